Source: an optimization exercise on an open RTL-to-GDS flow (aim: small area). Production flows keep margins and buffers that such runs may drop.
In this exercise RTL edits were held to simulation tests only and were not proved equivalent to the original.
Runs are listed by start time; runs that overlapped did not see each other's results, and the first one shown may already differ from the original design.
Not every run is shown, and edits may drop behaviour that the tests do not exercise.
No activity file was given, so power comes from the tool's default toggle rates.

$ cat flow/run.sh
#!/bin/bash
# Own layout flow: the standard flow (standard.sh) unchanged, except that synthesis reads
# the 64 disparity-lane pairs (module bt_pair) as a hand-mapped sky130 netlist written by
# flow/gen_pair.py, which implements the same function as the RTL's bt_pair, instead of
# synthesising them from the RTL. The rest of the design (all registers included) is
# synthesised from the RTL as usual, and floorplan, power grid, placement, CTS and routing are
# standard.sh's own.
set -euo pipefail
W=$(pwd)
python3 flow/gen_pair.py "$W/bt_pair_cells.v" > "$W/gen_pair.log" 2>&1
python3 - "$W" > "$W/prep.log" 2>&1 <<'PY'
import re, sys
w = sys.argv[1]
src = open(f'{w}/design.v').read()
m = re.search(r'^module bt_pair\b.*?^endmodule\b[^\n]*\n', src, re.S | re.M)
assert m, 'module bt_pair not found in design.v'
out = src[:m.start()] + src[m.end():] + '\n' + open(f'{w}/bt_pair_cells.v').read()
open(f'{w}/design_hm.v', 'w').write(out)
print('design_hm.v: bt_pair replaced by the cell netlist')
PY
{ cat "$W/config.mk"; echo "export VERILOG_FILES = $W/design_hm.v"; } > "$W/config_hm.mk"
sed "s#DESIGN_CONFIG=[^ ]*#DESIGN_CONFIG=$W/config_hm.mk#" "$W/standard.sh" > "$W/standard_hm.sh"
bash "$W/standard_hm.sh" "$@" > "$W/flow.log" 2>&1
$ cat flow/gen_pair.py
#!/usr/bin/env python3
"""Writes bt_pair_cells.v: module bt_pair (same ports and function as rtl/minmax3_0cycle.sv)
as a netlist of sky130_fd_sc_hd cells. Usage: gen_pair.py OUT.v"""
import sys

P = 'sky130_fd_sc_hd__'
lines = []
cnt = [0]


def cell(kind, **pins):
    cnt[0] += 1
    conn = ', '.join(f'.{k}({v})' for k, v in pins.items())
    lines.append(f'  {P}{kind} c{cnt[0]} ({conn});')


wires = []


def w(name, width=1):
    wires.append((name, width))
    return name


def add_chain(pfx, a, b, n, cin, need_sum_from):
    """ripple a+b+cin over bits 0..n-1 (a, b lists of net names); cin in {0,1}.
    Returns (sums dict bit->net for bits >= need_sum_from, carry_out net)."""
    sums = {}
    c = None
    for k in range(n):
        s = w(f'{pfx}_s{k}') if k >= need_sum_from else None
        co = w(f'{pfx}_c{k+1}')
        if k == 0:
            if cin == 0:
                if s:
                    cell('ha_1', A=a[0], B=b[0], SUM=s, COUT=co)
                else:
                    cell('and2_1', A=a[0], B=b[0], X=co)
            else:
                if s:
                    cell('xnor2_1', A=a[0], B=b[0], Y=s)
                cell('or2_1', A=a[0], B=b[0], X=co)
        else:
            if s:
                cell('fa_1', A=a[k], B=b[k], CIN=c, SUM=s, COUT=co)
            else:
                cell('maj3_1', A=a[k], B=b[k], C=c, X=co)
        c = co
        if s:
            sums[k] = s
    return sums, c


def bits(name, n):
    return [f'{name}[{k}]' for k in range(n)]


def lane(p, e):
    """cost of one lane; e = entry bus name. Returns list of 8 (net, inverted?)"""
    v1 = [f'{e}[{37+k}]' for k in range(8)]
    nv0 = [f'{e}[{29+k}]' for k in range(8)]
    v = [f'{e}[{21+k}]' for k in range(8)]
    vg1 = [f'{e}[{14+k}]' for k in range(7)]
    nvg0 = [f'{e}[{7+k}]' for k in range(7)]
    nvg = [f'{e}[{k}]' for k in range(7)]
    # intensity: a = v1+nu, b = u+nv0, c = v+nu1+1, d = v+nu0
    sa, ca = add_chain(p + 'ia', v1, bits('nu', 8), 8, 0, 2)
    sb, cb = add_chain(p + 'ib', bits('u', 8), nv0, 8, 0, 2)
    sc, cc = add_chain(p + 'ic', v, bits('nu1', 8), 8, 1, 2)
    sd, cd = add_chain(p + 'id', v, bits('nu0', 8), 8, 0, 2)
    c0 = []
    nc1 = []
    for k in range(6):
        x = w(f'{p}c0_{k}')
        cell('o22ai_1', A1=ca, A2=sa[k+2], B1=cb, B2=sb[k+2], Y=x)   # (~ca&~sa)|(~cb&~sb)
        c0.append(x)
        y = w(f'{p}nc1_{k}')
        cell('a2bb2oi_1', A1_N=cd, A2_N=sd[k+2], B1=cc, B2=sc[k+2], Y=y)  # ~((~cd&~sd)|(cc&sc))
        nc1.append(y)
    # ge = c0 >= c1 = carry(c0 + ~c1 + 1)
    k1 = w(f'{p}ik1')
    cell('or2_1', A=c0[0], B=nc1[0], X=k1)
    kk = k1
    for j in range(1, 6):
        nk = w(f'{p}ik{j+1}')
        cell('maj3_1', A=c0[j], B=nc1[j], C=kk, X=nk)
        kk = nk
    nge = w(f'{p}inge')
    cell('inv_1', A=kk, Y=nge)
    nci = []
    for k in range(6):
        x = w(f'{p}nci_{k}')
        # ~((ge & c1) | (~ge & c0))
        cell('a2bb2oi_1', A1_N=nge, A2_N=nc1[k], B1=nge, B2=c0[k], Y=x)
        nci.append(x)
    # gradient: a = vg1+nug, b = ug+nvg0, c = ug1+nvg, d = ug0p1+nvg
    ga, qa = add_chain(p + 'ga', vg1, bits('nug', 7), 7, 0, 0)
    gb, qb = add_chain(p + 'gb', bits('ug', 7), nvg0, 7, 0, 0)
    gc, qc = add_chain(p + 'gc', bits('ug1', 7), nvg, 7, 0, 0)
    gd, qd = add_chain(p + 'gd', bits('ug0p1', 7), nvg, 7, 0, 0)
    g0 = []
    ng1 = []
    for k in range(7):
        x = w(f'{p}g0_{k}')
        cell('o22ai_1', A1=qa, A2=ga[k], B1=qb, B2=gb[k], Y=x)
        g0.append(x)
        y = w(f'{p}ng1_{k}')
        cell('a2bb2oi_1', A1_N=qc, A2_N=gc[k], B1=qd, B2=gd[k], Y=y)
        ng1.append(y)
    k1 = w(f'{p}gk1')
    cell('or2_1', A=g0[0], B=ng1[0], X=k1)
    kk = k1
    for j in range(1, 7):
        nk = w(f'{p}gk{j+1}')
        cell('maj3_1', A=g0[j], B=ng1[j], C=kk, X=nk)
        kk = nk
    ngg = w(f'{p}gnge')
    cell('inv_1', A=kk, Y=ngg)
    ngi = []
    for k in range(7):
        x = w(f'{p}ngi_{k}')
        cell('a2bb2oi_1', A1_N=ngg, A2_N=ng1[k], B1=ngg, B2=g0[k], Y=x)
        ngi.append(x)
    out = []
    s0 = w(f'{p}s0')
    cell('xor2_1', A=nci[0], B=ngi[0], X=s0)
    out.append((s0, False))
    nk = w(f'{p}ak1')
    cell('or2_1', A=nci[0], B=ngi[0], X=nk)
    for j in range(1, 6):
        s = w(f'{p}ns{j}')
        nk2 = w(f'{p}ak{j+1}')
        cell('fa_1', A=nci[j], B=ngi[j], CIN=nk, SUM=s, COUT=nk2)
        out.append((s, True))
        nk = nk2
    s6 = w(f'{p}s6')
    cell('xor2_1', A=ngi[6], B=nk, X=s6)
    s7 = w(f'{p}s7')
    cell('nor2_1', A=ngi[6], B=nk, Y=s7)
    out.append((s6, False))
    out.append((s7, False))
    return out


lo = lane('L', 'e_lo')
hi = lane('H', 'e_hi')
# o_lo = rev ? cost_lo : cost_hi ; o_hi = rev ? cost_hi : cost_lo
for k in range(8):
    (nl, il), (nh, ih) = lo[k], hi[k]
    assert il == ih
    if il:
        cell('mux2i_1', A0=nh, A1=nl, S='rev', Y=f'o_lo[{k}]')
        cell('mux2i_1', A0=nl, A1=nh, S='rev', Y=f'o_hi[{k}]')
    else:
        cell('mux2_1', A0=nh, A1=nl, S='rev', X=f'o_lo[{k}]')
        cell('mux2_1', A0=nl, A1=nh, S='rev', X=f'o_hi[{k}]')

hdr = '''// generated by gen/gen_pair.py: bt_pair as sky130_fd_sc_hd cells
module bt_pair (
	input wire        rev,
	input wire [7:0]  nu, u, nu1, nu0,
	input wire [6:0]  nug, ug, ug1, ug0p1,
	input wire [44:0] e_lo,
	input wire [44:0] e_hi,
	output wire [7:0] o_lo,
	output wire [7:0] o_hi
);
'''
with open(sys.argv[1], 'w') as f:
    f.write(hdr)
    for n, _ in wires:
        f.write(f'  wire {n};\n')
    f.write('\n'.join(lines) + '\nendmodule\n')
print(f'{cnt[0]} cells', file=sys.stderr)
$ cat standard.sh
#!/bin/bash
# synth_recipe.tcl (not shown) runs the flow's synth.tcl, then flattens the netlist and writes it again
# the make line also repeats each setting of config.mk as NAME=value (left out here)
make -C /OpenROAD-flow-scripts/flow DESIGN_CONFIG=/design/flow/config.mk WORK_HOME=/design/flow/orfs CLKGATE_MAP_FILE= SYNTH_SCRIPT=/design/flow/synth_recipe.tcl "${@:-finish}"
$ cat config.mk
export PLATFORM = sky130hd
export DESIGN_NAME = calc_cost_bt
export DESIGN_NICKNAME = calc_cost_bt
export VERILOG_FILES = /design/flow/design.v
export SDC_FILE = /design/flow/constraint.sdc
export NUM_CORES = 8
export LEC_CHECK = 0
export CAP_MARGIN = 20
export CORE_MARGIN = 2
export CORE_UTILIZATION = 40
export SLEW_MARGIN = 20
$ cat constraint.sdc
create_clock -name core_clock -period 12.0 [get_ports {clk}]
set_input_delay 2.4000 -clock core_clock [delete_from_list [all_inputs] [get_ports {clk}]]
set_output_delay 2.4000 -clock core_clock [all_outputs]
set_load 0.01 [all_outputs]
$ cat design.v
`timescale 1ns / 1ns  
`default_nettype none
module minmax3_0cycle #(parameter Width=8) (
	input wire [Width-1:0] i_d0,
	input wire [Width-1:0] i_d1,
	input wire [Width-1:0] i_d2,
	output wire [Width-1:0] o_min,
	output wire [Width-1:0] o_max
);
wire [Width-1:0] lo01 = (i_d0 > i_d1) ? i_d1 : i_d0;
wire [Width-1:0] hi01 = (i_d0 > i_d1) ? i_d0 : i_d1;
assign o_min = (lo01 > i_d2) ? i_d2 : lo01;
assign o_max = (hi01 > i_d2) ? hi01 : i_d2;
endmodule
module bt_lane (
	input wire [7:0] nu, u, nu1, nu0,
	input wire [6:0] nug, ug, ug1, ug0p1,
	input wire [7:0] v1, nv0, v,
	input wire [6:0] vg1, nvg0, nvg,
	output wire [7:0] cost
);
wire [8:0] sa = {1'b0, v1} + {1'b0, nu};            
wire [8:0] sb = {1'b0, u}  + {1'b0, nv0};           
wire [8:0] sc = {1'b0, v}  + {1'b0, nu1} + 9'd1;    
wire [8:0] sd = {1'b0, v}  + {1'b0, nu0};           
wire [5:0] c0 = ({6{~sa[8]}} & ~sa[7:2]) | ({6{~sb[8]}} & ~sb[7:2]);
wire [5:0] c1 = ({6{ sc[8]}} &  sc[7:2]) | ({6{~sd[8]}} & ~sd[7:2]);
wire [5:0] ci = (c0 >= c1) ? c1 : c0;
wire [7:0] ga = {1'b0, vg1}   + {1'b0, nug};        
wire [7:0] gb = {1'b0, ug}    + {1'b0, nvg0};       
wire [7:0] gc = {1'b0, ug1}   + {1'b0, nvg};        
wire [7:0] gd = {1'b0, ug0p1} + {1'b0, nvg};        
wire [6:0] g0 = ({7{~ga[7]}} & ~ga[6:0]) | ({7{~gb[7]}} & ~gb[6:0]);
wire [6:0] g1 = ({7{~gc[7]}} & ~gc[6:0]) | ({7{ gd[7]}} &  gd[6:0]);
wire [6:0] gi = (g0 >= g1) ? g1 : g0;
assign cost = {2'b0, ci} + {1'b0, gi};
endmodule
module bt_pair (
	input wire        rev,
	input wire [7:0]  nu, u, nu1, nu0,
	input wire [6:0]  nug, ug, ug1, ug0p1,
	input wire [44:0] e_lo,
	input wire [44:0] e_hi,
	output wire [7:0] o_lo,
	output wire [7:0] o_hi
);
wire [7:0] cost_lo, cost_hi;
bt_lane lane_lo (
	.nu(nu), .u(u), .nu1(nu1), .nu0(nu0), .nug(nug), .ug(ug), .ug1(ug1), .ug0p1(ug0p1),
	.v1(e_lo[44:37]), .nv0(e_lo[36:29]), .v(e_lo[28:21]),
	.vg1(e_lo[20:14]), .nvg0(e_lo[13:7]), .nvg(e_lo[6:0]),
	.cost(cost_lo)
);
bt_lane lane_hi (
	.nu(nu), .u(u), .nu1(nu1), .nu0(nu0), .nug(nug), .ug(ug), .ug1(ug1), .ug0p1(ug0p1),
	.v1(e_hi[44:37]), .nv0(e_hi[36:29]), .v(e_hi[28:21]),
	.vg1(e_hi[20:14]), .nvg0(e_hi[13:7]), .nvg(e_hi[6:0]),
	.cost(cost_hi)
);
assign o_lo = rev ? cost_lo : cost_hi;
assign o_hi = rev ? cost_hi : cost_lo;
endmodule
`timescale 1ns / 1ns  
`default_nettype none
module calc_cost_bt (
    input wire                     clk,
    input wire                     rst,
    input wire [11-1:0]   i_width,
    input wire             [7:0]   i_pixel_left_row0,
    input wire             [7:0]   i_pixel_left_row1,
    input wire             [7:0]   i_pixel_left_row2,
    input wire             [7:0]   i_pixel_right_row0,
    input wire             [7:0]   i_pixel_right_row1,
    input wire             [7:0]   i_pixel_right_row2,
    input wire                     i_rst_calc_cost,
    input wire                     i_reverse,
    input wire [8-1:0]   i_min_disp,
    input wire [8-1:0]   i_max_disp,
    output reg    [128*8-1:0]   o_data,
    output reg                     o_valid,
    output reg                     o_calc_cost_one_row_done
);
reg   [11-1:0] x;
reg               [2:0] delay_cycles;
reg                     go;
reg                     state;
localparam
Idle = 0,
Running = 1;
wire [11:0] x_valid_fwd = {4'd0, i_max_disp} + 12'd6;
wire [11:0] x_valid_rev = {4'd0, i_min_disp} + 128 + 5;
wire [11:0] x_end_fwd   = {1'b0, i_width} + 12'd7;
wire [11:0] x_end_rev   = {1'b0, i_width} + 128 + {4'd0, i_min_disp} - {4'd0, i_max_disp} + 6;
wire hit_valid = ({1'b0, x} == (i_reverse ? x_valid_rev : x_valid_fwd));
wire hit_end   = ({1'b0, x} == (i_reverse ? x_end_rev   : x_end_fwd));
always @(posedge clk)
if (rst) begin
    state                         <= Idle;
    x                             <= 0;
    o_valid                       <= 0;
    go                            <= 0;
    delay_cycles                  <= 0;
    o_calc_cost_one_row_done      <= 1;
end else begin
    if (state==Idle && i_rst_calc_cost) begin
        state                     <= Running;
        x                         <= 0;
        o_valid                   <= 0;
        go                        <= 1;
        o_calc_cost_one_row_done  <= 0;
        delay_cycles              <= 0;
    end
    if (state==Running) begin
        x                                 <= x+1;
        if (hit_valid) begin
            o_valid                   <= 1;
            go                        <= 0;
            delay_cycles              <= 1;
        end
        else if (delay_cycles>0&&delay_cycles < 4) begin
            delay_cycles              <= delay_cycles+1;
        end
        if (delay_cycles==2)
            go                        <= 1;
        if (hit_end) begin
            state                     <= Idle;
            go                        <= 0;
            o_calc_cost_one_row_done  <= 1;
        end
    end
end
wire [11:0] x12 = {1'b0, x};
wire edge_w    = (x12 <= 12'd3) || (x12 >= {1'b0, i_width} + 12'd4);
wire pad_left  = i_reverse ? (x12 <= {4'd0, i_min_disp} + 128 + 2) : edge_w;
wire pad_right = i_reverse ? edge_w :
                 ((x12 <= {4'd0, i_min_disp} + 12'd3) || (x12 >= {1'b0, i_width} + {4'd0, i_min_disp} + 12'd4));
wire [7:0] l_pix, l_pix0, l_pix1;
wire [6:0] l_grd, l_grd0, l_grd1;
wire [7:0] r_pix, r_pix0, r_pix1;
wire [6:0] r_grd, r_grd0, r_grd1;
bt_front front_l (
    .clk(clk), .go(go), .rev(i_reverse), .pad(pad_left),
    .i_row0(i_pixel_left_row0), .i_row1(i_pixel_left_row1), .i_row2(i_pixel_left_row2),
    .o_pix(l_pix), .o_pix0(l_pix0), .o_pix1(l_pix1),
    .o_grd(l_grd), .o_grd0(l_grd0), .o_grd1(l_grd1)
);
bt_front front_r (
    .clk(clk), .go(go), .rev(i_reverse), .pad(pad_right),
    .i_row0(i_pixel_right_row0), .i_row1(i_pixel_right_row1), .i_row2(i_pixel_right_row2),
    .o_pix(r_pix), .o_pix0(r_pix0), .o_pix1(r_pix1),
    .o_grd(r_grd), .o_grd0(r_grd0), .o_grd1(r_grd1)
);
reg [7:0] nu, u, nu1, nu0;
reg [6:0] nug, ug, ug1, ug0p1;
reg [44:0] right_buffer [0:128-1];
integer ii;
always @(posedge clk) begin
    if (go) begin
        nu    <= ~l_pix;
        u     <= l_pix;
        nu1   <= ~l_pix1;
        nu0   <= ~l_pix0;
        nug   <= ~l_grd;
        ug    <= l_grd;
        ug1   <= l_grd1;
        ug0p1 <= l_grd0 + 7'd1;
        for (ii = 0; ii < 128-1; ii = ii+1)
            right_buffer[ii] <= right_buffer[ii+1];
        right_buffer[128-1] <= {r_pix1, ~r_pix0, r_pix, r_grd1, ~r_grd0, ~r_grd};
    end
end
wire [7:0] lane_out [0:128-1];
genvar gi;
generate for (gi = 0; gi < 128/2; gi = gi + 1) begin : g_pair
    bt_pair pair (
        .rev(i_reverse),
        .nu(nu), .u(u), .nu1(nu1), .nu0(nu0),
        .nug(nug), .ug(ug), .ug1(ug1), .ug0p1(ug0p1),
        .e_lo(right_buffer[gi]), .e_hi(right_buffer[128-1-gi]),
        .o_lo(lane_out[gi]), .o_hi(lane_out[128-1-gi])
    );
end endgenerate
always @(posedge clk) begin
    if (go)
        for (ii = 0; ii < 128; ii = ii+1)
            o_data[(128-1-ii)*8 +: 8] <= lane_out[ii];
end
endmodule
module bt_front (
    input wire        clk,
    input wire        go,
    input wire        rev,
    input wire        pad,
    input wire [7:0]  i_row0,
    input wire [7:0]  i_row1,
    input wire [7:0]  i_row2,
    output wire [7:0] o_pix,
    output wire [7:0] o_pix0,
    output wire [7:0] o_pix1,
    output wire [6:0] o_grd,
    output wire [6:0] o_grd0,
    output wire [6:0] o_grd1
);
reg  [7:0] row1_d1, row1_d2, pix_d3, pix_d4, pix_d5;
reg  [9:0] col_d1, col_d2;
reg  [6:0] grd_pre, grd_0, grd_1, grd_2;
wire [9:0] col = {2'b0, i_row0} + {1'b0, i_row1, 1'b0} + {2'b0, i_row2};
wire signed [10:0] sob = rev ? ({1'b0, col_d2} - {1'b0, col}) : ({1'b0, col} - {1'b0, col_d2});
wire [6:0] sob_clip = (sob < -11'sd63) ? 7'd0 : (sob > 11'sd63) ? 7'd126 : sob[6:0] + 7'd63;
always @(posedge clk) begin
    if (go) begin
        row1_d1 <= i_row1;
        row1_d2 <= row1_d1;
        col_d1  <= col;
        col_d2  <= col_d1;
        grd_pre <= sob_clip;
        pix_d3  <= pad ? 8'h3f : row1_d2;
        grd_0   <= pad ? 7'h3f : grd_pre;
        pix_d4  <= pix_d3;
        pix_d5  <= pix_d4;
        grd_1   <= grd_0;
        grd_2   <= grd_1;
    end
end
wire [8:0] pix_l = {1'b0, pix_d3} + {1'b0, pix_d4};
wire [8:0] pix_r = {1'b0, pix_d4} + {1'b0, pix_d5};
wire [7:0] grd_l = {1'b0, grd_0} + {1'b0, grd_1};
wire [7:0] grd_r = {1'b0, grd_1} + {1'b0, grd_2};
minmax3_0cycle #(8) mm_pix (
    .i_d0(pix_l[8:1]), .i_d1(pix_r[8:1]), .i_d2(pix_d4),
    .o_min(o_pix0), .o_max(o_pix1)
);
minmax3_0cycle #(7) mm_grd (
    .i_d0(grd_l[7:1]), .i_d1(grd_r[7:1]), .i_d2(grd_1),
    .o_min(o_grd0), .o_max(o_grd1)
);
assign o_pix = pix_d4;
assign o_grd = grd_1;
endmodule
==> summary.txt, run 1 <==
- Status: timing/DRC/antenna clean
- PD cells: 275 mW/mm^2
- P&R area growth vs syn: 14.2%
- Port buffer count: 1104
- Clock Power Share: approximately a fifth
- Filler Cell Count: 95300
- Yosys warns: 4
- Post-CTS Resized: 0
- Fmax: about 94 MHz
- Syn Area/Cell: 17.4 um^2
- Hold-fix buffers, CTS: 0
- CP Capture Point: o_data[6]
- Final Cycle Share: 89.0%
- Max Slew Vio Count: 0
- Nets: 35600
- Post-synthesis cell count: 25600
- WHS: just under 0.4 ns
- Largest family of logic cells by synthesized area: adder cells
- Net Sw Power: 61500 uW
- Share of cells above drive strength 1: 6.47%
- Number of synthesized flops with an enable pin: 6997
- Starting Density: between 40% and 50%
- Post-DP HPWL: 1230 mm
- Final Worst Setup Slack: 1.32 ns
- Static Leak: 0.174 uW
- Max stage delay on crit path: 0.73 ns
- Dpl ws: 1.63 ns
- Most common cell after layout, fill and taps aside: edfxtp_1
- I/O Pins: about 1100
- CP Class: flip-flop to flip-flop
- Critical Path Most Common Cell: fa_1
- Critical Path RT: 12.87 ns
- Simple-gate share of the synthesized area: slightly below 2%
- Core Box Area: 1.11 mm^2
- Largest net degree at the start of global routing: 201
- Flop pwr share: 25.9%
- Synth Area in Adders: 37.3%
- Worst rel slew slack: 7.61%
- Hold Path Class: flip-flop to flip-flop
- Die H: 1.06 mm
- Mapped Area: 0.445 mm^2
- DRT iter0 DRCs: 29700
- DR vias: ~260k
- Mux share of post-synthesis cell area: approximately 2.6%
- GRT Overall Usage: 28.8%
- Longest Clk Path Bufs: 5
- Die X-Extent: 1.06 mm
- DRC viols: 0
- Antenna Violating Nets Remaining: 0
- Worst Path Max Fanout: 30
- DIE AREA: 1.12 mm^2
- Root Driver: clkbuf_16
- Worst slew pin tran: 1.35 ns
- TritonCTS clock tree: yes
- Hold_sp: front_r.col_d1[8]
- Synth Flop Type: edfxtp_1
- Final hold vios: 0
- H-tree depth: 6
- Highest routed metal layer: met5
- Final min period: between 10 and 15 ns
- Comb pwr share: between 50% and 60%
- Synth cell types: 97
- Syn nets: ~33000
- Worst R2R Path Depth: 26
- Setup TNS Final: 0 ns
- Reg2reg start: nu0[0]
- Fin cells: 43600
- P_int: 78200 uW
- R2r endpoint: o_data[6]
- DR WL met2: 762 mm
- Post-synthesis compound-gate area fraction: 9.63%
- Register-to-Register Setup Slack: 1.32 ns
- Crit. End Element: flip-flop
- Worst-path clk slew: 0.06 ns
- Clock Skew: 0.112 ns
- Seq/Total Area, Yosys: 47.3%
- Commonest non-fill, non-tap cells in the layout: edfxtp_1, fa_1, a2bb2oi_1
- Grt ovf: 0
- Routed WL: 1610 mm
- Power Total: around 140000 uW
- Asr flop ratio synth: 0%
- Clk sinks: roughly 7000
- Dpl cells: 41900
- Pre-antenna DRT Iters: 6
- Critical path startpoint category: flip-flop
- WL met3: 140 mm
- MaxCap Viol Count: 0
- Avg Vias per Cell: 5.98
- #FFs+latches synth: 7015
- Final GP Congestion: 0.964
- RSZ-0062 raised after global routing: false
- WL/cell: 37.0 um
- First-pass GRT wire length: 2230 mm
- Switch share: about 44%
- Critical path arrival: around 12 ns
- Worst-Skew Late Latency: 1.22 ns
- Post CTS Setup Buffer Count: 0
- VDD IR max: about 300 uV
- Vias in the first global route: 274000
- CTS Buf Count: slightly above 800
- XOR/XNOR share of the synthesized area: 0.783%
- # rows: 387
- Final setup fails: 0
- Crit-path slowest cell: edfxtp_1
- M1 WL: 608 mm
- Antenna violations before repair: 110
- Worst Setup SP: nu0[0]
-- layer usage --
layer | vias to the layer above | GRT usage, %
li1 | 104000 | -
met1 | 141000 | 36.4
met2 | 12300 | 46.2
met3 | 3197 | 6.92
met4 | 26 | 15.0
met5 | - | 0
-- state kept, by name, summed over array words and instances, names as in the netlist, 10 cells and up --
| signal | cells |
|---|---|
| front_l.col_d2 | 10 |
| front_l.col_d1 | 10 |
| front_r.col_d2 | 10 |
| x | 11 |
| front_r.col_d1 | 10 |
| o_data | 1024 |
| right_buffer | 5760 |
-- final cells by class --
cell class	instances	area, um^2	share of cell area [%]
diodes	234	586	0.115
clock buffers	921	20700	4.07
clock inverters	569	6760	1.33
inverters	467	1750	0.345
multi-input cells	18000	233000	45.8
flip-flops and latches	7015	210000	41.4
well taps	14800	18500	3.64
repair buffers	1586	16800	3.30
-- how the worst min path moves through the flow --
| stage | endpoint | cells past startpoint | slack [ns] |
|---|---|---|---|
| final | front_r.col_d2[8] | 0 | 0.39 |
| after global routing | front_l.col_d2[0] | 0 | 0.43 |
| after detailed placement | front_l.col_d2[7] | 0 | 0.40 |
| after floorplan | front_l.col_d2[0] | 0 | 0.40 |
| after global placement | front_l.col_d2[7] | 0 | 0.40 |
| after CTS | right_buffer[17][21] | 0 | 0.41 |
-- kinds of logic after synthesis --
logic type | Yosys count
AO/OA/AOI/OAI | 5491
XOR/XNOR | 396
adder cells (fa/ha/maj) | 9545
buffers and inverters | 521
flip-flops | 7015
multiplexers | 1113
AND/OR/NAND/NOR | 1502
-- cell usage after synthesis (all sizes together) (33+ instances only) --
master | number | share of area (%)
a21o | 52 | 0.088
a21oi | 120 | 0.14
a2bb2oi | 3328 | 6.6
and2 | 396 | 0.56
clkbuf | 33 | 0.028
edfxtp | 6997 | 47
fa | 6821 | 31
ha | 804 | 2.3
inv | 466 | 0.39
maj3 | 1920 | 4.3
mux2 | 427 | 1.1
mux2i | 686 | 1.5
nand2 | 88 | 0.074
nand3 | 50 | 0.056
nor2 | 229 | 0.19
nor2b | 33 | 0.048
nor3 | 37 | 0.043
o21a | 34 | 0.057
o21ai | 117 | 0.13
o22ai | 1671 | 2.4
or2 | 531 | 0.75
xnor2 | 97 | 0.19
xor2 | 299 | 0.59
-- worst max-delay path: cells and delay by family, from the launching register on --
| family | cells | cell delay [ns] |
|---|---|---|
| AO/OA/AOI/OAI | 2 | 0.39 |
| multiplexers | 1 | 0.33 |
| XOR/XNOR | 1 | 0.22 |
| buffers and inverters | 2 | 0.77 |
| adder cells (fa/ha/maj) | 17 | 7.06 |
| AND/OR/NAND/NOR | 3 | 0.78 |
| flip-flops | 1 | 0.73 |
-- stage by stage --
step / utilization, % / area, um^2
6_report: 45.8 / 508000
3_5_place_dp: 43.3 / 480000
3_3_place_gp: 43.2 / 480000
5_1_grt: 45.8 / 508000
4_1_cts: 45.7 / 507000
2_1_floorplan: - / 445000
-- power groups by stage --
stage,combinational [uW],sequential [uW],clock (uW)
4_1_cts,76900,36300,26400
6_report,77500,36200,26000
5_1_grt,82200,36500,27300
3_3_place_gp,74900,36800,0
2_1_floorplan,39000,41200,0
3_5_place_dp,76400,36600,0
==> run 2: changes to the inputs <==
--- a/flow/run.sh
+++ b/flow/run.sh
@@ -6,3 +6,4 @@
 # synthesised from the RTL as usual, and floorplan, power grid, placement, CTS and routing are
-# standard.sh's own.
+# standard.sh's own, except that the port buffers standard.sh puts on every input and output
+# are the platform's smallest buffer (sky130_fd_sc_hd__buf_1).
 set -euo pipefail
@@ -20,3 +21,7 @@
 PY
-{ cat "$W/config.mk"; echo "export VERILOG_FILES = $W/design_hm.v"; } > "$W/config_hm.mk"
+{
+  cat "$W/config.mk"
+  echo "export VERILOG_FILES = $W/design_hm.v"
+  echo "export BUFFER_PORTS_ARGS = -buffer_cell sky130_fd_sc_hd__buf_1"
+} > "$W/config_hm.mk"
 sed "s#DESIGN_CONFIG=[^ ]*#DESIGN_CONFIG=$W/config_hm.mk#" "$W/standard.sh" > "$W/standard_hm.sh"
--- a/config.mk
+++ b/config.mk
@@ -9,3 +9,5 @@
 export CORE_MARGIN = 2
-export CORE_UTILIZATION = 40
+export CORE_UTILIZATION = 60
+export CTS_CLUSTER_DIAMETER = 100
+export CTS_CLUSTER_SIZE = 20
 export SLEW_MARGIN = 20
==> run 2 against run 1 <==
  * Still clean
  * Final cell count fell by 14%
  * Sequential cell count did not move
  * Count of clock-buffer cells in the layout fell by 492
  * First-iteration DRC count rose by 9.3%
  * Sequential share of layout area rose by 2.7 points
  * Sequential power barely moved
  * Final area fell by 6.1%
  * Die area fell by 33%
  * Non-clock buffer count fell by 91
  * Register-to-register slack improved by 0.22 ns
  * Critical path type unchanged
  * Largest cell class unchanged
  * Highest routed layer unchanged
==> summary.txt, run 2 <==
- DRT iter0 DRCs: 32400 (+9.3%)
- CTS Buf Count: 400 (-50%)
- Post-CTS Resized: 0 (unchanged)
- Post-DP HPWL: 1050 mm (-15%)
- Avg Vias per Cell: 6.86 (+15%)
- Post-synthesis compound-gate area fraction: 9.63% (unchanged)
- Max reg flops: 5760 (unchanged)
- Most frequent cell after synthesis: edfxtp_1
- Hold Path Class: flip-flop to flip-flop
- Routed WL: 1380 mm (-14%)
- Antenna violations before repair: 41 (-63%)
- Root Driver: clkbuf_16
- Critical path arrival: 11.33 ns (-0.22 ns)
- XOR/XNOR share of the synthesized area: 0.783% (unchanged)
- Mux share of post-synthesis cell area: 2.62% (unchanged)
- Hold-fix buffers, CTS: 0 (unchanged)
- MaxCap Viol Count: 0 (unchanged)
- Setup TNS Final: 0 ns (unchanged)
- First-pass GRT wire length: 1970 mm (-12%)
- Critical Path Most Common Cell: fa_1
- # rows: 316 (-18%)
- DIE AREA: 0.748 mm^2 (-33%)
- Worst Path Max Fanout: 56 (+87%)
- Final non-filler cell area: 0.477 mm^2 (-6.1%)
- Die H: 865 um (-18%)
- Seq/Total Area, Yosys: 47.3% (unchanged)
- Worst-path clk slew: 0.09 ns (+0.03 ns)
- Final Cycle Share: 87.2% (-1.8 points)
- Worst-Skew Late Latency: 1.14 ns (-0.08 ns)
- Die X-Extent: 865 um (-18%)
- Largest register by flop count: right_buffer
- Pre-antenna DRT Iters: 6 (unchanged)
- Max stage delay on crit path: 0.82 ns (+0.09 ns)
- Top Registers: right_buffer: 5760 flops, o_data: 1024 flops, x: 11 flops
- Largest area contributor in the netlist: edfxtp_1
- Filler Cell Count: 52600 (-45%)
- H-tree depth: 5 (-1)
- Share of cells above drive strength 1: 3.45% (-3.0 points)
- Synth cell types: 97 (unchanged)
- Vias in the first global route: 263000 (-4.1%)
- Crit-path slowest cell: edfxtp_1
- VDD IR max: 234 uV (-21%)
- DRC viols: 0 (unchanged)
- Simple-gate share of the synthesized area: 1.94% (unchanged)
- TritonCTS clock tree: yes
- Post-synthesis cell count: 25600 (unchanged)
- Yosys warns: 4 (unchanged)
- Most common cell after layout, fill and taps aside: edfxtp_1
- Share of the synthesized area in the top cell type: 47.2% (unchanged)
- P&R area growth vs syn: 7.19%
- WL/cell: 37.0 um (-0.14%)
- Grt ovf: 0 (unchanged)
- #FFs+latches synth: 7015 (unchanged)
- Critical path startpoint category: flip-flop
- Largest cells by area after synthesis: edfxtp_1, fa_1, a2bb2oi_1
- GRT Overall Usage: 37.4% (+8.7 points)
- Syn nets: 33300 (unchanged)
- Commonest non-fill, non-tap cells in the layout: edfxtp_1, fa_1, a2bb2oi_1
- Final hold vios: 0 (unchanged)
- PD cells: 250 mW/mm^2 (-9.2%)
- Critical Path RT: 12.87 ns (about the same)
- Antenna Violating Nets Remaining: 0 (unchanged)
- Synth Flop Type: edfxtp_1
- DR vias: 257000 (-1.7%)
- Max Slew Vio Count: 0 (unchanged)
- Port buffer count: 1104 (unchanged)
- Number of synthesized flops with an enable pin: 6997 (unchanged)
- Status: timing/DRC/antenna clean
- Starting Density: 60.1% (+20 points)
- CP bufs+invs: 2 (unchanged)
- Worst slew pin tran: 1.27 ns (-0.0806 ns)
- Crit path max-delay family: adder cells
- Final GP Congestion: 0.971 (+0.68%)
- Final setup fails: 0 (unchanged)
- Clk sinks: 7015 (unchanged)
- Clock Skew: 0.0682 ns (-0.0434 ns)
- Longest Clk Path Bufs: 4 (-1)
- Fmax: 95.6 MHz (+2.1%)
- Worst rel slew slack: 15.6% (+7.9 points)
- Post CTS Setup Buffer Count: 0 (unchanged)
- Final min period: 10.46 ns (-0.219 ns)
- Mapped Area: 0.445 mm^2 (unchanged)
- CP Class: flip-flop to flip-flop
- Post-synth top cells: edfxtp_1, fa_1, a2bb2oi_1
- Syn Area/Cell: 17.4 um^2 (unchanged)
- Nets: 35100 (-1.4%)
- Synth Area in Adders: 37.3% (unchanged)
- Asr flop ratio synth: 0% (unchanged)
- Static Leak: 0.163 uW (-6.5%)
- Core Box Area: 0.740 mm^2 (-33%)
- Largest net degree at the start of global routing: 185 (-8.0%)
- RSZ-0062 raised after global routing: false
- I/O Pins: 1105 (unchanged)
- Largest family of logic cells by synthesized area: adder cells
- Crit. End Element: flip-flop
- Placed cell area: 0.466 mm^2 (-2.9%)
==> run 2: layout make-up <==
class	instances	area (um^2)	share of cell area [%]
Antenna cell	22	55.1	0.0115
Clock buffer	429	10400	2.17
Clock inverter	57	613	0.129
Inverter	467	1750	0.368
Multi-Input combinational cell	18000	232000	48.7
Sequential cell	7015	210000	44.1
Tap cell	9858	12300	2.59
Timing Repair Buffer	1495	8880	1.86
==> run 2: through the flow <==
stage | setup WS (ns) | hold slack (ns) | instances | util (%) | total power (uW)
detailed placement | 1.70 | 0.405 | 36900 | 63.0 | 104000
finish | 1.54 | 0.399 | 37400 | 64.5 | 119000
global route | 1.39 | 0.395 | 37400 | 64.5 | 125000
global placement | 1.88 | 0.400 | 36900 | 63.0 | 102000
floorplan | -36.98 | 0.400 | 25600 | - | 80200
CTS | 1.72 | 0.385 | 37400 | 64.5 | 119000
==> run 2: metal layers <==
layer,routed length [um],GRT usage [%],vias to the layer above
met5,53,0,-
met4,63000,13.1,8
met3,149000,9.52,2353
met2,620000,55.9,13800
met1,550000,54.6,138000
li1,-,-,102000
==> run 2: path summary, 6_finish.rpt <==
kind,startpoint,endpoint,slack (ns),depth (start not counted)
hold reg to reg,front_r.col_d1[1],front_r.col_d2[1],0.40,0
hold / removal,front_r.col_d1[1],front_r.col_d2[1],0.40,0
setup / recovery,nu0[1],o_data[854],1.54,25
setup reg to reg,nu0[1],o_data[854],1.54,25
==> run 2: cell families (layout without fill, tap and decap cells) <==
group                      Yosys count  count (layout)
AOI/OAI and AO/OA                 5491            5491
other                                0              22
adders and majority gates         9545            9545
muxes                             1113            1113
and+or+nand+nor                   1502            1502
buffers and inverters              521            2448
xor gates and xnor gates           396             396
DFF                               7015            7015
==> run 2: where the power goes <==
group / internal (uW) / total [uW] / switching, uW / leakage, uW
Clock: 6270 / 14500 / 8200 / 0.00538
Combinational: 27100 / 68600 / 41500 / 0.0915
Sequential: 33200 / 36000 / 2830 / 0.0659
Total: 66600 / 119000 / 52500 / 0.163
==> run 3: changes to the inputs <==
==> design.v (replaced) <==
`timescale 1ns / 1ns  
`default_nettype none
module c_fa (input wire a, input wire b, input wire ci, output wire s, output wire co);
assign s  = a ^ b ^ ci;
assign co = (a & b) | (a & ci) | (b & ci);
endmodule
module c_ha (input wire a, input wire b, output wire s, output wire co);
assign s  = a ^ b;
assign co = a & b;
endmodule
module c_maj3 (input wire a, input wire b, input wire c, output wire y);
assign y = (a & b) | (a & c) | (b & c);
endmodule
module c_o22ai (input wire a1, input wire a2, input wire b1, input wire b2, output wire y);
assign y = ~((a1 | a2) & (b1 | b2));
endmodule
module c_a2bb2oi (input wire a1_n, input wire a2_n, input wire b1, input wire b2, output wire y);
assign y = ~((~a1_n & ~a2_n) | (b1 & b2));
endmodule
module c_and2 (input wire a, input wire b, output wire y);
assign y = a & b;
endmodule
module c_or2 (input wire a, input wire b, output wire y);
assign y = a | b;
endmodule
module c_xor2 (input wire a, input wire b, output wire y);
assign y = a ^ b;
endmodule
module c_nor2 (input wire a, input wire b, output wire y);
assign y = ~(a | b);
endmodule
module c_inv (input wire a, output wire y);
assign y = ~a;
endmodule
module c_mux2 (input wire a0, input wire a1, input wire s, output wire y);
assign y = s ? a1 : a0;
endmodule
module c_mux2i (input wire a0, input wire a1, input wire s, output wire y);
assign y = ~(s ? a1 : a0);
endmodule
module bt_addc #(parameter W = 8, parameter LO = 0, parameter CI1 = 0) (
	input wire  [W-1:0]  a,
	input wire  [W-1:0]  b,
	output wire [W-1:LO] s,
	output wire          co
);
wire [W:1] c;
genvar k;
generate
	if (LO == 0) begin : g_lo0
		c_ha u0 (.a(a[0]), .b(b[0]), .s(s[0]), .co(c[1]));
	end else begin : g_lo2
		if (CI1 == 0) begin : g_c0
			c_and2 u0 (.a(a[0]), .b(b[0]), .y(c[1]));
		end else begin : g_c1
			c_or2 u0 (.a(a[0]), .b(b[0]), .y(c[1]));
		end
		c_maj3 u1 (.a(a[1]), .b(b[1]), .c(c[1]), .y(c[2]));
	end
	for (k = (LO == 0 ? 1 : 2); k < W; k = k + 1) begin : g_fa
		c_fa u (.a(a[k]), .b(b[k]), .ci(c[k]), .s(s[k]), .co(c[k+1]));
	end
endgenerate
assign co = c[W];
endmodule
module bt_lane (
	input wire [7:0] nu, u, nu1, nu0,
	input wire [6:0] nug, ug, ug1, ug0p1,
	input wire [7:0] v1, nv0, v,
	input wire [6:0] vg1, nvg0, nvg,
	output wire [7:0] costx
);
genvar k;
wire [7:2] sa, sb, sc, sd;
wire ca, cb, cc, cd;
bt_addc #(8, 2, 0) i_a (.a(v1), .b(nu),  .s(sa), .co(ca));    
bt_addc #(8, 2, 0) i_b (.a(u),  .b(nv0), .s(sb), .co(cb));    
bt_addc #(8, 2, 1) i_c (.a(v),  .b(nu1), .s(sc), .co(cc));    
bt_addc #(8, 2, 0) i_d (.a(v),  .b(nu0), .s(sd), .co(cd));    
wire [5:0] c0, nc1;
generate for (k = 0; k < 6; k = k + 1) begin : g_ic
	c_o22ai   u0 (.a1(ca), .a2(sa[k+2]), .b1(cb), .b2(sb[k+2]), .y(c0[k]));
	c_a2bb2oi u1 (.a1_n(cd), .a2_n(sd[k+2]), .b1(cc), .b2(sc[k+2]), .y(nc1[k]));
end endgenerate
wire [6:1] ik;
c_or2 u_ik1 (.a(c0[0]), .b(nc1[0]), .y(ik[1]));
generate for (k = 1; k < 6; k = k + 1) begin : g_ik
	c_maj3 u (.a(c0[k]), .b(nc1[k]), .c(ik[k]), .y(ik[k+1]));
end endgenerate
wire inge;
c_inv u_inge (.a(ik[6]), .y(inge));
wire [5:0] nci;
generate for (k = 0; k < 6; k = k + 1) begin : g_ici
	c_a2bb2oi u (.a1_n(inge), .a2_n(nc1[k]), .b1(inge), .b2(c0[k]), .y(nci[k]));
end endgenerate
wire [6:0] ga, gb, gc, gd;
wire qa, qb, qc, qd;
bt_addc #(7, 0, 0) g_a (.a(vg1),   .b(nug),  .s(ga), .co(qa));   
bt_addc #(7, 0, 0) g_b (.a(ug),    .b(nvg0), .s(gb), .co(qb));   
bt_addc #(7, 0, 0) g_c (.a(ug1),   .b(nvg),  .s(gc), .co(qc));   
bt_addc #(7, 0, 0) g_d (.a(ug0p1), .b(nvg),  .s(gd), .co(qd));   
wire [6:0] g0, ng1;
generate for (k = 0; k < 7; k = k + 1) begin : g_gc
	c_o22ai   u0 (.a1(qa), .a2(ga[k]), .b1(qb), .b2(gb[k]), .y(g0[k]));
	c_a2bb2oi u1 (.a1_n(qc), .a2_n(gc[k]), .b1(qd), .b2(gd[k]), .y(ng1[k]));
end endgenerate
wire [7:1] gk;
c_or2 u_gk1 (.a(g0[0]), .b(ng1[0]), .y(gk[1]));
generate for (k = 1; k < 7; k = k + 1) begin : g_gk
	c_maj3 u (.a(g0[k]), .b(ng1[k]), .c(gk[k]), .y(gk[k+1]));
end endgenerate
wire gnge;
c_inv u_gnge (.a(gk[7]), .y(gnge));
wire [6:0] ngi;
generate for (k = 0; k < 7; k = k + 1) begin : g_gci
	c_a2bb2oi u (.a1_n(gnge), .a2_n(ng1[k]), .b1(gnge), .b2(g0[k]), .y(ngi[k]));
end endgenerate
wire [6:1] ak;
wire [5:1] ns;
c_xor2 u_s0  (.a(nci[0]), .b(ngi[0]), .y(costx[0]));
c_or2  u_ak1 (.a(nci[0]), .b(ngi[0]), .y(ak[1]));
generate for (k = 1; k < 6; k = k + 1) begin : g_ad
	c_fa u (.a(nci[k]), .b(ngi[k]), .ci(ak[k]), .s(ns[k]), .co(ak[k+1]));
end endgenerate
c_xor2 u_s6 (.a(ngi[6]), .b(ak[6]), .y(costx[6]));
c_nor2 u_s7 (.a(ngi[6]), .b(ak[6]), .y(costx[7]));
assign costx[5:1] = ns;
endmodule
module bt_pair (
	input wire        rev,
	input wire [7:0]  nu, u, nu1, nu0,
	input wire [6:0]  nug, ug, ug1, ug0p1,
	input wire [44:0] e_lo,
	input wire [44:0] e_hi,
	output wire [7:0] o_lo,
	output wire [7:0] o_hi
);
wire [7:0] x_lo, x_hi;    
bt_lane lane_lo (
	.nu(nu), .u(u), .nu1(nu1), .nu0(nu0), .nug(nug), .ug(ug), .ug1(ug1), .ug0p1(ug0p1),
	.v1(e_lo[44:37]), .nv0(e_lo[36:29]), .v(e_lo[28:21]),
	.vg1(e_lo[20:14]), .nvg0(e_lo[13:7]), .nvg(e_lo[6:0]),
	.costx(x_lo)
);
bt_lane lane_hi (
	.nu(nu), .u(u), .nu1(nu1), .nu0(nu0), .nug(nug), .ug(ug), .ug1(ug1), .ug0p1(ug0p1),
	.v1(e_hi[44:37]), .nv0(e_hi[36:29]), .v(e_hi[28:21]),
	.vg1(e_hi[20:14]), .nvg0(e_hi[13:7]), .nvg(e_hi[6:0]),
	.costx(x_hi)
);
genvar k;
generate for (k = 0; k < 8; k = k + 1) begin : g_mux
	if (k >= 1 && k <= 5) begin : g_inv
		c_mux2i m_lo (.a0(x_hi[k]), .a1(x_lo[k]), .s(rev), .y(o_lo[k]));
		c_mux2i m_hi (.a0(x_lo[k]), .a1(x_hi[k]), .s(rev), .y(o_hi[k]));
	end else begin : g_buf
		c_mux2 m_lo (.a0(x_hi[k]), .a1(x_lo[k]), .s(rev), .y(o_lo[k]));
		c_mux2 m_hi (.a0(x_lo[k]), .a1(x_hi[k]), .s(rev), .y(o_hi[k]));
	end
end endgenerate
endmodule
module bt_minmax #(parameter W = 8) (
	input wire [W-1:0]  l, c, r,
	input wire          gt_lc, gt_cr,
	output wire [W-1:0] o_min, o_max
);
function automatic [8:0] add8(input [7:0] a, input [7:0] b, input ci);
	integer k;
	reg cy;
	begin
		cy = ci;
		for (k = 0; k < 8; k = k + 1) begin
			add8[k] = a[k] ^ b[k] ^ cy;
			cy = (a[k] & b[k]) | (a[k] & cy) | (b[k] & cy);
		end
		add8[8] = cy;
	end
endfunction
wire [7:0] r8 = r;
wire [7:0] l8 = l;
wire [8:0] d_rl = add8(r8, ~l8, 1'b1);                 
wire       ge_rl = d_rl[8];
wire [W-1:0] mn = (!gt_lc && ge_rl) ? l : (gt_cr ? r : c);
wire [W-1:0] mx = (gt_lc && !ge_rl) ? l : (gt_cr ? c : r);
wire [8:0] smin = add8(c, mn, 1'b0);
wire [8:0] smax = add8(c, mx, 1'b0);
assign o_min = smin[W:1];
assign o_max = smax[W:1];
endmodule
`timescale 1ns / 1ns  
`default_nettype none
module calc_cost_bt (
    input wire                     clk,
    input wire                     rst,
    input wire [11-1:0]   i_width,
    input wire             [7:0]   i_pixel_left_row0,
    input wire             [7:0]   i_pixel_left_row1,
    input wire             [7:0]   i_pixel_left_row2,
    input wire             [7:0]   i_pixel_right_row0,
    input wire             [7:0]   i_pixel_right_row1,
    input wire             [7:0]   i_pixel_right_row2,
    input wire                     i_rst_calc_cost,
    input wire                     i_reverse,
    input wire [8-1:0]   i_min_disp,
    input wire [8-1:0]   i_max_disp,
    output reg    [128*8-1:0]   o_data,
    output reg                     o_valid,
    output reg                     o_calc_cost_one_row_done
);
reg   [11-1:0] x;
reg                     go;
reg    [2:0] delay_cycles;
reg          state;
function automatic ge12(input [11:0] a, input [11:0] b);
    integer k;
    reg c;
    begin
        c = 1'b1;
        for (k = 0; k < 12; k = k + 1)
            c = (a[k] & ~b[k]) | (a[k] & c) | (~b[k] & c);
        ge12 = c;
    end
endfunction
function automatic [11:0] add12(input [11:0] a, input [11:0] b, input ci);
    integer k;
    reg c;
    begin
        c = ci;
        for (k = 0; k < 12; k = k + 1) begin
            add12[k] = a[k] ^ b[k] ^ c;
            c = (a[k] & b[k]) | (a[k] & c) | (b[k] & c);
        end
    end
endfunction
wire [11:0] w12  = {1'b0, i_width};
wire [11:0] mn12 = {4'd0, i_min_disp};
wire [11:0] mx12 = {4'd0, i_max_disp};
wire [11:0] x12  = {1'b0, x};
wire [11:0] w_p4     = add12(w12, 12'd4, 1'b0);
wire [11:0] w_mn     = add12(w12, mn12, 1'b0);
wire [11:0] w_mn_p4  = add12(w_mn, 12'd4, 1'b0);
wire [11:0] t_valid  = i_reverse ? add12(mn12, 12'd133, 1'b0) : add12(mx12, 12'd6, 1'b0);
wire [11:0] t_end    = i_reverse ? add12(add12(w_mn, ~mx12, 1'b1), 12'd134, 1'b0) : add12(w12, 12'd7, 1'b0);
wire hit_valid = (x12 == t_valid);
wire hit_end   = (x12 == t_end);
always @(posedge clk)
if (rst) begin
    state                         <= 1'b0;
    x                             <= 0;
    o_valid                       <= 0;
    go                            <= 0;
    delay_cycles                  <= 0;
    o_calc_cost_one_row_done      <= 1;
end else begin
    if (!state && i_rst_calc_cost) begin
        state                     <= 1'b1;
        x                         <= 0;
        o_valid                   <= 0;
        go                        <= 1;
        o_calc_cost_one_row_done  <= 0;
        delay_cycles              <= 0;
    end
    if (state) begin
        x                                 <= x+1;
        if (hit_valid) begin
            o_valid                   <= 1;
            go                        <= 0;
            delay_cycles              <= 1;
        end
        else if (delay_cycles>0&&delay_cycles < 4) begin
            delay_cycles              <= delay_cycles+1;
        end
        if (delay_cycles==2)
            go                        <= 1;
        if (hit_end) begin
            state                     <= 1'b0;
            go                        <= 0;
            o_calc_cost_one_row_done  <= 1;
        end
    end
end
wire x_le3     = (x[10:2] == 9'd0);
wire edge_w    = x_le3 || ge12(x12, w_p4);
wire pad_left  = i_reverse ? !ge12(x12, add12(mn12, 12'd131, 1'b0)) : edge_w;
wire pad_right = i_reverse ? edge_w :
                   (!ge12(x12, add12(mn12, 12'd4, 1'b0)) || ge12(x12, w_mn_p4));
wire [7:0] l_pix, l_pix0, l_pix1, l_pix_d;
wire [6:0] l_grd, l_grd0, l_grd1, l_grd_d;
wire [7:0] r_pix, r_pix0, r_pix1, r_pix_d;
wire [6:0] r_grd, r_grd0, r_grd1, r_grd_d;
bt_front front_l (
    .clk(clk), .go(go), .rev(i_reverse), .pad(pad_left),
    .i_row0(i_pixel_left_row0), .i_row1(i_pixel_left_row1), .i_row2(i_pixel_left_row2),
    .o_pix(l_pix), .o_pix0(l_pix0), .o_pix1(l_pix1), .o_pix_d(l_pix_d),
    .o_grd(l_grd), .o_grd0(l_grd0), .o_grd1(l_grd1), .o_grd_d(l_grd_d)
);
bt_front front_r (
    .clk(clk), .go(go), .rev(i_reverse), .pad(pad_right),
    .i_row0(i_pixel_right_row0), .i_row1(i_pixel_right_row1), .i_row2(i_pixel_right_row2),
    .o_pix(r_pix), .o_pix0(r_pix0), .o_pix1(r_pix1), .o_pix_d(r_pix_d),
    .o_grd(r_grd), .o_grd0(r_grd0), .o_grd1(r_grd1), .o_grd_d(r_grd_d)
);
reg  [7:0] nu, nu1, nu0;
reg  [6:0] nug, ug1, ug0p1;
wire [7:0] u  = l_pix_d;
wire [6:0] ug = l_grd_d;
reg  [44:0] right_buffer [0:128-2];
reg   [7:0] rb_v1, rb_nv0;
reg   [6:0] rb_vg1, rb_nvg0, rb_nvg;
wire [44:0] rb_head = {rb_v1, rb_nv0, r_pix_d, rb_vg1, rb_nvg0, rb_nvg};
integer ii;
always @(posedge clk) begin
    if (go) begin
        nu    <= ~l_pix;
        nu1   <= ~l_pix1;
        nu0   <= ~l_pix0;
        nug   <= ~l_grd;
        ug1   <= l_grd1;
        ug0p1 <= l_grd0 + 7'd1;
        for (ii = 0; ii < 128-2; ii = ii+1)
            right_buffer[ii] <= right_buffer[ii+1];
        right_buffer[128-2] <= rb_head;
        rb_v1   <= r_pix1;
        rb_nv0  <= ~r_pix0;
        rb_vg1  <= r_grd1;
        rb_nvg0 <= ~r_grd0;
        rb_nvg  <= ~r_grd;
    end
end
wire [7:0] lane_out [0:128-1];
genvar gi;
generate for (gi = 0; gi < 128/2; gi = gi + 1) begin : g_pair
    bt_pair pair (
        .rev(i_reverse),
        .nu(nu), .u(u), .nu1(nu1), .nu0(nu0),
        .nug(nug), .ug(ug), .ug1(ug1), .ug0p1(ug0p1),
        .e_lo(right_buffer[gi]), .e_hi(gi == 0 ? rb_head : right_buffer[128-1-gi]),
        .o_lo(lane_out[gi]), .o_hi(lane_out[128-1-gi])
    );
end endgenerate
always @(posedge clk) begin
    if (go)
        for (ii = 0; ii < 128; ii = ii+1)
            o_data[(128-1-ii)*8 +: 8] <= lane_out[ii];
end
endmodule
module bt_front (
    input wire        clk,
    input wire        go,
    input wire        rev,
    input wire        pad,
    input wire [7:0]  i_row0,
    input wire [7:0]  i_row1,
    input wire [7:0]  i_row2,
    output wire [7:0] o_pix,
    output wire [7:0] o_pix0,
    output wire [7:0] o_pix1,
    output wire [6:0] o_grd,
    output wire [6:0] o_grd0,
    output wire [6:0] o_grd1,
    output wire [7:0] o_pix_d,
    output wire [6:0] o_grd_d
);
reg  [7:0] row1_d1, row1_d2, pix_d3, pix_d4, pix_d5;
reg  [9:0] col_d1, col_d2;
reg  [6:0] grd_pre, grd_0, grd_1, grd_2;
reg        pix_gt45, grd_gt12;
function automatic [11:0] add11(input [10:0] a, input [10:0] b, input ci);
    integer k;
    reg cy;
    begin
        cy = ci;
        for (k = 0; k < 11; k = k + 1) begin
            add11[k] = a[k] ^ b[k] ^ cy;
            cy = (a[k] & b[k]) | (a[k] & cy) | (b[k] & cy);
        end
        add11[11] = cy;
    end
endfunction
wire [11:0] s02 = add11({3'd0, i_row0}, {3'd0, i_row2}, 1'b0);
wire [11:0] shi = add11({2'd0, s02[8:1]}, {3'd0, i_row1}, 1'b0);
wire [9:0]  col = {shi[8:0], s02[0]};
wire [11:0] d = add11({1'b0, col}, ~{1'b0, col_d2}, 1'b1);
wire [10:0] e = d[10:0] ^ {11{rev}};
wire e_hi_zero = (e[9:6] == 4'b0000);
wire e_hi_ones = (e[9:6] == 4'b1111);
wire sat_hi = !e[10] && (!e_hi_zero || (rev && (e[5:0] == 6'h3f)));
wire sat_lo =  e[10] && (!e_hi_ones || (!rev && (e[5:0] == 6'h00)));
wire [11:0] mid = add11({4'd0, e[6:0]}, 11'd63, rev);
wire [6:0] sob_clip = sat_lo ? 7'd0 : (sat_hi ? 7'd126 : mid[6:0]);
always @(posedge clk) begin
    if (go) begin
        row1_d1  <= i_row1;
        row1_d2  <= row1_d1;
        col_d1   <= col;
        col_d2   <= col_d1;
        grd_pre  <= sob_clip;
        pix_d3   <= pad ? 8'h3f : row1_d2;
        grd_0    <= pad ? 7'h3f : grd_pre;
        pix_d4   <= pix_d3;
        pix_d5   <= pix_d4;
        grd_1    <= grd_0;
        grd_2    <= grd_1;
        pix_gt45 <= pix_gt34;
        grd_gt12 <= grd_gt01;
    end
end
wire [11:0] d43 = add11({3'd0, pix_d4}, ~{3'd0, pix_d3}, 1'b1);    
wire pix_gt34 = !d43[11];
wire [11:0] d10 = add11({4'd0, grd_1}, ~{4'd0, grd_0}, 1'b1);    
wire grd_gt01 = !d10[11];
bt_minmax #(8) mm_pix (
    .l(pix_d3), .c(pix_d4), .r(pix_d5), .gt_lc(pix_gt34), .gt_cr(pix_gt45),
    .o_min(o_pix0), .o_max(o_pix1)
);
bt_minmax #(7) mm_grd (
    .l(grd_0), .c(grd_1), .r(grd_2), .gt_lc(grd_gt01), .gt_cr(grd_gt12),
    .o_min(o_grd0), .o_max(o_grd1)
);
assign o_pix   = pix_d4;
assign o_grd   = grd_1;
assign o_pix_d = pix_d5;
assign o_grd_d = grd_2;
endmodule
==> flow/run.sh (replaced) <==
#!/bin/bash
# Own layout flow: the standard flow (standard.sh, with config.mk's settings) with two
# changes that leave the netlist's logic and registers as the standard synthesis makes them:
#  1. after the standard synthesis, the gates of the disparity lanes that Yosys/ABC sized up
#     (a2bb2oi_2, maj3_2, mux2_4) are put back to their smallest size (drive strength only);
#  2. the port buffers that placement puts on every input and output are the platform's
#     smallest buffer (sky130_fd_sc_hd__buf_1).
# Floorplan, power grid, placement, CTS and routing are otherwise standard.sh's own.
set -euo pipefail
W=$(pwd)
R=$W/orfs/results/sky130hd/calc_cost_bt/base
{
  cat "$W/config.mk"
  echo "export BUFFER_PORTS_ARGS = -buffer_cell sky130_fd_sc_hd__buf_1"
} > "$W/config_own.mk"
sed "s#DESIGN_CONFIG=[^ ]*#DESIGN_CONFIG=$W/config_own.mk#" "$W/standard.sh" > "$W/standard_own.sh"
# 1. standard synthesis
bash "$W/standard_own.sh" synth > "$W/synth.log" 2>&1
# drive strengths of the lane gates
python3 - "$R/1_2_yosys.v" > "$W/resize.log" 2>&1 <<'PY'
import re, sys
p = sys.argv[1]
src = open(p).read()
swap = {'a2bb2oi_2': 'a2bb2oi_1', 'maj3_2': 'maj3_1', 'mux2_4': 'mux2_1'}
count = {}
def sub(m):
    cell = m.group(2)
    count[cell] = count.get(cell, 0) + 1
    return m.group(1) + 'sky130_fd_sc_hd__' + swap[cell] + m.group(3)
pat = re.compile(r'^(\s*)sky130_fd_sc_hd__(' + '|'.join(swap) + r')(\s)', re.M)
out = pat.sub(sub, src)
open(p, 'w').write(out)
print('resized:', count)
PY
rm -f "$R/1_synth.odb" "$R/1_synth.sdc"
# 2. the rest of the standard flow
bash "$W/standard_own.sh" "$@" > "$W/flow.log" 2>&1
--- a/config.mk
+++ b/config.mk
@@ -13 +13,3 @@
 export SLEW_MARGIN = 20
+export SYNTH_HIERARCHICAL = 1
+export SYNTH_MINIMUM_KEEP_SIZE = 0
removed: flow/gen_pair.py
==> run 3 against run 2 <==
  * Global-route usage is 1.3 points higher
  * Worst setup slack lost 0.0038 ns
  * Sequential share of layout area is 0.30 points higher
  * Still clean
  * Final cell count is 1.4% lower
  * Worst hold slack improved by 0.023 ns
  * Count of clock-buffer cells in the layout fell by 5
  * Clock power about the same
  * Sequential cell count increased by 4
  * Die area fell by 0.84%
  * First-iteration DRC count shrank 4.3%
  * Total power decreased by 7.6%
  * Critical path depth increased by 1
  * Highest routed layer unchanged
==> summary.txt, run 3 <==
- Status: timing/DRC/antenna clean
- DR vias: 253000 (-1.3%)
- Starting Density: 60.3% (+0.13 points)
- Vias in the first global route: 260000 (-1.1%)
- Post-DP HPWL: 1060 mm (+1.5%)
- # rows: 314 (-0.63%)
- Largest register by flop count: right_buffer
- Port buffer count: 1104 (unchanged)
- Register-to-Register Setup Slack: 1.54 ns (about the same)
- Die X-Extent: 861 um (-0.42%)
- First-pass GRT wire length: 1990 mm (+1.1%)
- Worst Path Max Fanout: 33 (-41%)
- Hold-fix buffers, CTS: 0 (unchanged)
- RSZ-0062 raised after global routing: false
- Hold_sp: right_buffer[39][29]
- I/O Pins: 1105 (unchanged)
- Final setup fails: 0 (unchanged)
- Critical path arrival: 11.33 ns (about the same)
- DIE AREA: 0.742 mm^2 (-0.84%)
- Worst slew pin tran: 1.24 ns (-0.0270 ns)
- H-tree depth: 5 (unchanged)
- Static Leak: 0.161 uW (-1.0%)
- P&R area growth vs syn: 7.44%
- Yosys warns: 12 (+8)
- Final Worst Setup Slack: 1.54 ns (-0.00377 ns)
- WL/cell: 38.5 um (+4.3%)
- Reg2reg start: ug1[1]
- Worst R2R Path Depth: 26 (+4.0%)
- Avg Vias per Cell: 6.87 (about the same)
- Filler Cell Count: 51700 (-1.7%)
- Crit-path slowest cell: edfxtp_1
- MaxCap Viol Count: 0 (unchanged)
- Root Driver: clkbuf_16
- DRT iter0 DRCs: 31000 (-4.3%)
- Most common cell after layout, fill and taps aside: edfxtp_1
- WHS: 0.422 ns (+0.0228 ns)
- Post-CTS Resized: 0 (unchanged)
- Fmax: 95.6 MHz (about the same)
- Final GP Congestion: 1.00 (+3.0%)
- Final Cycle Share: 87.2% (about the same)
- Top Registers: right_buffer: 5715 flops, o_data: 1024 flops, x: 11 flops
- Hold worst-path end: right_buffer[38][29]
- R2r endpoint: o_data[30]
- Grt ovf: 0 (unchanged)
- Critical Path RT: 12.86 ns (about the same)
- Dpl ws: 1.67 ns (-0.0268 ns)
- Largest net degree at the start of global routing: 190 (+2.7%)
- Syn nets: 32600 (-1.9%)
- Critical Path Most Common Cell: fa_1
- Die H: 861 um (-0.42%)
- Clk sinks: 7019 (+0.057%)
- Setup TNS Final: 0 ns (unchanged)
- Clock Skew: 0.0650 ns (-0.00319 ns)
- Nets: 34500 (-1.7%)
- Hold depth: 0 (unchanged)
- Max Slew Vio Count: 0 (unchanged)
- Final min period: 10.46 ns (+0.00377 ns)
- Commonest non-fill, non-tap cells in the layout: edfxtp_1, fa_1, a2bb2oi_1
- Max stage delay on crit path: 0.80 ns (-0.02 ns)
- Pre-antenna DRT Iters: 8 (+2)
- CP Class: flip-flop to flip-flop
- Post CTS Setup Buffer Count: 0 (unchanged)
- VDD IR max: 227 uV (-3.0%)
- Routed WL: 1420 mm (+2.8%)
- Worst-path clk slew: 0.09 ns (about the same)
- Syn Area/Cell: 17.6 um^2 (+1.2%)
- Antenna Violating Nets Remaining: 0 (unchanged)
- Worst rel slew slack: 17.0% (+1.5 points)
- CTS Buf Count: 399 (-0.25%)
- Core Box Area: 0.732 mm^2 (-1.1%)
- TritonCTS clock tree: yes
- Hold Path Class: flip-flop to flip-flop
- DRC viols: 0 (unchanged)
- Post-synthesis cell count: 25100 (-2.0%)
- Final hold vios: 0 (unchanged)
- GRT Overall Usage: 38.8% (+1.3 points)
- Worst-Skew Late Latency: 1.16 ns (+0.02 ns)
- PD cells: 232 mW/mm^2 (-7.0%)
- Crit. End Element: flip-flop
- Longest Clk Path Bufs: 4 (unchanged)
- Max reg flops: 5715 (-0.78%)
- Share of cells above drive strength 1: 3.57% (+0.12 points)
- Critical path startpoint category: flip-flop
- Antenna violations before repair: 55 (+34%)
- Mapped Area: 0.441 mm^2 (-0.85%)
run 3: worst max-delay path, delay by kind of cell, from the launching register on:
family	cells	cell delay, ns
flops	1	0.80
xor+xnor	1	0.20
compound gates	2	0.34
simple gates	2	0.51
fa+ha+maj	17	6.83
mux	1	0.31
buf+inv	3	1.12
run 3: per-stage QoR:
| step | utilization (%) | instance area, um^2 | cells | power, uW |
|---|---|---|---|---|
| 6_report | 64.8 | 474000 | 36900 | 110000 |
| 3_3_place_gp | 63.2 | 463000 | 36300 | 93300 |
| 2_1_floorplan | - | 441000 | 25100 | 75300 |
| 4_1_cts | 64.7 | 474000 | 36800 | 109000 |
| 5_1_grt | 64.7 | 474000 | 36800 | 115000 |
| 3_5_place_dp | 63.2 | 463000 | 36400 | 94600 |
run 3: power by group:
| group | switching [uW] | leakage [uW] | internal [uW] |
|---|---|---|---|
| clock | 8290 | 0.00541 | 6320 |
| combinational | 35800 | 0.0900 | 23400 |
| sequential | 3080 | 0.0657 | 33100 |
| total | 47200 | 0.161 | 62900 |
run 3: worst max-delay path by stage:
stage            from                 to
3_3_place_gp   ug1[1]        o_data[798]
5_1_grt        ug1[1]        o_data[806]
3_5_place_dp   ug1[1]        o_data[806]
4_1_cts        ug1[1]        o_data[806]
2_1_floorplan      go  front_l.col_d1[0]
6_report       ug1[1]         o_data[30]
run 3: layout make-up:
type	count	area (um^2)	area share (%)
multi-input combinational	17400	228000	48.2
timing repair buffer	1531	9470	2.00
inverter	607	2280	0.481
clock buffer	424	10300	2.18
tap	9796	12300	2.59
antenna	34	85.1	0.0180
sequential	7019	211000	44.4
clock inverter	54	756	0.159
run 3: layer usage:
layer / up-vias / part of all wire (%) / global-route usage, %
met2: 14200 / 46 / 59.0
li1: 100000 / - / -
met1: 136000 / 38 / 53.2
met5: - / 0.014 / 0
met3: 3208 / 10 / 9.50
met4: 28 / 6.5 / 19.4
==> run 4: changes to the inputs <==
--- a/design.v
+++ b/design.v
@@ -25,4 +25,4 @@
 endmodule
-module c_xor2 (input wire a, input wire b, output wire y);
-assign y = a ^ b;
+module c_xnor2 (input wire a, input wire b, output wire y);
+assign y = ~(a ^ b);
 endmodule
@@ -119,3 +119,3 @@
 wire [5:1] ns;
-c_xor2 u_s0  (.a(nci[0]), .b(ngi[0]), .y(costx[0]));
+c_xnor2 u_s0 (.a(nci[0]), .b(ngi[0]), .y(costx[0]));
 c_or2  u_ak1 (.a(nci[0]), .b(ngi[0]), .y(ak[1]));
@@ -124,3 +124,3 @@
 end endgenerate
-c_xor2 u_s6 (.a(ngi[6]), .b(ak[6]), .y(costx[6]));
+c_xnor2 u_s6 (.a(ngi[6]), .b(ak[6]), .y(costx[6]));
 c_nor2 u_s7 (.a(ngi[6]), .b(ak[6]), .y(costx[7]));
@@ -152,3 +152,3 @@
 generate for (k = 0; k < 8; k = k + 1) begin : g_mux
-	if (k >= 1 && k <= 5) begin : g_inv
+	if (k <= 6) begin : g_inv
 		c_mux2i m_lo (.a0(x_hi[k]), .a1(x_lo[k]), .s(rev), .y(o_lo[k]));
@@ -302,6 +302,8 @@
 );
-reg  [7:0] nu, nu1, nu0;
-reg  [6:0] nug, ug1, ug0p1;
-wire [7:0] u  = l_pix_d;
-wire [6:0] ug = l_grd_d;
+reg  [7:0] nu1, nu0;
+reg  [6:0] ug1, ug0p1;
+wire [7:0] u   = l_pix_d;
+wire [6:0] ug  = l_grd_d;
+wire [7:0] nu  = ~u;
+wire [6:0] nug = ~ug;
 reg  [44:0] right_buffer [0:128-2];
@@ -313,6 +315,4 @@
     if (go) begin
-        nu    <= ~l_pix;
         nu1   <= ~l_pix1;
         nu0   <= ~l_pix0;
-        nug   <= ~l_grd;
         ug1   <= l_grd1;
==> run 4 against run 3 <==
  * Routed wire length decreased by 2.0%
  * Clock skew is 0.0081 ns lower
  * Non-clock buffer count fell by 43
  * Die area shrank 0.16%
  * Sequential share of layout area up 0.093 points
  * Via count down 0.67%
  * Sequential cell count is 15 lower
  * Final cell count decreased by 0.19%
  * Global-route usage is 0.71 points lower
  * Worst setup slack better by 0.22 ns
  * Combinational power shrank 8.8%
  * Register-to-register slack better by 0.22 ns
  * Largest power group unchanged
==> summary.txt, run 4 <==
- Status: timing/DRC/antenna clean
- First-pass GRT wire length: 1960 mm (-1.2%)
- Post-DP HPWL: 1040 mm (-2.4%)
- Worst-Skew Late Latency: 1.14 ns (-0.02 ns)
- Final GP Congestion: 0.968 (-3.2%)
- Avg Vias per Cell: 6.84 (-0.48%)
- Post-synthesis cell count: 25100 (-0.044%)
- DIE AREA: 0.741 mm^2 (-0.16%)
- Yosys warns: 12 (unchanged)
- Dpl cells: 36300 (-0.14%)
- Share of cells above drive strength 1: 3.38% (-0.19 points)
- Hold_sp: front_l.col_d1[7]
- RSZ-0062 raised after global routing: false
- Critical Path RT: 12.84 ns (-0.02 ns)
- Top Registers: right_buffer: 5715 flops, o_data: 1024 flops, x: 11 flops
- Commonest non-fill, non-tap cells in the layout: edfxtp_1, fa_1, a2bb2oi_1
- Worst Setup SP: ug1[0]
- Mapped Area: 0.440 mm^2 (-0.16%)
- Post CTS Setup Buffer Count: 0 (unchanged)
- Largest register by flop count: right_buffer
- P&R area growth vs syn: 7.16%
- Hold depth: 0 (unchanged)
- Worst-path clk slew: 0.09 ns (about the same)
- Hold-fix buffers, CTS: 0 (unchanged)
- TritonCTS clock tree: yes
- Dpl ws: 1.93 ns (+0.262 ns)
- Final setup fails: 0 (unchanged)
- Fin cells: 36800 (-0.19%)
- Longest Clk Path Bufs: 4 (unchanged)
- Vias in the first global route: 260000 (+0.14%)
- Largest net degree at the start of global routing: 194 (+2.1%)
- DRT iter0 DRCs: 30000 (-3.3%)
- Grt ovf: 0 (unchanged)
- Syn nets: 32600 (-0.034%)
- Final hold vios: 0 (unchanged)
- CP Class: flip-flop to flip-flop
- Clock Skew: 0.0570 ns (-0.00806 ns)
- Antenna violations before repair: 48 (-13%)
- MaxCap Viol Count: 0 (unchanged)
- Root Driver: clkbuf_16
- Nets: 34500 (-0.17%)
- Reg2reg start: ug1[0]
- Hold Path Class: flip-flop to flip-flop
- Static Leak: 0.161 uW (-0.28%)
- Port buffer count: 1104 (unchanged)
- Antenna Violating Nets Remaining: 0 (unchanged)
- Final min period: 10.25 ns (-0.217 ns)
- Fmax: 97.6 MHz (+2.1%)
- Worst slew pin tran: 1.40 ns (+0.161 ns)
- PD cells: 219 mW/mm^2 (-5.6%)
- Crit. End Element: flip-flop
- Max Slew Vio Count: 0 (unchanged)
- Die X-Extent: 861 um (about the same)
- Routed WL: 1390 mm (-2.0%)
- Syn Area/Cell: 17.6 um^2 (-0.12%)
- Critical path startpoint category: flip-flop
- Final Worst Setup Slack: 1.75 ns (+0.217 ns)
- Clk sinks: 7004 (-0.21%)
- Worst R2R Path Depth: 26 (unchanged)
- Pre-antenna DRT Iters: 8 (unchanged)
- Setup TNS Final: 0 ns (unchanged)
- DR vias: 252000 (-0.67%)
- Starting Density: 60.2% (about the same)
- DRC viols: 0 (unchanged)
- H-tree depth: 5 (unchanged)
- Worst Path Max Fanout: 45 (+36%)
- WL/cell: 37.8 um (-1.8%)
- Final Cycle Share: 85.4% (-1.8 points)
- Critical path arrival: 11.09 ns (-0.24 ns)
- Worst rel slew slack: 3.94% (-13 points)
- VDD IR max: 190 uV (-16%)
- Core Box Area: 0.731 mm^2 (-0.11%)
- Power Total: 104000 uW (-6.0%)
- Most common cell after layout, fill and taps aside: edfxtp_1
- # rows: 314 (unchanged)
- Post-CTS Resized: 0 (unchanged)
- Max reg flops: 5715 (unchanged)
- CTS Buf Count: 395 (-1.0%)
- I/O Pins: 1105 (unchanged)
- Die H: 861 um (about the same)
- GRT Overall Usage: 38.1% (-0.71 points)
==> run 4: critical path, stage by stage, from the launching register on <==
cell and delay (ns):
edfxtp_1 0.66, buf_12 0.29, ha_1 0.43, fa_1 0.38, fa_1 0.39, fa_1 0.41, fa_1 0.41, fa_1 0.40
fa_1 0.50, a2bb2oi_1 0.18, or2_1 0.25, maj3_1 0.36, maj3_1 0.36, maj3_1 0.37, maj3_1 0.36, maj3_1 0.37
maj3_1 0.36, inv_1 0.29, a2bb2oi_1 0.29, or2_1 0.31, fa_1 0.38, fa_1 0.39, fa_1 0.39, fa_1 0.38
fa_1 0.45, xnor2_1 0.25, mux2i_1 0.11
==> run 4: path summary, 6_finish.rpt <==
| path | to | slack (ns) |
|---|---|---|
| max | o_data[1014] | 1.75 |
| max reg2reg | o_data[1014] | 1.75 |
| min | front_l.col_d2[7] | 0.41 |
| min reg2reg | front_l.col_d2[7] | 0.41 |
==> run 4: metal layers <==
metal / vias to the layer above / GRT usage (%) / wire length (um)
li1: 100000 / - / -
met2: 13700 / 60.1 / 658000
met1: 135000 / 51.5 / 519000
met3: 3171 / 8.15 / 130000
met4: 8 / 17.8 / 85800
met5: - / 0 / 43
==> run 4: metrics by stage <==
stage               util (%)  cell area (um^2)  hold slack, ns
floorplan                  -            440000           0.400
global placement        63.1            461000           0.400
detailed placement      63.1            461000           0.405
CTS                     64.5            472000           0.417
global route            64.5            472000           0.420
finish                  64.6            472000           0.413
==> run 4: report_power, final <==
part / switching [uW] / internal (uW)
clock: 8230 / 6050
sequential: 2580 / 32500
combinational: 32600 / 21500
==> run 4: cell type report <==
cell class / instances / area [um^2]
fillers: 51600 / 259000
multi-input cells: 17400 / 228000
flip-flops and latches: 7004 / 210000
well taps: 9796 / 12300
clock buffers: 419 / 10000
repair buffers: 1488 / 8570
inverters: 603 / 2370
clock inverters: 56 / 644
diodes: 20 / 50.0
==> run 5: changes to the inputs <==
--- a/design.v
+++ b/design.v
@@ -28,5 +28,2 @@
 endmodule
-module c_nor2 (input wire a, input wire b, output wire y);
-assign y = ~(a | b);
-endmodule
 module c_inv (input wire a, output wire y);
@@ -34,7 +31,5 @@
 endmodule
-module c_mux2 (input wire a0, input wire a1, input wire s, output wire y);
-assign y = s ? a1 : a0;
-endmodule
-module c_mux2i (input wire a0, input wire a1, input wire s, output wire y);
-assign y = ~(s ? a1 : a0);
+module c_a222oi (input wire a1, input wire a2, input wire b1, input wire b2, input wire c1,
+                 input wire c2, output wire y);
+assign y = ~((a1 & a2) | (b1 & b2) | (c1 & c2));
 endmodule
@@ -70,3 +65,3 @@
 	input wire [6:0] vg1, nvg0, nvg,
-	output wire [7:0] costx
+	output wire [7:0] ncost
 );
@@ -119,3 +114,3 @@
 wire [5:1] ns;
-c_xnor2 u_s0 (.a(nci[0]), .b(ngi[0]), .y(costx[0]));
+c_xnor2 u_s0 (.a(nci[0]), .b(ngi[0]), .y(ncost[0]));
 c_or2  u_ak1 (.a(nci[0]), .b(ngi[0]), .y(ak[1]));
@@ -124,8 +119,10 @@
 end endgenerate
-c_xnor2 u_s6 (.a(ngi[6]), .b(ak[6]), .y(costx[6]));
-c_nor2 u_s7 (.a(ngi[6]), .b(ak[6]), .y(costx[7]));
-assign costx[5:1] = ns;
+c_xnor2 u_s6 (.a(ngi[6]), .b(ak[6]), .y(ncost[6]));
+c_or2   u_s7 (.a(ngi[6]), .b(ak[6]), .y(ncost[7]));
+assign ncost[5:1] = ns;
 endmodule
 module bt_pair (
-	input wire        rev,
+	input wire        hold,
+	input wire        s_lr,
+	input wire        s_rl,
 	input wire [7:0]  nu, u, nu1, nu0,
@@ -134,6 +131,8 @@
 	input wire [44:0] e_hi,
-	output wire [7:0] o_lo,
-	output wire [7:0] o_hi
+	input wire [7:0]  q_lo,
+	input wire [7:0]  q_hi,
+	output wire [7:0] d_lo,
+	output wire [7:0] d_hi
 );
-wire [7:0] x_lo, x_hi;    
+wire [7:0] nx_lo, nx_hi;    
 bt_lane lane_lo (
@@ -142,3 +141,3 @@
 	.vg1(e_lo[20:14]), .nvg0(e_lo[13:7]), .nvg(e_lo[6:0]),
-	.costx(x_lo)
+	.ncost(nx_lo)
 );
@@ -148,13 +147,13 @@
 	.vg1(e_hi[20:14]), .nvg0(e_hi[13:7]), .nvg(e_hi[6:0]),
-	.costx(x_hi)
+	.ncost(nx_hi)
 );
+wire [7:0] nq_lo, nq_hi;
 genvar k;
-generate for (k = 0; k < 8; k = k + 1) begin : g_mux
-	if (k <= 6) begin : g_inv
-		c_mux2i m_lo (.a0(x_hi[k]), .a1(x_lo[k]), .s(rev), .y(o_lo[k]));
-		c_mux2i m_hi (.a0(x_lo[k]), .a1(x_hi[k]), .s(rev), .y(o_hi[k]));
-	end else begin : g_buf
-		c_mux2 m_lo (.a0(x_hi[k]), .a1(x_lo[k]), .s(rev), .y(o_lo[k]));
-		c_mux2 m_hi (.a0(x_lo[k]), .a1(x_hi[k]), .s(rev), .y(o_hi[k]));
-	end
+generate for (k = 0; k < 8; k = k + 1) begin : g_out
+	c_inv    i_lo (.a(q_lo[k]), .y(nq_lo[k]));
+	c_inv    i_hi (.a(q_hi[k]), .y(nq_hi[k]));
+	c_a222oi m_lo (.a1(nq_lo[k]), .a2(hold), .b1(nx_lo[k]), .b2(s_lr), .c1(nx_hi[k]), .c2(s_rl),
+	               .y(d_lo[k]));
+	c_a222oi m_hi (.a1(nq_hi[k]), .a2(hold), .b1(nx_hi[k]), .b2(s_lr), .c1(nx_lo[k]), .c2(s_rl),
+	               .y(d_hi[k]));
 end endgenerate
@@ -329,3 +328,6 @@
 end
-wire [7:0] lane_out [0:128-1];
+wire [7:0] lane_next [0:128-1];
+wire       o_hold = !go;
+wire       o_s_lr = go && i_reverse;
+wire       o_s_rl = go && !i_reverse;
 genvar gi;
@@ -333,3 +335,3 @@
     bt_pair pair (
-        .rev(i_reverse),
+        .hold(o_hold), .s_lr(o_s_lr), .s_rl(o_s_rl),
         .nu(nu), .u(u), .nu1(nu1), .nu0(nu0),
@@ -337,3 +339,4 @@
         .e_lo(right_buffer[gi]), .e_hi(gi == 0 ? rb_head : right_buffer[128-1-gi]),
-        .o_lo(lane_out[gi]), .o_hi(lane_out[128-1-gi])
+        .q_lo(o_data[(128-1-gi)*8 +: 8]), .q_hi(o_data[gi*8 +: 8]),
+        .d_lo(lane_next[gi]), .d_hi(lane_next[128-1-gi])
     );
@@ -341,5 +344,4 @@
 always @(posedge clk) begin
-    if (go)
-        for (ii = 0; ii < 128; ii = ii+1)
-            o_data[(128-1-ii)*8 +: 8] <= lane_out[ii];
+    for (ii = 0; ii < 128; ii = ii+1)
+        o_data[(128-1-ii)*8 +: 8] <= lane_next[ii];
 end
==> run 5 against run 4 <==
  * Highest routed layer unchanged
  * Fmax is 2.6% lower
  * First-iteration DRC count is 28% higher
  * Routed wire length is 0.59% higher
  * Global-route usage is 0.79 points higher
  * Sequential share of layout area is 1.7 points lower
  * Register-to-register slack worse by 0.27 ns
  * Synthesized area is 1.4% lower
  * Largest cell class unchanged
==> summary.txt, run 5 <==
- Fmax: 95.1 MHz (-2.6%)
- Dpl ws: 1.72 ns (-0.216 ns)
- Clock Skew: 0.0585 ns (+0.00155 ns)
- CTS Buf Count: 393 (-0.51%)
- DIE AREA: 0.730 mm^2 (-1.4%)
- WL/cell: 37.0 um (-2.3%)
- Most common cell after layout, fill and taps aside: fa_1
- Worst Path Max Fanout: 55 (+22%)
- Crit. End Element: flip-flop
- Fin util: 64.7% (+0.19 points)
- Core Box Area: 0.721 mm^2 (-1.3%)
- H-tree depth: 5 (unchanged)
- Die H: 855 um (-0.71%)
- Vias in the first global route: 265000 (+1.8%)
- Hold-fix buffers, CTS: 0 (unchanged)
- Post CTS Setup Buffer Count: 0 (unchanged)
- MaxCap Viol Count: 0 (unchanged)
- Worst-path clk slew: 0.09 ns (about the same)
- Max Slew Vio Count: 0 (unchanged)
- Final setup fails: 0 (unchanged)
- DRC viols: 0 (unchanged)
- Avg Vias per Cell: 6.92 (+1.3%)
- Syn nets: 33700 (+3.1%)
- CP bufs+invs: 3 (+1)
- Placed cell area: 0.455 mm^2 (-1.3%)
- Max stage delay on crit path: 0.63 ns (-0.03 ns)
- Critical Path Most Common Cell: fa_1
- GRT Overall Usage: 38.9% (+0.79 points)
- Max reg flops: 5715 (unchanged)
- DRT iter0 DRCs: 38500 (+28%)
- Final hold vios: 0 (unchanged)
- # rows: 312 (-0.64%)
- Setup TNS Final: 0 ns (unchanged)
- Mapped Area: 0.434 mm^2 (-1.4%)
- Final Worst Setup Slack: 1.48 ns (-0.270 ns)
- Antenna violations before repair: 39 (-19%)
- Crit path max-delay family: adder cells
- Antenna Violating Nets Remaining: 0 (unchanged)
- Port buffer count: 1104 (unchanged)
- Worst slew pin tran: 1.26 ns (-0.141 ns)
- Hold Path Class: flip-flop to flip-flop
- Die X-Extent: 855 um (-0.71%)
- Critical path startpoint category: flip-flop
- Final min period: 10.52 ns (+0.270 ns)
- Starting Density: 60.2% (about the same)
- Critical path arrival: 11.51 ns (+0.42 ns)
- Largest register by flop count: right_buffer
- Post-DP HPWL: 1050 mm (+1.4%)
- Crit-path slowest cell: buf_4
- Worst-Skew Late Latency: 1.14 ns (about the same)
- Root Driver: clkbuf_16
- Nets: 35600 (+3.1%)
- Largest net degree at the start of global routing: 197 (+1.5%)
- Final non-filler cell area: 0.467 mm^2 (-1.0%)
- Critical Path RT: 12.99 ns (+0.15 ns)
- RSZ-0062 raised after global routing: false
- Longest Clk Path Bufs: 4 (unchanged)
- Final Cycle Share: 87.6% (+2.3 points)
- DR vias: 262000 (+4.3%)
- CP Class: flip-flop to flip-flop
- Status: timing/DRC/antenna clean
- TritonCTS clock tree: yes
- Clk sinks: 7004 (unchanged)
- Syn Area/Cell: 16.7 um^2 (-5.3%)
- Filler Cell Count: 51800 (+0.40%)
- Yosys warns: 12 (unchanged)
- Post-CTS Resized: 0 (unchanged)
- Worst rel slew slack: 15.4% (+11 points)
- Final GP Congestion: 0.969 (about the same)
- Grt ovf: 0 (unchanged)
- I/O Pins: 1105 (unchanged)
- Share of cells above drive strength 1: 3.47% (+0.091 points)
- Post-synthesis cell count: 26100 (+4.1%)
- Top Registers: right_buffer: 5715 flops, o_data: 1024 flops, x: 11 flops
- Routed WL: 1400 mm (+0.59%)
- Pre-antenna DRT Iters: 22 (+14)
- P&R area growth vs syn: 7.57%
- Commonest non-fill, non-tap cells in the layout: fa_1, edfxtp_1, a2bb2oi_1
- First-pass GRT wire length: 1980 mm (+0.81%)
## run 5: changes by cell type in the layout (fill, tap and decap cells not counted), sizes merged, moves of 6 or more
cell    change
edfxtp   -1024
buf        +57
inv      +1024
nand3       -9
mux2i     -900
nor2      -126
or2       +127
dfxtp    +1024
mux2      -127
a222oi   +1023
clkbuf    +239
xnor2       -6
clkinv     -10
## run 5: layout make-up
class | instances | area [um^2] | share of cell area, %
flip-flops and latches | 7004 | 200000 | 42.8
clock buffers | 658 | 11000 | 2.35
diodes | 25 | 62.6 | 0.0134
inverters | 1627 | 6220 | 1.33
repair buffers | 1545 | 9200 | 1.97
clock inverters | 47 | 652 | 0.140
well taps | 9577 | 12000 | 2.57
multi-input cells | 17400 | 228000 | 48.8
## run 5: path summary, 6_finish.rpt
check / from / endpoint / slack [ns] / depth (start not counted)
worst min register to register: front_r.col_d1[3] / front_r.col_d2[3] / 0.42 / 0
worst max-delay path: nu0[0] / o_data[599] / 1.48 / 27
worst min-delay path: front_r.col_d1[3] / front_r.col_d2[3] / 0.42 / 0
worst max register to register: nu0[0] / o_data[599] / 1.48 / 27
## run 5: stage by stage
| stage | instances | hold slack, ns |
|---|---|---|
| 3_5_place_dp | 37200 | 0.405 |
| 6_report | 37900 | 0.425 |
| 4_1_cts | 37900 | 0.425 |
| 5_1_grt | 37900 | 0.432 |
| 2_1_floorplan | 26100 | 0.400 |
| 3_3_place_gp | 37200 | 0.401 |
## run 5: worst register-to-register path, cell delays in order, from the launching register on
cell and delay, ns:
edfxtp_1 0.43, buf_12 0.23, buf_4 0.87, and2_1 0.33, maj3_1 0.36, fa_1 0.38
fa_1 0.39, fa_1 0.40, fa_1 0.41, fa_1 0.40, fa_1 0.48, a2bb2oi_1 0.18
or2_1 0.24, maj3_1 0.36, maj3_1 0.37, maj3_1 0.37, maj3_1 0.37, maj3_1 0.36
inv_1 0.25, a2bb2oi_1 0.26, or2_1 0.30, fa_1 0.38, fa_1 0.39, fa_1 0.41
fa_1 0.39, fa_1 0.51, or2_1 0.29, a222oi_1 0.29
## run 5: per-layer routing
| metal | global-route usage (%) | vias up | share of wire, % |
|---|---|---|---|
| li1 | - | 105000 | - |
| met1 | 56.6 | 139000 | 39 |
| met4 | 17.8 | 10 | 5.9 |
| met5 | 0 | - | 0.0051 |
| met3 | 11.2 | 2585 | 12 |
| met2 | 54.9 | 16100 | 43 |
Power of run 5 is not shown: default switching activity piles up to over one toggle a cycle in this logic, so the estimate is an artifact.
==> run 6: changes to the inputs <==
--- a/design.v
+++ b/design.v
@@ -44,14 +44,18 @@
 generate
-	if (LO == 0) begin : g_lo0
+	if (LO == 0 && CI1 == 0) begin : g_b0_ha
 		c_ha u0 (.a(a[0]), .b(b[0]), .s(s[0]), .co(c[1]));
-	end else begin : g_lo2
-		if (CI1 == 0) begin : g_c0
-			c_and2 u0 (.a(a[0]), .b(b[0]), .y(c[1]));
-		end else begin : g_c1
-			c_or2 u0 (.a(a[0]), .b(b[0]), .y(c[1]));
-		end
-		c_maj3 u1 (.a(a[1]), .b(b[1]), .c(c[1]), .y(c[2]));
+	end else if (LO == 0) begin : g_b0_xn
+		c_xnor2 u0 (.a(a[0]), .b(b[0]), .y(s[0]));
+		c_or2   u1 (.a(a[0]), .b(b[0]), .y(c[1]));
+	end else if (CI1 == 0) begin : g_b0_and
+		c_and2 u0 (.a(a[0]), .b(b[0]), .y(c[1]));
+	end else begin : g_b0_or
+		c_or2 u0 (.a(a[0]), .b(b[0]), .y(c[1]));
 	end
-	for (k = (LO == 0 ? 1 : 2); k < W; k = k + 1) begin : g_fa
-		c_fa u (.a(a[k]), .b(b[k]), .ci(c[k]), .s(s[k]), .co(c[k+1]));
+	for (k = 1; k < W; k = k + 1) begin : g_bit
+		if (k < LO) begin : g_maj
+			c_maj3 u (.a(a[k]), .b(b[k]), .c(c[k]), .y(c[k+1]));
+		end else begin : g_fa
+			c_fa u (.a(a[k]), .b(b[k]), .ci(c[k]), .s(s[k]), .co(c[k+1]));
+		end
 	end
@@ -60,2 +64,21 @@
 endmodule
+module bt_ge #(parameter W = 8) (
+	input wire [W-1:0] a,
+	input wire [W-1:0] b,
+	output wire        ge
+);
+wire [W-1:0] nb;
+wire [W:1]   c;
+genvar k;
+generate
+	for (k = 0; k < W; k = k + 1) begin : g_inv
+		c_inv u (.a(b[k]), .y(nb[k]));
+	end
+	c_or2 u0 (.a(a[0]), .b(nb[0]), .y(c[1]));
+	for (k = 1; k < W; k = k + 1) begin : g_maj
+		c_maj3 u (.a(a[k]), .b(nb[k]), .c(c[k]), .y(c[k+1]));
+	end
+endgenerate
+assign ge = c[W];
+endmodule
 module bt_lane (
@@ -165,24 +188,12 @@
 );
-function automatic [8:0] add8(input [7:0] a, input [7:0] b, input ci);
-	integer k;
-	reg cy;
-	begin
-		cy = ci;
-		for (k = 0; k < 8; k = k + 1) begin
-			add8[k] = a[k] ^ b[k] ^ cy;
-			cy = (a[k] & b[k]) | (a[k] & cy) | (b[k] & cy);
-		end
-		add8[8] = cy;
-	end
-endfunction
-wire [7:0] r8 = r;
-wire [7:0] l8 = l;
-wire [8:0] d_rl = add8(r8, ~l8, 1'b1);                 
-wire       ge_rl = d_rl[8];
+wire ge_rl;                                             
+bt_ge #(W) u_rl (.a(r), .b(l), .ge(ge_rl));
 wire [W-1:0] mn = (!gt_lc && ge_rl) ? l : (gt_cr ? r : c);
 wire [W-1:0] mx = (gt_lc && !ge_rl) ? l : (gt_cr ? c : r);
-wire [8:0] smin = add8(c, mn, 1'b0);
-wire [8:0] smax = add8(c, mx, 1'b0);
-assign o_min = smin[W:1];
-assign o_max = smax[W:1];
+wire [W-1:1] smin, smax;
+wire cmin, cmax;
+bt_addc #(W, 1, 0) u_mn (.a(c), .b(mn), .s(smin), .co(cmin));
+bt_addc #(W, 1, 0) u_mx (.a(c), .b(mx), .s(smax), .co(cmax));
+assign o_min = {cmin, smin};
+assign o_max = {cmax, smax};
 endmodule
@@ -369,19 +380,14 @@
 reg        pix_gt45, grd_gt12;
-function automatic [11:0] add11(input [10:0] a, input [10:0] b, input ci);
-    integer k;
-    reg cy;
-    begin
-        cy = ci;
-        for (k = 0; k < 11; k = k + 1) begin
-            add11[k] = a[k] ^ b[k] ^ cy;
-            cy = (a[k] & b[k]) | (a[k] & cy) | (b[k] & cy);
-        end
-        add11[11] = cy;
-    end
-endfunction
-wire [11:0] s02 = add11({3'd0, i_row0}, {3'd0, i_row2}, 1'b0);
-wire [11:0] shi = add11({2'd0, s02[8:1]}, {3'd0, i_row1}, 1'b0);
-wire [9:0]  col = {shi[8:0], s02[0]};
-wire [11:0] d = add11({1'b0, col}, ~{1'b0, col_d2}, 1'b1);
-wire [10:0] e = d[10:0] ^ {11{rev}};
+wire [7:0] s02;
+wire       c02;
+bt_addc #(8, 0, 0) u_s02 (.a(i_row0), .b(i_row2), .s(s02), .co(c02));
+wire [7:0] s_hi;
+wire       c_hi;
+bt_addc #(8, 0, 0) u_col (.a({c02, s02[7:1]}), .b(i_row1), .s(s_hi), .co(c_hi));
+wire [9:0] col = {c_hi, s_hi, s02[0]};
+wire [9:0] ncol_d2 = ~col_d2;
+wire [9:0] d;
+wire       cd;                                          
+bt_addc #(10, 0, 1) u_sob (.a(col), .b(ncol_d2), .s(d), .co(cd));
+wire [10:0] e = {~cd, d} ^ {11{rev}};
 wire e_hi_zero = (e[9:6] == 4'b0000);
@@ -390,4 +396,12 @@
 wire sat_lo =  e[10] && (!e_hi_ones || (!rev && (e[5:0] == 6'h00)));
-wire [11:0] mid = add11({4'd0, e[6:0]}, 11'd63, rev);
-wire [6:0] sob_clip = sat_lo ? 7'd0 : (sat_hi ? 7'd126 : mid[6:0]);
+wire [6:0] mc;                                          
+wire [6:0] mid;
+assign mc[0] = rev;
+genvar k;
+generate for (k = 0; k < 6; k = k + 1) begin : g_mid
+    assign mid[k]  = ~(e[k] ^ mc[k]);
+    assign mc[k+1] = e[k] | mc[k];
+end endgenerate
+assign mid[6] = e[6] ^ mc[6];
+wire [6:0] sob_clip = sat_lo ? 7'd0 : (sat_hi ? 7'd126 : mid);
 always @(posedge clk) begin
@@ -409,6 +423,7 @@
 end
-wire [11:0] d43 = add11({3'd0, pix_d4}, ~{3'd0, pix_d3}, 1'b1);    
-wire pix_gt34 = !d43[11];
-wire [11:0] d10 = add11({4'd0, grd_1}, ~{4'd0, grd_0}, 1'b1);    
-wire grd_gt01 = !d10[11];
+wire pix_ge43, grd_ge10;
+bt_ge #(8) u_p43 (.a(pix_d4), .b(pix_d3), .ge(pix_ge43));
+bt_ge #(7) u_g10 (.a(grd_1), .b(grd_0), .ge(grd_ge10));
+wire pix_gt34 = !pix_ge43;
+wire grd_gt01 = !grd_ge10;
 bt_minmax #(8) mm_pix (
==> run 6 against run 5 <==
  * Still clean
  * Via count about the same
  * Register-to-register slack improved by 0.13 ns
  * Non-clock buffer count decreased by 61
  * Global-route usage increased by 0.45 points
  * First-iteration DRC count increased by 11%
  * Sequential share of layout area increased by 0.15 points
  * Critical path depth unchanged
  * Final cell count decreased by 1.0%
==> summary.txt, run 6 <==
- Clk sinks: 7004 (unchanged)
- Nets: 35200 (-1.0%)
- Top Registers: right_buffer: 5715 flops, o_data: 1024 flops, x: 11 flops
- Multi-input gate area: 0.227 mm^2 (-0.26%)
- Die H: 854 um (-0.10%)
- Hold-fix buffers, CTS: 0 (unchanged)
- Worst slew pin tran: 1.31 ns (+0.0509 ns)
- Antenna violations before repair: 43 (+10%)
- H-tree depth: 5 (unchanged)
- WL/cell: 37.8 um (+2.3%)
- Core Box Area: 0.721 mm^2 (-0.11%)
- Routed WL: 1420 mm (+1.3%)
- Mapped Area: 0.433 mm^2 (-0.21%)
- Status: timing/DRC/antenna clean
- Largest register by flop count: right_buffer
- Sequential cell area: 0.200 mm^2 (unchanged)
- Hold Path Class: flip-flop to flip-flop
- Longest Clk Path Bufs: 4 (unchanged)
- Crit-path slowest cell: fa_1
- DRT iter0 DRCs: 42700 (+11%)
- DR vias: 262000 (-0.099%)
- Final hold vios: 0 (unchanged)
- Worst R2R Path Depth: 27 (unchanged)
- Post CTS Setup Buffer Count: 0 (unchanged)
- Share of cells above drive strength 1: 3.36% (-0.11 points)
- Grt peak-use layer: met1
- Max Slew Vio Count: 0 (unchanged)
- First-pass GRT wire length: 1990 mm (+0.44%)
- Grt ovf: 0 (unchanged)
- Pre-antenna DRT Iters: 23 (+4.5%)
- Final Cycle Share: 86.6% (-1.1 points)
- Filler Cell Count: 51400 (-0.78%)
- Crit. End Element: flip-flop
- Final non-filler cell area: 0.465 mm^2 (-0.36%)
- Fmax: 96.2 MHz (+1.2%)
- Final setup fails: 0 (unchanged)
- Max stage delay on crit path: 0.50 ns (-0.13 ns)
- Critical Path Most Common Cell: fa_1
- Largest net degree at the start of global routing: 217 (+10%)
- WHS: 0.416 ns (-0.00860 ns)
- Commonest non-fill, non-tap cells in the layout: fa_1, edfxtp_1, a2bb2oi_1
- Post-synthesis cell count: 25800 (-1.1%)
- Syn nets: 33400 (-0.89%)
- RSZ-0062 raised after global routing: false
- Placed cell area: 0.454 mm^2 (-0.36%)
- Most common cell after layout, fill and taps aside: fa_1
- Critical path startpoint category: flip-flop
- Hold depth: 0 (unchanged)
- Worst-path clk slew: 0.09 ns (about the same)
- Starting Density: 60.1% (-0.062 points)
- Final Worst Setup Slack: 1.61 ns (+0.128 ns)
- I/O Pins: 1105 (unchanged)
- Vias in the first global route: 262000 (-1.3%)
- Yosys warns: 10 (-2)
- Port buffer count: 1104 (unchanged)
- Root Driver: clkbuf_16
- # rows: 312 (unchanged)
- Setup TNS Final: 0 ns (unchanged)
- Grt met2 use: 53.8% (-1.1 points)
- Antenna Violating Nets Remaining: 0 (unchanged)
- Worst Path Max Fanout: 47 (-15%)
- CTS Buf Count: 396 (+0.76%)
- P&R area growth vs syn: 7.41%
- Clock Skew: 0.0636 ns (+0.00511 ns)
- DIE AREA: 0.729 mm^2 (-0.21%)
- M1 GR Usage: 59.8% (+3.1 points)
- Worst rel slew slack: 12.6% (-2.8 points)
- MaxCap Viol Count: 0 (unchanged)
- Critical Path RT: 13.01 ns (+0.02 ns)
- Syn Area/Cell: 16.8 um^2 (+0.92%)
- GRT Overall Usage: 39.3% (+0.45 points)
- Post-CTS Resized: 0 (unchanged)
- Dpl ws: 1.83 ns (+0.109 ns)
- GRT met3 Usage: 12.6% (+1.4 points)
- Worst-Skew Late Latency: 1.14 ns (about the same)
- Final min period: 10.39 ns (-0.128 ns)
- CP Class: flip-flop to flip-flop
- TritonCTS clock tree: yes
- Avg Vias per Cell: 6.99 (+0.92%)
- Critical path arrival: 11.40 ns (-0.11 ns)
- Die X-Extent: 854 um (-0.10%)
- Final GP Congestion: 0.980 (+1.1%)
- DRC viols: 0 (unchanged)
- Max reg flops: 5715 (unchanged)
- Post-DP HPWL: 1060 mm (+0.52%)
-- run 6: cell count changes in the layout (fill, tap and decap cells not counted), moves of 11 or more --
| cell | change |
|---|---|
| maj3_1 | +26 |
| clkinv_8 | +11 |
| mux2i_1 | -58 |
| buf_4 | -51 |
| fa_1 | +16 |
| mux2_1 | +76 |
| o21ai_0 | -68 |
| nand2_1 | -58 |
| nor2_1 | -12 |
| nor2b_1 | -14 |
| mux2_2 | +30 |
| clkbuf_1 | -14 |
| ha_1 | -24 |
| inv_1 | -125 |
-- run 6: area by class of cell --
class,instances,share of cell area [%]
timing repair buffer,1484,1.85
antenna,18,0.00968
sequential,7004,43.0
clock inverter,44,0.123
inverter,1501,1.24
tap,9577,2.57
clock buffer,648,2.37
multi-input combinational,17200,48.9
-- run 6: worst paths after layout --
| path | startpoint | slack (ns) | end |
|---|---|---|---|
| max | ug1[0] | 1.61 | o_data[399] |
| min | right_buffer[1][29] | 0.42 | right_buffer[0][29] |
| max reg2reg | ug1[0] | 1.61 | o_data[399] |
| min reg2reg | right_buffer[1][29] | 0.42 | right_buffer[0][29] |
-- run 6: per-stage QoR --
step	utilization, %	std cells
after detailed placement	63.0	36800
after CTS	64.6	37500
after global placement	63.0	36800
after floorplan	-	25800
after global routing	64.6	37500
final	64.6	37500
-- run 6: critical path, delay by kind of cell (launching register included) --
kind,cells,cell delay (ns)
AOI/OAI and AO/OA,3,0.67
adders and majority gates,18,7.11
buffers and inverters,3,1.07
DFF,1,0.39
and+or+nand+nor,3,0.78
-- run 6: per-layer routing --
layer / vias to the layer above / part of all wire [%]
li1: 103000 / -
met1: 139000 / 40
met2: 17500 / 42
met3: 2426 / 14
met4: 20 / 4.6
met5: - / 0.0093
Power of run 6 is not shown: the default activity estimate is doubtful for this run.
==> run 7: changes to the inputs <==
--- a/flow/run.sh
+++ b/flow/run.sh
@@ -6,3 +6,4 @@
 #  2. the port buffers that placement puts on every input and output are the platform's
-#     smallest buffer (sky130_fd_sc_hd__buf_1).
+#     smallest buffer (sky130_fd_sc_hd__buf_1);
+#  3. clock tree synthesis does not add dummy loads to balance the leaf clusters.
 # Floorplan, power grid, placement, CTS and routing are otherwise standard.sh's own.
@@ -14,2 +15,3 @@
   echo "export BUFFER_PORTS_ARGS = -buffer_cell sky130_fd_sc_hd__buf_1"
+  echo "export CTS_ARGS = -sink_clustering_enable -repair_clock_nets -sink_clustering_size 20 -sink_clustering_max_diameter 100 -dont_use_dummy_load"
 } > "$W/config_own.mk"
==> run 7 against run 6 <==
  * Still clean
  * Via count about the same
  * Routed wire length about the same
  * Synthesized area unchanged
  * Synthesized cell count unchanged
==> summary.txt, run 7 <==
- Post-CTS Resized: 0 (unchanged)
- H-tree depth: 5 (unchanged)
- Die H: 854 um (unchanged)
- Post-DP HPWL: 1060 mm (unchanged)
- Max reg flops: 5715 (unchanged)
- Status: timing/DRC/antenna clean
- Mapped Area: 0.433 mm^2 (unchanged)
- CP Capture Point: o_data[447]
- Antenna Violating Nets Remaining: 0 (unchanged)
- Final min period: 10.40 ns (+0.0110 ns)
- Worst slew pin tran: 1.30 ns (-0.00578 ns)
- Hold-fix buffers, CTS: 0 (unchanged)
- Worst rel slew slack: 13.0% (+0.39 points)
- DRT iter0 DRCs: 42200 (-1.2%)
- Top Registers: right_buffer: 5715 flops, o_data: 1024 flops, x: 11 flops
- Critical path startpoint category: flip-flop
- DR vias: 262000 (+0.026%)
- Vias in the first global route: 261000 (-0.22%)
- I/O Pins: 1105 (unchanged)
- R2r endpoint: o_data[447]
- Crit-path slowest cell: fa_1
- Worst R2R Path Depth: 27 (unchanged)
- Register-to-Register Setup Slack: 1.60 ns (about the same)
- Setup TNS Final: 0 ns (unchanged)
- WL/cell: 38.1 um (+0.70%)
- Worst Path Max Fanout: 47 (unchanged)
- Critical Path Most Common Cell: fa_1
- First-pass GRT wire length: 1990 mm (-0.15%)
- # rows: 312 (unchanged)
- Worst Setup SP: ug1[0]
- Largest register by flop count: right_buffer
- CTS Buf Count: 396 (unchanged)
- Clk sinks: 7004 (unchanged)
- RSZ-0062 raised after global routing: false
- Placed cell area: 0.454 mm^2 (unchanged)
- Dpl ws: 1.83 ns (unchanged)
- Clock Skew: 0.0754 ns (+0.0118 ns)
- Max Slew Vio Count: 0 (unchanged)
- Final setup fails: 0 (unchanged)
- Reg2reg start: ug1[0]
- Syn Area/Cell: 16.8 um^2 (unchanged)
- Post CTS Setup Buffer Count: 0 (unchanged)
- P&R area growth vs syn: 7.02%
- Syn nets: 33400 (unchanged)
- Final hold vios: 0 (unchanged)
- Max stage delay on crit path: 0.51 ns (about the same)
- Port buffer count: 1104 (unchanged)
- Yosys warns: 10 (unchanged)
- Hold Path Class: flip-flop to flip-flop
- Starting Density: 60.1% (unchanged)
- DRC viols: 0 (unchanged)
- Largest net degree at the start of global routing: 217 (unchanged)
- Final non-filler cell area: 0.464 mm^2 (-0.36%)
- Grt ovf: 0 (unchanged)
- Hold depth: 0 (unchanged)
- Final Worst Setup Slack: 1.60 ns (-0.0110 ns)
- Antenna violations before repair: 45 (+4.7%)
- Share of cells above drive strength 1: 3.20% (-0.16 points)
- GRT Overall Usage: 39.3% (about the same)
- DIE AREA: 0.729 mm^2 (unchanged)
- TritonCTS clock tree: yes
- Post-synthesis cell count: 25800 (unchanged)
- Critical Path RT: 13.00 ns (about the same)
- Commonest non-fill, non-tap cells in the layout: fa_1, edfxtp_1, a2bb2oi_1
- Avg Vias per Cell: 7.04 (+0.80%)
- Critical path arrival: 11.40 ns (about the same)
- Routed WL: 1420 mm (about the same)
- Worst-path clk slew: 0.09 ns (about the same)
- Crit. End Element: flip-flop
- Most common cell after layout, fill and taps aside: fa_1
- MaxCap Viol Count: 0 (unchanged)
- Final GP Congestion: 0.980 (unchanged)
- Worst-Skew Late Latency: 1.11 ns (-0.03 ns)
- Core Box Area: 0.721 mm^2 (unchanged)
- Final Cycle Share: 86.7% (+0.091 points)
- Nets: 35200 (unchanged)
- Fmax: 96.1 MHz (-0.11%)
- Die X-Extent: 854 um (unchanged)
- WHS: 0.398 ns (-0.0181 ns)
- CP Class: flip-flop to flip-flop
- Root Driver: clkbuf_16
- Longest Clk Path Bufs: 4 (unchanged)
- Pre-antenna DRT Iters: 21 (-8.7%)
run 7: how the worst min path moves through the flow:
| stage | startpoint | end | slack (ns) |
|---|---|---|---|
| detailed placement | front_l.row1_d1[1] | front_l.row1_d2[1] | 0.40 |
| global placement | front_l.col_d1[3] | front_l.col_d2[3] | 0.40 |
| CTS | right_buffer[1][29] | right_buffer[0][29] | 0.41 |
| global route | front_l.row1_d1[1] | front_l.row1_d2[1] | 0.43 |
| finish | right_buffer[1][29] | right_buffer[0][29] | 0.40 |
| floorplan | front_l.col_d1[0] | front_l.col_d2[0] | 0.40 |
run 7: metrics by stage:
stage                     cells  util [%]
after CTS                 37200      64.3
after detailed placement  36800      63.0
final                     37200      64.3
after floorplan           25800         -
after global placement    36800      63.0
after global routing      37200      64.3
run 7: layer usage:
metal / routed length (um) / share of wire, % / vias up / GRT usage [%]
met5: 138 / 0.0097 / - / 0
met4: 64800 / 4.6 / 22 / 13.7
met3: 196000 / 14 / 2459 / 12.6
met2: 588000 / 41 / 17900 / 53.9
met1: 568000 / 40 / 139000 / 59.7
li1: - / - / 103000 / -
run 7: area by class of cell:
| class | instances | area (um^2) |
|---|---|---|
| fillers | 51400 | 257000 |
| multi-input cells | 17200 | 227000 |
| flip-flops and latches | 7004 | 200000 |
| well taps | 9577 | 12000 |
| clock buffers | 396 | 9910 |
| repair buffers | 1484 | 8630 |
| inverters | 1501 | 5750 |
| diodes | 25 | 62.6 |
run 7: worst max-delay path: cells and delay by family, from the launching register on:
family | cells | cell delay (ns)
simple gates | 3 | 0.78
compound gates | 3 | 0.63
fa+ha+maj | 18 | 7.21
buf+inv | 3 | 1.08
flops | 1 | 0.39
Power of run 7 is not shown: the default activity estimate is doubtful for this run.
==> run 8: changes to the inputs <==
--- a/flow/run.sh
+++ b/flow/run.sh
@@ -1,3 +1,3 @@
 #!/bin/bash
-# Own layout flow: the standard flow (standard.sh, with config.mk's settings) with two
+# Own layout flow: the standard flow (standard.sh, with config.mk's settings) with three
 # changes that leave the netlist's logic and registers as the standard synthesis makes them:
@@ -7,3 +7,4 @@
 #     smallest buffer (sky130_fd_sc_hd__buf_1);
-#  3. clock tree synthesis does not add dummy loads to balance the leaf clusters.
+#  3. clock tree synthesis builds the tree from clkbuf_8 (clkbuf_16 at the root), with leaf
+#     clusters of at most 14 registers within 80 um, and adds no dummy loads.
 # Floorplan, power grid, placement, CTS and routing are otherwise standard.sh's own.
@@ -15,3 +16,3 @@
   echo "export BUFFER_PORTS_ARGS = -buffer_cell sky130_fd_sc_hd__buf_1"
-  echo "export CTS_ARGS = -sink_clustering_enable -repair_clock_nets -sink_clustering_size 20 -sink_clustering_max_diameter 100 -dont_use_dummy_load"
+  echo "export CTS_ARGS = -sink_clustering_enable -repair_clock_nets -sink_clustering_size 14 -sink_clustering_max_diameter 80 -dont_use_dummy_load -buf_list sky130_fd_sc_hd__clkbuf_8 -root_buf sky130_fd_sc_hd__clkbuf_16"
 } > "$W/config_own.mk"
--- a/config.mk
+++ b/config.mk
@@ -10,4 +10,4 @@
 export CORE_UTILIZATION = 60
-export CTS_CLUSTER_DIAMETER = 100
-export CTS_CLUSTER_SIZE = 20
+export CTS_CLUSTER_DIAMETER = 80
+export CTS_CLUSTER_SIZE = 14
 export SLEW_MARGIN = 20
==> run 8 against run 7 <==
  * Die area did not move
  * Routed wire length rose by 0.22%
  * Count of clock-buffer cells in the layout rose by 199
  * Clock skew rose by 0.014 ns
  * Final area fell by 0.36%
  * Worst setup slack improved by 0.021 ns
  * Critical endpoint unchanged
  * Synthesized cell count did not move
  * Fmax rose by 0.21%
  * Via count rose by 0.38%
==> summary.txt, run 8 <==
- Final non-filler cell area: 0.462 mm^2 (-0.36%)
- Status: timing/DRC/antenna clean
- Vias in the first global route: 263000 (+0.61%)
- Die X-Extent: 854 um (unchanged)
- DRC viols: 0 (unchanged)
- Max Slew Vio Count: 0 (unchanged)
- Avg Vias per Cell: 7.03 (-0.17%)
- Grt ovf: 0 (unchanged)
- Worst-Skew Late Latency: 1.32 ns (+0.21 ns)
- DR vias: 263000 (+0.38%)
- Top Registers: right_buffer: 5715 flops, o_data: 1024 flops, x: 11 flops
- Final min period: 10.38 ns (-0.0213 ns)
- Largest register by flop count: right_buffer
- Starting Density: 60.1% (unchanged)
- Pre-antenna DRT Iters: 17 (-19%)
- Longest Clk Path Bufs: 4 (unchanged)
- Fmax: 96.3 MHz (+0.21%)
- Worst Setup SP: ug1[0]
- Final hold vios: 0 (unchanged)
- CP Class: flip-flop to flip-flop
- Worst-path clk slew: 0.09 ns (about the same)
- Placed cell area: 0.454 mm^2 (unchanged)
- Antenna Violating Nets Remaining: 0 (unchanged)
- Dpl ws: 1.83 ns (unchanged)
- Worst Path Max Fanout: 47 (unchanged)
- Hold Path Class: flip-flop to flip-flop
- RSZ-0062 raised after global routing: false
- Nets: 35400 (+0.57%)
- Mapped Area: 0.433 mm^2 (unchanged)
- Max reg flops: 5715 (unchanged)
- Root Driver: clkbuf_16
- DRT iter0 DRCs: 42400 (+0.38%)
- Clock Skew: 0.0899 ns (+0.0145 ns)
- Largest net degree at the start of global routing: 217 (unchanged)
- Yosys warns: 10 (unchanged)
- Post-DP HPWL: 1060 mm (unchanged)
- GRT Overall Usage: 39.3% (+0.072 points)
- Final Cycle Share: 86.5% (-0.18 points)
- Commonest non-fill, non-tap cells in the layout: fa_1, edfxtp_1, a2bb2oi_1
- Post-CTS Resized: 0 (unchanged)
- Reg2reg start: ug1[0]
- Worst slew pin tran: 1.22 ns (-0.0814 ns)
- H-tree depth: 6 (+1)
- Critical path arrival: 11.58 ns (+0.18 ns)
- # rows: 312 (unchanged)
- Sequential cell area: 0.200 mm^2 (unchanged)
- Final setup fails: 0 (unchanged)
- Hold depth: 0 (unchanged)
- I/O Pins: 1105 (unchanged)
- Setup TNS Final: 0 ns (unchanged)
- WL/cell: 37.9 um (-0.33%)
- CTS Buf Count: 595 (+50%)
- Syn Area/Cell: 16.8 um^2 (unchanged)
- Final Worst Setup Slack: 1.62 ns (+0.0213 ns)
- Dpl cells: 36800 (unchanged)
- Share of cells above drive strength 1: 3.89% (+0.69 points)
- Syn nets: 33400 (unchanged)
- First-pass GRT wire length: 1990 mm (+0.18%)
- Fin cells: 37400 (+0.55%)
- MaxCap Viol Count: 0 (unchanged)
- Post CTS Setup Buffer Count: 0 (unchanged)
- Core Box Area: 0.721 mm^2 (unchanged)
- Critical Path RT: 13.20 ns (+0.20 ns)
- R2r endpoint: o_data[447]
- Routed WL: 1420 mm (+0.22%)
- P&R area growth vs syn: 6.64%
- Final GP Congestion: 0.980 (unchanged)
- Register-to-Register Setup Slack: 1.62 ns (+0.02 ns)
- Die H: 854 um (unchanged)
- Port buffer count: 1104 (unchanged)
- Critical path startpoint category: flip-flop
- Clk sinks: 7004 (unchanged)
- TritonCTS clock tree: yes
- Multi-input gate area: 0.227 mm^2 (about the same)
- Most common cell after layout, fill and taps aside: fa_1
- Filler Cell Count: 51700 (+0.59%)
- Hold-fix buffers, CTS: 0 (unchanged)
- Post-synthesis cell count: 25800 (unchanged)
- Antenna violations before repair: 37 (-18%)
- DIE AREA: 0.729 mm^2 (unchanged)
- Worst rel slew slack: 18.1% (+5.1 points)
- Worst R2R Path Depth: 27 (unchanged)
- CP Capture Point: o_data[447]
- Crit. End Element: flip-flop
run 8: how the worst min path moves through the flow:
stage | startpoint | end
global placement | front_l.col_d1[3] | front_l.col_d2[3]
floorplan | front_l.col_d1[0] | front_l.col_d2[0]
CTS | front_l.col_d1[4] | front_l.col_d2[4]
global route | front_l.row1_d1[1] | front_l.row1_d2[1]
finish | front_r.row1_d1[2] | front_r.row1_d2[2]
detailed placement | front_l.row1_d1[1] | front_l.row1_d2[1]
run 8: worst max-delay path, stage by stage (launching register included):
cell       delay, ns
edfxtp_1        0.40
buf_4           0.37
buf_12          0.39
ha_1            0.41
fa_1            0.38
fa_1            0.39
fa_1            0.40
fa_1            0.41
fa_1            0.40
fa_1            0.51
a2bb2oi_1       0.19
or2_1           0.25
maj3_1          0.36
maj3_1          0.37
maj3_1          0.37
maj3_1          0.37
maj3_1          0.39
maj3_1          0.39
inv_1           0.29
a2bb2oi_1       0.14
or2_1           0.27
fa_1            0.39
fa_1            0.39
fa_1            0.39
fa_1            0.43
fa_1            0.41
or2_1           0.26
a222oi_1        0.29
run 8: metrics by stage:
stage / util, % / hold slack [ns]
detailed placement: 63.0 / 0.405
global route: 64.1 / 0.430
floorplan: - / 0.400
CTS: 64.1 / 0.421
finish: 64.1 / 0.423
global placement: 63.0 / 0.401
run 8: layout make-up:
class	count	area share (%)
tap	9577	2.59
timing repair buffer	1485	1.87
clock buffer	595	1.77
antenna	30	0.0162
multi-input combinational	17200	49.2
inverter	1501	1.24
sequential	7004	43.3
run 8: metal layers:
metal  track usage (%)  part of all wire (%)  vias to the layer above
met3              12.7                    14                     2597
li1                  -                     -                   103000
met1              59.7                    40                   139000
met5            0.0525                0.0096                        -
met4              14.1                   4.6                       10
met2              53.8                    41                    17900
Power of run 8 is not shown: the default activity estimate is doubtful for this run.
==> run 9: changes to the inputs <==
--- a/design.v
+++ b/design.v
@@ -19,2 +19,5 @@
 endmodule
+module c_a22o (input wire a1, input wire a2, input wire b1, input wire b2, output wire y);
+assign y = (a1 & a2) | (b1 & b2);
+endmodule
 module c_and2 (input wire a, input wire b, output wire y);
@@ -35,2 +38,14 @@
 endmodule
+module bt_hold #(parameter W = 8) (
+	input wire         go,
+	input wire         ngo,
+	input wire [W-1:0] n,
+	input wire [W-1:0] q,
+	output wire [W-1:0] d
+);
+genvar k;
+generate for (k = 0; k < W; k = k + 1) begin : g_bit
+	c_a22o u (.a1(go), .a2(n[k]), .b1(ngo), .b2(q[k]), .y(d[k]));
+end endgenerate
+endmodule
 module bt_addc #(parameter W = 8, parameter LO = 0, parameter CI1 = 0) (
@@ -312,28 +327,30 @@
 );
-reg  [7:0] nu1, nu0;
-reg  [6:0] ug1, ug0p1;
-wire [7:0] u   = l_pix_d;
-wire [6:0] ug  = l_grd_d;
-wire [7:0] nu  = ~u;
-wire [6:0] nug = ~ug;
-reg  [44:0] right_buffer [0:128-2];
-reg   [7:0] rb_v1, rb_nv0;
-reg   [6:0] rb_vg1, rb_nvg0, rb_nvg;
-wire [44:0] rb_head = {rb_v1, rb_nv0, r_pix_d, rb_vg1, rb_nvg0, rb_nvg};
+wire ngo = !go;
+reg  [29:0] lp_q;                                       
+wire [29:0] lp_d;
+bt_hold #(30) h_lp (.go(go), .ngo(ngo), .n({~l_pix1, ~l_pix0, l_grd1, l_grd0 + 7'd1}),
+                    .q(lp_q), .d(lp_d));
+wire [7:0] nu1   = lp_q[29:22];
+wire [7:0] nu0   = lp_q[21:14];
+wire [6:0] ug1   = lp_q[13:7];
+wire [6:0] ug0p1 = lp_q[6:0];
+wire [7:0] u     = l_pix_d;
+wire [6:0] ug    = l_grd_d;
+wire [7:0] nu    = ~u;
+wire [6:0] nug   = ~ug;
+reg  [36:0] rbh_q;                                      
+wire [36:0] rbh_d;
+bt_hold #(37) h_rbh (.go(go), .ngo(ngo), .n({r_pix1, ~r_pix0, r_grd1, ~r_grd0, ~r_grd}),
+                     .q(rbh_q), .d(rbh_d));
+wire [44:0] rb_head = {rbh_q[36:21], r_pix_d, rbh_q[20:0]};
+reg  [45*(128-1)-1:0] right_buffer;
+wire [45*(128-1)-1:0] rb_d;
+bt_hold #(45*(128-1)) h_rb (.go(go), .ngo(ngo),
+                               .n({rb_head, right_buffer[45*(128-1)-1:45]}),
+                               .q(right_buffer), .d(rb_d));
 integer ii;
 always @(posedge clk) begin
-    if (go) begin
-        nu1   <= ~l_pix1;
-        nu0   <= ~l_pix0;
-        ug1   <= l_grd1;
-        ug0p1 <= l_grd0 + 7'd1;
-        for (ii = 0; ii < 128-2; ii = ii+1)
-            right_buffer[ii] <= right_buffer[ii+1];
-        right_buffer[128-2] <= rb_head;
-        rb_v1   <= r_pix1;
-        rb_nv0  <= ~r_pix0;
-        rb_vg1  <= r_grd1;
-        rb_nvg0 <= ~r_grd0;
-        rb_nvg  <= ~r_grd;
-    end
+    lp_q         <= lp_d;
+    rbh_q        <= rbh_d;
+    right_buffer <= rb_d;
 end
@@ -349,3 +366,4 @@
         .nug(nug), .ug(ug), .ug1(ug1), .ug0p1(ug0p1),
-        .e_lo(right_buffer[gi]), .e_hi(gi == 0 ? rb_head : right_buffer[128-1-gi]),
+        .e_lo(right_buffer[45*gi +: 45]),
+        .e_hi(gi == 0 ? rb_head : right_buffer[45*(128-1-gi) +: 45]),
         .q_lo(o_data[(128-1-gi)*8 +: 8]), .q_hi(o_data[gi*8 +: 8]),
==> run 9 against run 8 <==
  * Still clean on timing, DRC and antenna
  * Register-to-register slack better by 0.07 ns
  * Final cell count grew 16%
  * Count of clock-buffer cells in the layout up 3
  * Worst hold slack worse by 0.0017 ns
  * First-iteration DRC count is 4.6% lower
  * Sequential cell count unchanged
  * Critical endpoint is now o_data[703]
==> summary.txt, run 9 <==
- Hold Path Class: flip-flop to flip-flop
- WL/cell: 37.1 um (-2.3%)
- Mapped Area: 0.426 mm^2 (-1.7%)
- Dpl ws: 1.98 ns (+0.148 ns)
- DIE AREA: 0.717 mm^2 (-1.7%)
- Core Box Area: 0.708 mm^2 (-1.8%)
- Worst rel slew slack: 8.45% (-9.7 points)
- Worst R2R Path Depth: 26 (-3.7%)
- Largest register by flop count: right_buffer
- I/O Pins: 1105 (unchanged)
- Critical Path RT: 13.20 ns (about the same)
- Clk sinks: 7004 (unchanged)
- Share of cells above drive strength 1: 3.64% (-0.25 points)
- Syn Area/Cell: 13.5 um^2 (-20%)
- CTS Buf Count: 598 (+0.50%)
- Nets: 41300 (+17%)
- Crit. End Element: flip-flop
- Avg Vias per Cell: 7.18 (+2.1%)
- DRT iter0 DRCs: 40400 (-4.6%)
- TritonCTS clock tree: yes
- Final setup fails: 0 (unchanged)
- Vias in the first global route: 313000 (+19%)
- Max Slew Vio Count: 0 (unchanged)
- Final hold vios: 0 (unchanged)
- Setup TNS Final: 0 ns (unchanged)
- Fmax: 97.0 MHz (+0.64%)
- CP Class: flip-flop to flip-flop
- Final Worst Setup Slack: 1.69 ns (+0.0661 ns)
- WHS: 0.421 ns (-0.00171 ns)
- Starting Density: 60.2% (about the same)
- MaxCap Viol Count: 0 (unchanged)
- Status: timing/DRC/antenna clean
- H-tree depth: 6 (unchanged)
- # rows: 309 (-0.96%)
- Post CTS Setup Buffer Count: 0 (unchanged)
- Antenna violations before repair: 50 (+35%)
- Reg2reg start: lp_q[7]
- Syn nets: 39100 (+17%)
- Post-CTS Resized: 0 (unchanged)
- GRT Overall Usage: 44.2% (+4.8 points)
- Antenna Violating Nets Remaining: 0 (unchanged)
- Hold depth: 0 (unchanged)
- Largest net degree at the start of global routing: 218 (+0.46%)
- Worst-path clk slew: 0.09 ns (about the same)
- Worst slew pin tran: 1.37 ns (+0.150 ns)
- P&R area growth vs syn: 6.99%
- DRC viols: 0 (unchanged)
- Top Registers: right_buffer: 5715 flops, o_data: 1024 flops, rbh_q: 37 flops
- Root Driver: clkbuf_16
- Hold_sp: front_l.col_d1[6]
- Longest Clk Path Bufs: 4 (unchanged)
- Post-synthesis cell count: 31600 (+22%)
- Final Cycle Share: 85.9% (-0.55 points)
- Port buffer count: 1104 (unchanged)
- First-pass GRT wire length: 2270 mm (+14%)
- Commonest non-fill, non-tap cells in the layout: fa_1, dfxtp_1, a22o_1
- Register-to-Register Setup Slack: 1.69 ns (+0.07 ns)
- Most common cell after layout, fill and taps aside: fa_1
- Routed WL: 1600 mm (+13%)
- Yosys warns: 8 (-2)
- Pre-antenna DRT Iters: 20 (+3)
- Critical path startpoint category: flip-flop
- DR vias: 311000 (+18%)
- Placed cell area: 0.447 mm^2 (-1.4%)
- Grt ovf: 0 (unchanged)
- Final non-filler cell area: 0.456 mm^2 (-1.4%)
- Worst Setup SP: lp_q[7]
- Die H: 847 um (-0.84%)
- Post-DP HPWL: 1190 mm (+13%)
- Clock Skew: 0.143 ns (+0.0534 ns)
- Worst-Skew Late Latency: 1.38 ns (+0.06 ns)
- Die X-Extent: 847 um (-0.84%)
- Critical path arrival: 11.51 ns (-0.07 ns)
- RSZ-0062 raised after global routing: false
- Worst Path Max Fanout: 37 (-21%)
- Final min period: 10.31 ns (-0.0661 ns)
- Hold-fix buffers, CTS: 0 (unchanged)
- Max reg flops: 5715 (unchanged)
- Final GP Congestion: 1.00 (+2.5%)
[run 9: path summary, 6_finish.rpt]
kind                  endpoint
max                o_data[703]
max reg2reg        o_data[703]
min          front_l.col_d2[6]
min reg2reg  front_l.col_d2[6]
[run 9: critical path: stages (launching register included)]
cell and delay (ns):
dfxtp_4 0.53, buf_12 0.26, ha_1 0.40, fa_1 0.38
fa_1 0.38, fa_1 0.39, fa_1 0.39, fa_1 0.39
fa_1 0.51, a2bb2oi_1 0.20, or2_1 0.25, maj3_1 0.36
maj3_1 0.37, maj3_1 0.36, maj3_1 0.36, maj3_1 0.37
maj3_1 0.36, inv_1 0.31, a2bb2oi_1 0.19, or2_1 0.28
fa_1 0.40, fa_1 0.40, fa_1 0.39, fa_1 0.39
fa_1 0.68, or2_1 0.36, a222oi_1 0.30
[run 9: cell type report]
class	count	area [um^2]
diodes	41	103
inverters	1504	5760
well taps	9485	11900
clock buffers	598	8240
repair buffers	1594	9570
fillers	54100	252000
multi-input cells	23000	278000
flip-flops and latches	7004	142000
[run 9: per-layer routing]
layer	up-vias	GRT usage, %	routed length (um)
met3	5318	11.9	169000
met4	22	30.9	144000
li1	127000	-	-
met2	18400	67.4	714000
met1	159000	55.0	576000
met5	-	0.185	299
[run 9: stage by stage]
stage,utilization (%),std cells
detailed placement,63.2,42600
global placement,63.2,42600
CTS,64.4,43200
finish,64.4,43200
global route,64.4,43200
floorplan,-,31600
Power of run 9 is not shown: the default activity estimate is doubtful for this run.
==> run 10: changes to the inputs <==
--- a/config.mk
+++ b/config.mk
@@ -9,3 +9,3 @@
 export CORE_MARGIN = 2
-export CORE_UTILIZATION = 60
+export CORE_UTILIZATION = 55
 export CTS_CLUSTER_DIAMETER = 80
==> run 10 against run 9 <==
  * Synthesized area is the same
  * Still clean
  * Routed wire length up 1.8%
  * Sequential share of layout area decreased by 0.080 points
  * Critical path type unchanged
==> summary.txt, run 10 <==
- Crit. End Element: flip-flop
- Clk sinks: 7004 (unchanged)
- Sequential cell area: 0.142 mm^2 (unchanged)
- Max Slew Vio Count: 0 (unchanged)
- Crit-path slowest cell: dfxtp_4
- RSZ-0062 raised after global routing: false
- Largest net degree at the start of global routing: 227 (+4.1%)
- Hold-fix buffers, CTS: 0 (unchanged)
- Crit path max-delay family: adder cells
- Critical path arrival: 11.57 ns (+0.06 ns)
- Commonest non-fill, non-tap cells in the layout: fa_1, dfxtp_1, a22o_1
- I/O Pins: 1105 (unchanged)
- Die X-Extent: 884 um (+4.4%)
- Hold Path Class: flip-flop to flip-flop
- Multi-input gate area: 0.278 mm^2 (about the same)
- H-tree depth: 6 (unchanged)
- Critical Path RT: 13.23 ns (+0.03 ns)
- Nets: 41300 (-0.019%)
- Max stage delay on crit path: 0.51 ns (-0.17 ns)
- Syn Area/Cell: 13.5 um^2 (unchanged)
- MaxCap Viol Count: 0 (unchanged)
- Final hold vios: 0 (unchanged)
- Clock Skew: 0.102 ns (-0.0409 ns)
- WHS: 0.413 ns (-0.00754 ns)
- Final GP Congestion: 0.983 (-2.1%)
- Static Leak: 0.190 uW
- Grt ovf: 0 (unchanged)
- DIE AREA: 0.782 mm^2 (+9.0%)
- Worst Path Max Fanout: 28 (-24%)
- Antenna violations before repair: 48 (-4.0%)
- Worst slew pin tran: 1.27 ns (-0.104 ns)
- Final Cycle Share: 86.2% (+0.23 points)
- Status: timing/DRC/antenna clean
- Mapped Area: 0.426 mm^2 (unchanged)
- Post-CTS Resized: 0 (unchanged)
- Die H: 884 um (+4.4%)
- Pre-antenna DRT Iters: 21 (+5.0%)
- Setup TNS Final: 0 ns (unchanged)
- Core Box Area: 0.773 mm^2 (+9.2%)
- Post CTS Setup Buffer Count: 0 (unchanged)
- Syn nets: 39100 (unchanged)
- Final setup fails: 0 (unchanged)
- Final min period: 10.34 ns (+0.0273 ns)
- Port buffer count: 1104 (unchanged)
- Most common cell after layout, fill and taps aside: fa_1
- Routed WL: 1630 mm (+1.8%)
- Starting Density: 55.1% (-5.0 points)
- WL/cell: 37.1 um (+0.18%)
- PD cells: 306 mW/mm^2
- VDD IR max: approximately 480 uV
- Largest register by flop count: right_buffer
- Filler Cell Count: 62600 (+16%)
- TritonCTS clock tree: yes
- Post-DP HPWL: 1230 mm (+3.2%)
- CP bufs+invs: 3 (+1)
- Critical Path Most Common Cell: fa_1
- Worst rel slew slack: 14.8% (+6.3 points)
- Vias in the first global route: 311000 (-0.67%)
- Max reg flops: 5715 (unchanged)
- P&R area growth vs syn: 7.26%
- DR vias: 307000 (-1.3%)
- Avg Vias per Cell: 6.97 (-2.9%)
- Antenna Violating Nets Remaining: 0 (unchanged)
- CP Class: flip-flop to flip-flop
- Worst-path clk slew: 0.11 ns (+0.02 ns)
- DRT iter0 DRCs: 38700 (-4.3%)
- Share of cells above drive strength 1: 3.60% (-0.038 points)
- Worst-Skew Late Latency: 1.36 ns (-0.02 ns)
- Longest Clk Path Bufs: 4 (unchanged)
- Yosys warns: 8 (unchanged)
- Fmax: 96.7 MHz (-0.26%)
- Root Driver: clkbuf_16
- Critical path startpoint category: flip-flop
- DRC viols: 0 (unchanged)
- CTS Buf Count: 604 (+1.0%)
- Top Registers: right_buffer: 5715 flops, o_data: 1024 flops, rbh_q: 37 flops
- First-pass GRT wire length: 2310 mm (+1.6%)
- # rows: 323 (+4.5%)
- Post-synthesis cell count: 31600 (unchanged)
- GRT Overall Usage: 41.1% (-3.1 points)
run 10: layer usage:
metal	up-vias	track usage (%)	share of wire, %	wire length (um)
li1	127000	-	-	-
met1	159000	52.1	38	613000
met2	15800	63.7	45	736000
met3	4489	9.70	9.2	151000
met4	12	26.1	8.1	133000
met5	-	0	0.0041	67
run 10: through the flow:
| stage | cell area, um^2 | total power [uW] | utilization, % | worst slack (ns) | instances |
|---|---|---|---|---|---|
| 2_1_floorplan | 426000 | 89900 | - | -784.10 | 31600 |
| 3_3_place_gp | 449000 | 123000 | 58.0 | 1.90 | 43300 |
| 3_5_place_dp | 449000 | 126000 | 58.1 | 1.85 | 43300 |
| 4_1_cts | 457000 | 138000 | 59.1 | 1.85 | 43900 |
| 5_1_grt | 457000 | 147000 | 59.1 | 1.44 | 44000 |
| 6_report | 457000 | 140000 | 59.1 | 1.66 | 44000 |
run 10: path summary, 6_finish.rpt:
kind	end	start	depth (start not counted)	slack, ns
min reg2reg	front_l.row1_d2[0]	front_l.row1_d1[0]	0	0.41
max	o_data[15]	lp_q[7]	27	1.66
max reg2reg	o_data[15]	lp_q[7]	27	1.66
min	front_l.row1_d2[0]	front_l.row1_d1[0]	0	0.41
run 10: report_power, final:
part | leakage [uW] | total [uW] | internal, uW | switching (uW)
logic | 0.128 | 93100 | 36900 | 56200
clock network | 0.00435 | 12700 | 4500 | 8190
registers | 0.0572 | 33900 | 27800 | 6150
total | 0.190 | 140000 | 69200 | 70500
run 10: layout make-up:
type	count	area share, %
sequential	7004	31.1
tap	10200	2.80
antenna	17	0.00931
timing repair buffer	1580	2.15
clock buffer	604	1.82
multi-input combinational	23000	60.9
inverter	1504	1.26

static timing again, ports no longer ideal:
No port has a modelled driver above. Below, the same layouts with a new extraction and two added sets of constraints.
Step 1 sets driving cells, clkbuf_16 on the clock port and buf_2 on the other inputs (assumed; they add their load-dependent delay and slew).
Step 2, shift: input delay + t, output delay - t, t = (earliest + latest rising clock arrival at the registers) / 2. This alone moves slack from input paths to output paths.
Slacks: ideal / step 1 / step 2; pairs: ideal / step 1.
run	shift t [ns]	slack for setup (ns)	hold slack, ns	clock arrival spread, ns	pins driven straight from the clock port
run 1	1.345	1.320 / 1.320 / 1.320	0.395 / 0.395 / 0.395	0.115 / 0.116	1
run 2	1.264	1.539 / 1.539 / 1.539	0.399 / 0.399 / 0.399	0.072 / 0.071	1
run 3	1.286	1.535 / 1.535 / 1.535	0.422 / 0.422 / 0.422	0.078 / 0.077	1
run 4	1.277	1.752 / 1.752 / 1.752	0.413 / 0.413 / 0.413	0.060 / 0.060	1
run 5	1.272	1.482 / 1.482 / 1.482	0.425 / 0.425 / 0.425	0.061 / 0.061	1
run 6	1.261	1.610 / 1.610 / 1.610	0.416 / 0.416 / 0.416	0.065 / 0.064	1
run 7	1.236	1.599 / 1.599 / 1.599	0.398 / 0.398 / 0.398	0.093 / 0.093	1
run 8	1.446	1.621 / 1.621 / 1.621	0.423 / 0.423 / 0.423	0.105 / 0.105	1
run 9	1.459	1.687 / 1.687 / 1.687	0.421 / 0.421 / 0.421	0.159 / 0.159	1
run 10	1.496	1.659 / 1.659 / 1.659	0.413 / 0.413 / 0.413	0.111 / 0.112	1
After both steps setup and hold are still met in every run listed.
